Context: an optimization exercise on an open-source flow, tuned for small area. The choices shown serve that exercise and are no tape-out recipe.
RTL that was checked went through simulation tests only; none was proved equivalent to the original.
Order is by start time. A run may have started before the one above it ended, and the first run may already hold edits.
Not every run is shown, and edits may drop behaviour that the tests do not exercise.
The RTL of run 12 was laid out without a check of its function.
Power and IR drop assume default switching activity.

### flow/config.mk
export PLATFORM = sky130hd
export DESIGN_NAME = top
export DESIGN_NICKNAME = top
export VERILOG_FILES = /design/flow/design.v
export SDC_FILE = /design/flow/constraint.sdc
export NUM_CORES = 4
export LEC_CHECK = 0
export CAP_MARGIN = 20
export CORE_MARGIN = 2
export CORE_UTILIZATION = 40
export SLEW_MARGIN = 20
### flow/constraint.sdc
create_clock -name core_clock -period 10.0 [get_ports {CLK}]
set_input_delay 2.0000 -clock core_clock [delete_from_list [all_inputs] [get_ports {CLK}]]
set_output_delay 2.0000 -clock core_clock [all_outputs]
set_load 0.01 [all_outputs]
### flow/design.v
module top (
    input CLK,     
    input RST,     
    input PIN_19,  
    output PIN_12,  
    output PIN_13,  
    output PIN_14,  
    output PIN_15,  
    output PIN_16,  
    output PIN_20,  
    output PIN_24,  
    output LED,    
    output USBPU   
);
    assign USBPU = 0;   
    assign LED = 0;  
    wire [2:0] rgb;  
    wire hsync;  
    wire vsync;  
    wire red;  
    wire green;  
    wire blue;  
    wire [9:0] x;  
    wire [9:0] y;
    wire [7:0] eightbit_mod_1;  
    wire servopulse_1;  
    wire cue_music;
    wire wave_form;
    reg serial;
    always @(posedge CLK) begin
      if (RST)
        serial <= 1'b1;
      else
        serial <= PIN_19;
      end
    uart_rx uart_rx_1 (
      .CLK (CLK),
      .RST (RST),
      .i_Rx_Serial (serial),
      .o_Rx_Byte (eightbit_mod_1)
      );
    vga_tx vga_tx_1 (
      .CLK (CLK),  
      .RST (RST),
      .rgb (rgb),  
      .hsync (hsync),  
      .vsync (vsync),
      .red (red),
      .green (green),
      .blue (blue),
      .x (x),
      .y (y));
    game game_1 (
      .CLK (CLK),
      .RST (RST),
      .eightbit_mod_1 (eightbit_mod_1),
      .x (x),
      .y (y),
      .rgb (rgb),
      .hit (cue_music)
      );
    servo servo_1 (
      .CLK (CLK),
      .RST (RST),
      .eightbit_mod_1 (eightbit_mod_1),
      .o_servopulse (servopulse_1)
      );
    music music_1 (
      .CLK (CLK),
      .RST (RST),
      .start (cue_music),
      .wave_form (wave_form)
      );
    assign PIN_12 = hsync;  
    assign PIN_13 = vsync;
    assign PIN_14 = red;  
    assign PIN_15 = green;  
    assign PIN_16 = blue;  
    assign PIN_24 = servopulse_1;  
    assign PIN_20 = wave_form;
endmodule  
module game (
  input CLK,
  input RST,
  input [7:0] eightbit_mod_1,
  input [9:0] x,
  input [9:0] y,
  output [2:0] rgb,
  output hit );
reg [27:0] tone;
    always @(posedge CLK) begin
    if (RST)
      tone <= 0;
    else
      tone <= tone +1;
    end
wire [7:0] ramp = (tone[25] ? tone[24:17] : ~tone[24:17]);
assign wall = (x == ramp);
assign player = (x > eightbit_mod_1 - 2 ? (x < eightbit_mod_1 + 2 ? 1 : 0) : 0)
  && (y > 25 ? (y < 30 ? 1 : 0) : 0);
assign impact = player && wall;
assign hit = impact;
assign box1 = (x > 0 ? (x < 116 ? 1 : 0) : 0);  
assign box2 = (x > 58 ? (x < 232 ? 1 : 0) : 0);  
assign box3 = (x > 174 ? (x < 348 ? 1 : 0) : 0);  
assign box4 = (x > 290 ? (x < 348 ? 1 : 0) : 0);  
assign rgb [2] = wall;  
assign rgb [1] = player;  
assign rgb [0] = impact;  
endmodule  
module servo (
    input CLK,
    input RST,
    input [7:0] eightbit_mod_1,  
    output o_servopulse    
    );
parameter ClkDiv = 63;  
reg [5:0] ClkCount;  
reg ClkTick;
reg [11:0] PulseCount;  
reg [7:0] RCServo_position;  
reg RCServo_pulse;  
  always @(posedge CLK) begin
    if (RST)
      ClkTick <= 1'b0;
    else
      ClkTick <= (ClkCount==ClkDiv);  
    end
  always @(posedge CLK) begin
    if (RST)
    ClkCount <= 0;
    else if (ClkTick)  
    ClkCount <= 0;  
    else
    ClkCount <= ClkCount +1;
    end
  always @(posedge CLK) begin
    if (RST)
    PulseCount <= 0;
    else if (ClkTick)  
    PulseCount <= PulseCount +1;  
    end
  always @(posedge CLK) begin
    if (RST)
    RCServo_position <= 0;
    else
    RCServo_position <= eightbit_mod_1;  
    end
  always @(posedge CLK) begin
   if (RST)
   RCServo_pulse <= 1'b0;
   else
   RCServo_pulse <= (PulseCount < {4'b0001, RCServo_position});
   end
assign o_servopulse = RCServo_pulse;
endmodule  
module uart_rx
  #(parameter CLKS_PER_BIT = 1667)
  (input CLK,
   input RST,
   input i_Rx_Serial,
   output [7:0] o_Rx_Byte
   );
  parameter s_IDLE         = 3'b000;
  parameter s_RX_START_BIT = 3'b001;
  parameter s_RX_DATA_BITS = 3'b010;
  parameter s_RX_STOP_BIT  = 3'b011;
  parameter s_CLEANUP      = 3'b100;
  reg          r_Rx_Data_R;
  reg          r_Rx_Data;
  reg [10:0] r_Clock_Count;
  reg [2:0]  r_Bit_Index;  
  reg [7:0]  r_Rx_Byte;
  reg        r_Rx_DV;
  reg [2:0]  r_SM_Main;
  always @(posedge CLK) begin
    if (RST)
     begin
      r_Rx_Data_R <= 1'b1;
      r_Rx_Data   <= 1'b1;
     end
    else
     begin
      r_Rx_Data_R <= i_Rx_Serial;
      r_Rx_Data   <= r_Rx_Data_R;
     end
     end
  always @(posedge CLK)
    if (RST)
    begin
      r_Clock_Count <= 0;
      r_Bit_Index   <= 0;
      r_Rx_Byte     <= 0;
      r_Rx_DV       <= 0;
      r_SM_Main     <= 0;
    end
    else
    begin
      case (r_SM_Main)
        s_IDLE :
          begin
            r_Rx_DV       <= 1'b0;
            r_Clock_Count <= 0;
            r_Bit_Index   <= 0;
            if (r_Rx_Data == 1'b0)           
              r_SM_Main <= s_RX_START_BIT;
            else
              r_SM_Main <= s_IDLE;
          end
        s_RX_START_BIT :
          begin
            if (r_Clock_Count == (CLKS_PER_BIT-1)/2)
              begin
                if (r_Rx_Data == 1'b0)
                  begin
                    r_Clock_Count <= 0;   
                    r_SM_Main     <= s_RX_DATA_BITS;
                  end
                else
                  r_SM_Main <= s_IDLE;
              end
            else
              begin
                r_Clock_Count <= r_Clock_Count + 1;
                r_SM_Main     <= s_RX_START_BIT;
              end
          end  
        s_RX_DATA_BITS :
          begin
            if (r_Clock_Count < CLKS_PER_BIT-1)
              begin
                r_Clock_Count <= r_Clock_Count + 1;
                r_SM_Main     <= s_RX_DATA_BITS;
              end
            else
              begin
                r_Clock_Count          <= 0;
                r_Rx_Byte[r_Bit_Index] <= r_Rx_Data;
                if (r_Bit_Index < 7)
                  begin
                    r_Bit_Index <= r_Bit_Index + 1;
                    r_SM_Main   <= s_RX_DATA_BITS;
                  end
                else
                  begin
                    r_Bit_Index <= 0;
                    r_SM_Main   <= s_RX_STOP_BIT;
                  end
              end
          end  
        s_RX_STOP_BIT :
          begin
            if (r_Clock_Count < CLKS_PER_BIT-1)
              begin
                r_Clock_Count <= r_Clock_Count + 1;
                r_SM_Main     <= s_RX_STOP_BIT;
              end
            else
              begin
                r_Rx_DV       <= 1'b1;
                r_Clock_Count <= 0;
                r_SM_Main     <= s_CLEANUP;
              end
          end  
        s_CLEANUP :
          begin
            r_SM_Main <= s_IDLE;
            r_Rx_DV   <= 1'b0;
          end
        default :
          r_SM_Main <= s_IDLE;
      endcase
    end
assign o_Rx_Byte = r_Rx_Byte;
endmodule  
module vga_tx (
  input CLK,
  input RST,
  input [2:0] rgb,
  output hsync,
  output vsync,
  output reg red,
  output reg green,
  output reg blue,
  output reg [9:0] x,
  output reg [9:0] y );
  parameter active_h_video = 407;  
  parameter active_v_video = 480;
  parameter h_FP = 10;  
  parameter h_pulse = 61;  
  parameter h_BP = 31;  
  parameter v_FP = 10;  
  parameter v_pulse = 2;  
  parameter v_BP = 33;  
  parameter blank_h = h_FP + h_pulse + h_BP;  
  parameter blank_v = v_FP + v_pulse + v_BP;
  parameter h_total = blank_h + active_h_video;  
  parameter v_total = blank_v + active_v_video;
  reg [8:0] h_counter;
  reg [9:0] v_counter;
  wire active_video;
  always @(posedge CLK) begin
    if (RST)
     begin
      h_counter <= 0;
      v_counter <= 0;
     end
    else if (h_counter < h_total -1)  
     h_counter <= h_counter +1;  
    else
     begin
      h_counter <= 0;  
      if (v_counter < v_total -1)  
       v_counter <= v_counter +1;  
      else
       v_counter <= 0;   
     end
    end
  assign hsync = (h_counter >= h_FP && h_counter < h_FP + h_pulse) ? 0:1;
  assign vsync = (v_counter >= v_FP && v_counter < v_FP + v_pulse) ? 0:1;
  assign active_video = (h_counter >= h_FP + h_pulse + h_BP
    && v_counter >= v_FP + v_pulse + v_BP) ? 1:0;
  always @(posedge CLK) begin
   if (RST)
    begin
     red <= 0;
     green <= 0;
     blue <= 0;
     x <= 0;
     y <= 0;
    end
   else if (active_video == 1)  
    begin
     red <= rgb [2];
     green <= rgb [1];
     blue <= rgb [0];
     x <= h_counter - h_FP - h_pulse - h_BP;  
     y <= v_counter - v_FP - v_pulse - v_BP;  
    end
   else  
    begin
     red <= 0;  
     green <= 0;
     blue <= 0;
     x <= 0;
     y <= 0;
    end
  end
  endmodule  
  module music (
      input CLK,     
      input RST,
      input start,
      output reg wave_form  
      );
  reg [30:0] tone;
   always @(posedge CLK) begin
   if (RST)
    tone <= 0;
   else if (start == 1)
    tone <= tone + 1;
   else
    tone <= 0;
    end
  wire [7:0] fullnote;
  music_ROM get_fullnote (
    .CLK (CLK),
    .RST (RST),
    .address (tone[27:26]),
    .note (fullnote)
    );
  wire [2:0] octave;
  wire [3:0] note;
  divide_by12 get_octave_and_note (
    .numer (fullnote[5:0]),
    .quotient (octave),
    .remain (note)
    );
reg [8:0] clkdivider;
  always @(note) begin
    case (note)
     0: clkdivider = 512-1;  
     1: clkdivider = 483-1;
     2: clkdivider = 456-1;
     3: clkdivider = 431-1;
     4: clkdivider = 406-1;
     5: clkdivider = 384-1;
     6: clkdivider = 362-1;
     7: clkdivider = 342-1;
     8: clkdivider = 323-1;
     9: clkdivider = 304-1;
    10: clkdivider = 287-1;
    11: clkdivider = 271-1;
    12: clkdivider = 0;
    13: clkdivider = 0;
    14: clkdivider = 0;
    15: clkdivider = 0;
    endcase
    end
reg [8:0] counter_note;
 always @(posedge CLK) begin
  if (RST)
    counter_note <= 0;
  else if (counter_note==0)
    counter_note <= clkdivider;
  else
    counter_note <= counter_note - 1;
    end
reg [7:0] counter_octave;
  always @(posedge CLK) begin
    if (RST)
      counter_octave <= 0;
    else if (counter_note==0)
    begin
      if(counter_octave==0)
       counter_octave <= (octave==0 ? 255 : octave==1 ? 127 : octave==2 ?
        63 : octave==3 ? 31 : octave==4 ? 15 : 7);
      else
      counter_octave <= counter_octave - 1;
      end
    end
  always @(posedge CLK) begin
    if (RST)
    wave_form <= 1'b0;
    else if (counter_note==0 && counter_octave==0 && tone[30]==0 && fullnote!=0)
    wave_form <= ~wave_form;
    end
endmodule  
module divide_by12 (
    input [5:0] numer,
    output reg [2:0] quotient,
    output [3:0] remain
    );
  reg [1:0] remain_bit3_bit2;
  always @(numer[5:2])  
    case(numer[5:2])
       0: begin quotient=0; remain_bit3_bit2=0; end
       1: begin quotient=0; remain_bit3_bit2=1; end
       2: begin quotient=0; remain_bit3_bit2=2; end
       3: begin quotient=1; remain_bit3_bit2=0; end
       4: begin quotient=1; remain_bit3_bit2=1; end
       5: begin quotient=1; remain_bit3_bit2=2; end
       6: begin quotient=2; remain_bit3_bit2=0; end
       7: begin quotient=2; remain_bit3_bit2=1; end
       8: begin quotient=2; remain_bit3_bit2=2; end
       9: begin quotient=3; remain_bit3_bit2=0; end
      10: begin quotient=3; remain_bit3_bit2=1; end
      11: begin quotient=3; remain_bit3_bit2=2; end
      12: begin quotient=4; remain_bit3_bit2=0; end
      13: begin quotient=4; remain_bit3_bit2=1; end
      14: begin quotient=4; remain_bit3_bit2=2; end
      15: begin quotient=5; remain_bit3_bit2=0; end
      endcase
      assign remain[1:0] = numer[1:0];   
      assign remain[3:2] = remain_bit3_bit2;   
    endmodule  
      module music_ROM (
      	input CLK,
      	input RST,
      	input [1:0] address,
      	output reg [7:0] note
        );
      always @(posedge CLK)
      if (RST)
      	  note <= 8'd0;
      else
      case(address)
      	  0: note <= 8'd25;
      	  1: note <= 8'd30;
      	  2: note <= 8'd35;
      	  3: note <= 8'd20;
      	default: note <= 8'd0;
      endcase
    endmodule  
### flow/run.sh
#!/bin/bash
# synth_recipe.tcl (not shown) runs the flow's synth.tcl, then flattens the netlist and writes it again
# the make line also repeats each setting of config.mk as NAME=value (left out here)
make -C /OpenROAD-flow-scripts/flow DESIGN_CONFIG=/design/flow/config.mk WORK_HOME=/design/flow/orfs CLKGATE_MAP_FILE= SYNTH_SCRIPT=/design/flow/synth_recipe.tcl finish
==> flow_summary.ini, run 1 <==
[sta]
relSlewSlack_pct = 41.1
tns_ns = 0
tightest_slew_ns = 0.876
fin_crit_ns = 4.26
maxSlewViolCount = 0
rsz0062_at_grt = no
clock.fmax_mhz = 235
skew_ns = 0.00884
min_period_over_period_pct = 42.6
setup_slack_ns = 5.74
whs_ns = 0.410
finalSetupViolations = 0
hold_viol = 0

[power]
power_density_mw_per_mm2 = 175
irDropWorstVdd_v = 0.000113
finalPower_mw = 1.72
cellLeakagePower_nw = 3.67

[synth]
ys_top_cells_by_count = dfxtp_1, nor2_1, nand2_1
yosysUniqueCellTypes = 62
ys_seq_area_share_pct = 40.7
synth_area_per_cell_um2 = 8.48
yosysMostFrequentCell = dfxtp_1
synth_edf_count = 0
synthCells = 1062
yosysTopAreaCell = dfxtp_1
yosys-top-cells-area = dfxtp_1, ha_1, nor2_1
synth-seq-cells = 183
ys.flop_type = dfxtp_1
netlist_area_mm2 = 0.00901
yosys_warnings = 15
synth_top_area_share_pct = 40.7
async_flop_share_pct = 0

[worst_setup_path]
critPathCaptureType = output pin
r2r_start = uart_rx_1.r_Rx_Byte[4]$_SDFFE_PP0P_
crit_top_cell = inv_1
crit_arrival_ns = 2.26
critPathMaxStageDelay_ns = 0.53
crit_slowest_cell = clkdlybuf4s50_1
crit_fanout = 7
path_class = reg2out
r2r_setup_slack_ns = 6.48
startpoint = vga_tx_1.h_counter[2]$_SDFF_PP0_
crit_required_ns = 8.00
cp_cell_sequence = inv_1 > ha_1 > inv_1 > o21ai_0 > a211oi_1 > o32ai_1 > nand2_1 > clkdlybuf4s50_1
start_kind = flip-flop

[clock_network]
cts_resized = 0
cts_setup_buffers = 0
cts_tree = done
clockBufferDepth = 2
root_buffer = clkbuf_16
cts_hold_buf = 0
htree_levels = 4
cts_sinks = 183
clock_latency_ns = 0.43
cts_buffers = 17
clkTransAtPathRegs_ns = 0.07

[floorplanning]
die_area_mm2 = 0.0237
rows = 54
die_h_um = 154
coreArea_mm2 = 0.0220
start_util_pct = 41.0
dieWidth_um = 154
boundaryPins = 12

[detailed_routing]
first_iter_violations = 258
via_count = 6712
dr.pass1.iters = 4
avgViaCountPerCell = 5.00
route.detailed.wl_per_inst_um = 12.0
wirelength_um = 16100
drcViolationCount = 0
ant_nets = 0

[placement]
port_buffers = 9
gp_congestion = 0.812
hpwl_um = 11500
place_ws_ns = 6.16

[global_routing]
globalRoute.totalOverflow = 0
track_usage_pct = 14.4
grt_pass1_vias = 6236
grt_antenna_before_repair = 0
grt_max_degree = 64
grt_pass1_wl_um = 28800

[min_path]
holdCritPathClass = reg2reg
hp-start = serial$_SDFF_PP1_

[finish]
fillers = 2146
syn2layout_area_growth_pct = 9.18
nNetsFinal = 1111
insertedDiodeCount = 0
drive_gt1_share_pct = 4.99

[run_status]
status = complete, no violations

[run]
drv_cap = 0
==> path summary, 6_finish.rpt <==
kind                                                         end  cells past startpoint
worst max-delay path                                      PIN_12                      8
worst min-delay path            uart_rx_1.r_Rx_Data_R$_SDFF_PP1_                      1
worst max register to register       music_1.tone[10]$_SDFF_PP0_                     10
worst min register to register  uart_rx_1.r_Rx_Data_R$_SDFF_PP1_                      1
==> per-stage QoR <==
| step | util (%) | instances | instance area (um2) |
|---|---|---|---|
| 3_5_place_dp | 42.2 | 1310 | 9260 |
| 6_report | 44.8 | 1342 | 9840 |
| 2_1_floorplan | - | 1065 | 9020 |
| 3_3_place_gp | 42.2 | 1310 | 9260 |
| 4_1_cts | 44.8 | 1342 | 9840 |
| 5_1_grt | 44.8 | 1342 | 9840 |
==> critical path, delay by kind of cell, from the launching register on <==
family                     cells  cell delay [ns]
buffers and inverters          3             0.68
AOI/OAI and AO/OA              3             0.43
DFF                            1             0.45
and+or+nand+nor                1             0.09
adders and majority gates      1             0.18
==> placed cells by master (no fill, tap or decap), types with 7 or more instances in the layout <==
master,count
nand3_1,54
mux2i_1,7
inv_1,54
clkdlybuf4s50_1,8
nor4_1,14
nor2b_1,14
nor2_1,182
xnor2_1,59
a21o_1,7
or2_2,13
or3_1,12
clkbuf_16,17
and4_1,11
ha_1,59
a211oi_1,11
o21ai_0,29
nand2_1,74
dfxtp_1,183
nor3_1,31
xor2_1,60
a31oi_1,10
and3_1,17
a21oi_1,34
nand4_1,20
==> cell type report <==
class | instances | area, um2 | area share (%)
clock buffer | 20 | 457 | 4.64
clock inverter | 12 | 116 | 1.18
inverter | 54 | 203 | 2.06
multi-input combinational | 783 | 4950 | 50.3
sequential | 183 | 3660 | 37.2
tap | 280 | 350 | 3.56
timing repair buffer | 10 | 95.1 | 0.967
==> state kept, by name (all words and copies together) (netlist names), 9 cells and up <==
name,count
music_1.tone,31
game_1.tone,26
servo_1.PulseCount,12
uart_rx_1.r_Clock_Count,11
vga_tx_1.v_counter,10
vga_tx_1.x,10
music_1.counter_note,9
vga_tx_1.h_counter,9
vga_tx_1.y,9
==> logic make-up after synthesis <==
logic type | share of synthesized area [%]
flops | 40.7
buf+inv | 4.50
mux | 1.03
compound gates | 9.35
fa+ha+maj | 8.19
xor+xnor | 11.6
other cells | 0.0416
simple gates | 24.7
==> per-layer routing <==
metal | vias to the layer above | global-route usage (%) | wire length [um]
li1 | 3561 | - | -
met2 | 75 | 22.4 | 6950
met5 | - | 0 | 0
met1 | 3057 | 19.5 | 8480
met4 | 0 | 5.92 | 241
met3 | 19 | 3.04 | 447
==> power breakdown <==
group / internal (mW) / total [mW] / switching, mW
Clock: 0.360 / 0.648 / 0.289
Sequential: 0.768 / 0.805 / 0.0372
Combinational: 0.114 / 0.270 / 0.156
Total: 1.24 / 1.72 / 0.482
==> run 2, diff against run 1 <==
==> flow/design.v (replaced) <==
module top (
    input CLK,     
    input RST,     
    input PIN_19,  
    output PIN_12,  
    output PIN_13,  
    output PIN_14,  
    output PIN_15,  
    output PIN_16,  
    output PIN_20,  
    output PIN_24,  
    output LED,    
    output USBPU   
);
    assign USBPU = 0;
    assign LED = 0;
    reg [3:0] sync;
    always @(posedge CLK) begin
      if (RST)
        sync <= 4'b1111;
      else
        sync <= {sync[2:0], PIN_19};
    end
    wire rx = sync[3];
    reg [10:0] cnt;
    reg [3:0]  st;
    reg [7:0]  pos;
    always @(posedge CLK) begin
      if (RST) begin
        cnt <= 0;
        st  <= 0;
        pos <= 0;
      end else begin
        if (st[3]) begin
          if (cnt < 1666)
            cnt <= cnt + 1;
          else begin
            cnt <= 0;
            pos[st[2:0]] <= rx;
            st <= (st == 4'd15) ? 4'd2 : st + 1;
          end
        end else case (st[1:0])
          2'd0: begin
            cnt <= 0;
            if (!rx) st <= 4'd1;
          end
          2'd1: begin
            if (cnt == 833) begin
              cnt <= 0;
              st  <= rx ? 4'd0 : 4'd8;
            end else
              cnt <= cnt + 1;
          end
          2'd2: begin
            if (cnt < 1666)
              cnt <= cnt + 1;
            else begin
              cnt <= 0;
              st  <= 4'd3;
            end
          end
          2'd3: st <= 4'd0;
        endcase
      end
    end
    reg [8:0] hc;
    reg [9:0] vc;
    wire hwrap = (hc == 9'd405);    
    always @(posedge CLK) begin
      if (RST) begin
        hc <= 9'd408;
        vc <= 0;
      end else begin
        hc <= hwrap ? 9'd409 : hc + 1;
        if (hwrap)
          vc <= (vc == 10'd524) ? 10'd0 : vc + 1;
      end
    end
    assign PIN_12 = ~(hc >= 9'd418 && hc < 9'd479);
    assign PIN_13 = ~(hwrap ? (vc == 10'd9 || vc == 10'd10)
                            : (vc == 10'd10 || vc == 10'd11));
    reg [25:0] tone;
    always @(posedge CLK) begin
      if (RST)
        tone <= {26{1'b1}};
      else
        tone <= tone + 1;
    end
    wire [7:0] ramp = tone[25] ? tone[24:17] : ~tone[24:17];
    wire active = (hc <= 9'd405 || hc == 9'd511) && (vc >= 10'd45);
    wire [8:0] x = (hc == 9'd511) ? 9'd0 : hc;
    wire wall = (x == {1'b0, ramp});
    wire [9:0] d = {1'b0, x} + 10'd1 - {2'b0, pos};    
    wire player = (pos >= 8'd2) && (d < 10'd3) && (vc >= 10'd71) && (vc <= 10'd74);
    assign PIN_14 = active & wall;
    assign PIN_15 = active & player;
    assign PIN_16 = active & wall & player;
    reg [5:0] ClkCount;
    reg ClkTick;
    reg [11:0] PulseCount;
    reg RCServo_pulse;
    always @(posedge CLK) begin
      if (RST) begin
        ClkTick <= 1'b0;
        ClkCount <= 0;
        PulseCount <= 0;
        RCServo_pulse <= 1'b0;
      end else begin
        ClkTick <= (ClkCount == 6'd63);
        ClkCount <= ClkTick ? 6'd0 : ClkCount + 1;
        if (ClkTick)
          PulseCount <= PulseCount + 1;
        RCServo_pulse <= (PulseCount < {4'b0001, pos});
      end
    end
    assign PIN_24 = RCServo_pulse;
    reg [8:0] cn;
    reg [8:0] co;
    reg wave_form;
    always @(posedge CLK) begin
      if (RST) begin
        cn <= 9'd29;
        co <= 9'd256;
        wave_form <= 1'b0;
      end else if (cn == 0) begin
        cn <= 9'd482;
        co <= (co == 0) ? 9'd63 : co - 1;
        if (co == 0)
          wave_form <= ~wave_form;
      end else
        cn <= cn - 1;
    end
    assign PIN_20 = wave_form;
endmodule
==> run 2 against run 1 <==
  * Register-to-register slack better by 0.96 ns
  * Worst hold slack gained 0.0039 ns
  * Highest routed layer unchanged
  * Critical endpoint is now PIN_16
  * Global-route usage rose by 1.5 points
  * Clock-buffer cell count decreased by 11
  * Non-clock buffer count rose by 1
  * Via count fell by 27%
==> flow_summary.ini, run 2 <==
[placement]
place_ws_ns = 3.24
port_buffers = 9
gp_congestion = 0.818
hpwl_um = 8830

[sta]
finalSetupViolations = 0
maxSlewViolCount = 0
tightest_slew_ns = 0.800
fin_crit_ns = 7.18
hold_viol = 0
rsz0062_at_grt = no
clock.fmax_mhz = 139
min_period_over_period_pct = 71.8
relSlewSlack_pct = 46.7
setup_slack_ns = 2.82
skew_ns = 0.00489
whs_ns = 0.414
tns_ns = 0

[finish]
register_area_mm2 = 0.00222
fin_util_pct = 44.6
nNetsFinal = 779
final_cell_mix = dfxtp_1, nor2_1, nand2_1
regMostFlops = tone
multi_input_area_mm2 = 0.00379
drive_gt1_share_pct = 5.31
largest_register_ffs = 26
fillers = 1523
insertedDiodeCount = 0
syn2layout_area_growth_pct = 8.57
top_regs = tone x26, PulseCount x12, cnt x11
final_common_cell = dfxtp_1

[synth]
synth_area_per_cell_um2 = 8.47
ys_top_cells_by_count = dfxtp_1, nor2_1, nand2_1
ys.flop_type = dfxtp_1
yosys-top-cells-area = dfxtp_1, ha_1, xor2_1
ys_seq_area_share_pct = 35.5
synth_top_area_share_pct = 35.5
yosysTopAreaCell = dfxtp_1
synth_edf_count = 0
yosys_warnings = 1
synthCells = 739
async_flop_share_pct = 0
yosysMostFrequentCell = dfxtp_1
netlist_area_mm2 = 0.00626
yosysUniqueCellTypes = 62
synth-seq-cells = 111

[clock_network]
root_buffer = clkbuf_16
cts_setup_buffers = 0
clock_latency_ns = 0.36
cts_sinks = 111
clockBufferDepth = 2
cts_buffers = 9
cts_resized = 0
clkTransAtPathRegs_ns = 0.08
cts_tree = done
htree_levels = 3
cts_hold_buf = 0

[worst_setup_path]
critPathMaxStageDelay_ns = 0.55
path_class = reg2out
crit_fanout = 14
crit_buf_inv = 4
critPathCaptureType = output pin
crit_top_cell = ha_1
cp_top_family = simple AND/OR/NAND/NOR gates
start_kind = flip-flop
crit_slowest_cell = clkdlybuf4s50_1
crit_required_ns = 8.00
cp_cell_sequence = ha_1 > nand2_1 > nor2_1 > nand4_1 > inv_1 > ha_1 > nand2b_1 > ha_1 > inv_1 > ha_1 > inv_1 > fa_1 > xor2_1 > nand4_1 > or4b_1 > nor4_1 > nand4_1 > nor2b_1 > clkdlybuf4s50_1
crit_arrival_ns = 5.18

[detailed_routing]
ant_nets = 0
avgViaCountPerCell = 5.21
wirelength_um = 12300
via_count = 4932
drcViolationCount = 0
dr.pass1.iters = 4
first_iter_violations = 275
route.detailed.wl_per_inst_um = 13.0

[global_routing]
grt_pass1_vias = 4734
grt_antenna_before_repair = 0
grt_max_degree = 86
track_usage_pct = 15.9
globalRoute.totalOverflow = 0
grt_pass1_wl_um = 21700

[floorplanning]
coreArea_mm2 = 0.0153
dieWidth_um = 129
start_util_pct = 41.0
rows = 45
die_h_um = 129
boundaryPins = 12
die_area_mm2 = 0.0167

[power]
power_density_mw_per_mm2 = 170
cellLeakagePower_nw = 2.58
finalPower_mw = 1.16
irDropWorstVdd_v = 0.0000947

[run]
drv_cap = 0

[min_path]
holdCritPathClass = reg2reg

[run_status]
status = complete, no violations
[run 2: per-stage QoR]
stage | area (um2) | std cells
after floorplan | 6270 | 740
after global placement | 6500 | 930
after detailed placement | 6500 | 930
after CTS | 6800 | 946
after global routing | 6800 | 946
final | 6800 | 946
[run 2: path summary, 6_finish.rpt]
path | from | to | slack [ns] | cells past startpoint
worst max-delay path | hc[0]$_SDFF_PP0_ | PIN_16 | 2.82 | 19
worst min-delay path | sync[2]$_SDFF_PP1_ | sync[3]$_SDFF_PP1_ | 0.41 | 1
worst max register to register | hc[0]$_SDFF_PP0_ | vc[6]$_SDFFE_PP0P_ | 7.44 | 6
worst min register to register | sync[2]$_SDFF_PP1_ | sync[3]$_SDFF_PP1_ | 0.41 | 1
[run 2: layout make-up]
cell class / count / share of cell area, %
multi-input cells: 565 / 55.8
flip-flops and latches: 111 / 32.7
well taps: 211 / 3.88
clock buffers: 9 / 3.31
inverters: 32 / 1.77
repair buffers: 11 / 1.47
clock inverters: 7 / 1.10
[run 2: power by group]
| part | leakage [nW] | switching, mW | internal, mW | total (mW) |
|---|---|---|---|---|
| logic | 1.53 | 0.137 | 0.115 | 0.251 |
| registers | 0.902 | 0.0614 | 0.482 | 0.544 |
| clock network | 0.148 | 0.184 | 0.178 | 0.361 |
| total | 2.58 | 0.382 | 0.775 | 1.16 |
[run 2: layer usage]
metal	GRT usage, %	routed length [um]
met3	4.00	407
met5	0	0
met1	19.7	5870
met4	3.77	91
met2	27.7	5920
[run 2: cells by family (layout without fill, tap and decap cells)]
family / count (synthesis) / in the layout / share of synthesized area, %
xor gates and xnor gates: 82 / 82 / 11.5
muxes: 4 / 4 / 0.639
DFF: 111 / 111 / 35.5
and+or+nand+nor: 319 / 319 / 26.9
other: 1 / 2 / 0.0599
AOI/OAI and AO/OA: 112 / 112 / 12.1
adders and majority gates: 46 / 46 / 9.31
buffers and inverters: 64 / 59 / 4.02
==> run 3, diff against run 2 <==
==> flow/design.v (replaced) <==
module top (
    input CLK,     
    input RST,     
    input PIN_19,  
    output PIN_12,  
    output PIN_13,  
    output PIN_14,  
    output PIN_15,  
    output PIN_16,  
    output PIN_20,  
    output PIN_24,  
    output LED,    
    output USBPU   
);
    function [11:0] inc12(input [11:0] a);
      integer i;
      reg c;
      begin
        c = 1'b1;
        for (i = 0; i < 12; i = i + 1) begin
          inc12[i] = a[i] ^ c;
          c = c & a[i];
        end
      end
    endfunction
    function lt12(input [11:0] a, input [11:0] b);
      integer i;
      reg l;
      begin
        l = 1'b0;
        for (i = 0; i < 12; i = i + 1)
          l = (~a[i] & b[i]) | (~(a[i] ^ b[i]) & l);
        lt12 = l;
      end
    endfunction
    function [11:0] sub12(input [11:0] a, input [11:0] b);
      integer i;
      reg c;
      begin
        c = 1'b1;
        for (i = 0; i < 12; i = i + 1) begin
          sub12[i] = a[i] ^ ~b[i] ^ c;
          c = (a[i] & ~b[i]) | (a[i] & c) | (~b[i] & c);
        end
      end
    endfunction
    assign USBPU = 0;
    assign LED = 0;
    reg [3:0] sync;
    always @(posedge CLK) begin
      if (RST)
        sync <= 4'b1111;
      else
        sync <= {sync[2:0], PIN_19};
    end
    wire rx = sync[3];
    localparam [10:0] UART_MID = 11'd323;
    localparam [10:0] UART_END = 11'd497;
    reg [10:0] cnt;
    reg [3:0]  st;
    reg [7:0]  pos;
    wire [11:0] st_inc = inc12({9'd0, st[2:0]});
    wire [10:0] cnt_inc = {cnt[9:0], ~(cnt[10] ^ cnt[8])};
    wire cnt_end = (cnt == UART_END);
    wire cnt_mid = (cnt == UART_MID);
    always @(posedge CLK) begin
      if (RST) begin
        cnt <= 0;
        st  <= 0;
        pos <= 0;
      end else begin
        if (st[3]) begin
          if (!cnt_end)
            cnt <= cnt_inc;
          else begin
            cnt <= 0;
            pos[st[2:0]] <= rx;
            st <= (st == 4'd15) ? 4'd2 : {1'b1, st_inc[2:0]};
          end
        end else case (st[1:0])
          2'd0: begin
            cnt <= 0;
            if (!rx) st <= 4'd1;
          end
          2'd1: begin
            if (cnt_mid) begin
              cnt <= 0;
              st  <= rx ? 4'd0 : 4'd8;
            end else
              cnt <= cnt_inc;
          end
          2'd2: begin
            if (!cnt_end)
              cnt <= cnt_inc;
            else begin
              cnt <= 0;
              st  <= 4'd3;
            end
          end
          2'd3: st <= 4'd0;
        endcase
      end
    end
    reg [8:0] hc;
    reg [9:0] vc;
    wire [11:0] hc_inc = inc12({3'd0, hc});
    wire [11:0] vc_inc = inc12({2'd0, vc});
    wire hwrap = (hc == 9'd405);    
    always @(posedge CLK) begin
      if (RST) begin
        hc <= 9'd408;
        vc <= 0;
      end else begin
        hc <= hwrap ? 9'd409 : hc_inc[8:0];
        if (hwrap)
          vc <= (vc == 10'd524) ? 10'd0 : vc_inc[9:0];
      end
    end
    assign PIN_12 = ~(!lt12({3'd0, hc}, 12'd418) && lt12({3'd0, hc}, 12'd479));
    assign PIN_13 = ~(hwrap ? (vc == 10'd9 || vc == 10'd10)
                            : (vc == 10'd10 || vc == 10'd11));
    reg [8:0] tone_hi;
    reg [16:0] pre;
    wire [11:0] th_inc = inc12({3'd0, tone_hi});
    wire pre_low0 = (pre[15:0] == 16'd0);
    wire pre_wrap = pre_low0 & ~pre[16];
    always @(posedge CLK) begin
      if (RST) begin
        pre <= 17'd0;
        tone_hi <= 9'h1ff;
      end else begin
        pre <= {pre[15:0], pre[16] ^ pre[13] ^ pre_low0};
        if (pre_wrap)
          tone_hi <= th_inc[8:0];
      end
    end
    wire [25:17] tone = tone_hi;
    wire [7:0] ramp = tone[25] ? tone[24:17] : ~tone[24:17];
    wire active = (lt12({3'd0, hc}, 12'd406) || hc == 9'd511) && !lt12({2'd0, vc}, 12'd45);
    wire [8:0] x = (hc == 9'd511) ? 9'd0 : hc;
    wire wall = (x == {1'b0, ramp});
    wire [11:0] d = sub12(inc12({3'd0, x}), {4'd0, pos});    
    wire player = (pos[7:1] != 7'd0) && (d[11:2] == 10'd0) && (d[1:0] != 2'd3) && (vc[9:2] == 8'd18 && vc[1:0] != 2'd3 || vc[9:2] == 8'd17 && vc[1:0] == 2'd3);
    assign PIN_14 = active & wall;
    assign PIN_15 = active & player;
    assign PIN_16 = active & wall & player;
    localparam [6:0] SRV_TERM = 7'd113;
    reg [6:0] pre_s;
    reg [11:0] PulseCount;
    reg RCServo_pulse;
    wire tick = (pre_s == SRV_TERM);
    always @(posedge CLK) begin
      if (RST) begin
        pre_s <= 0;
        PulseCount <= 0;
        RCServo_pulse <= 1'b0;
      end else begin
        pre_s <= tick ? 7'd0 : {pre_s[5:0], ~(pre_s[6] ^ pre_s[5])};
        if (tick)
          PulseCount <= inc12(PulseCount);
        RCServo_pulse <= lt12(PulseCount, {4'b0001, pos});
      end
    end
    assign PIN_24 = RCServo_pulse;
    localparam [14:0] MUS_TERM = 15'd25261;
    localparam [14:0] MUS_RST  = 15'd10100;
    reg [14:0] mper;
    reg [2:0] mcnt;
    reg wave_form;
    wire [11:0] mc_inc = inc12({9'd0, mcnt});
    wire mterm = (mper == MUS_TERM);
    always @(posedge CLK) begin
      if (RST) begin
        mper <= MUS_RST;
        mcnt <= 3'd0;
        wave_form <= 1'b0;
      end else begin
        mper <= mterm ? 15'd0 : {mper[13:0], ~(mper[14] ^ mper[13])};
        if (mterm) begin
          if (mcnt[2])
            wave_form <= ~wave_form;
          else
            mcnt <= mc_inc[2:0];
        end
      end
    end
    assign PIN_20 = wave_form;
endmodule
==> flow/flow/run.sh (new file) <==
#!/bin/bash
# Standard layout (the standard flow's own flow), output logged to standard.log.
bash standard.sh > standard.log 2>&1
==> flow/standard.sh (new file) <==
#!/bin/bash
# synth_recipe.tcl (not shown) runs the flow's synth.tcl, then flattens the netlist and writes it again
# the make line also repeats each setting of config.mk as NAME=value (left out here)
make -C /OpenROAD-flow-scripts/flow DESIGN_CONFIG=/design/flow/config.mk WORK_HOME=/design/flow/orfs CLKGATE_MAP_FILE= SYNTH_SCRIPT=/design/flow/synth_recipe.tcl "${@:-finish}"
removed: flow/run.sh
==> run 3 against run 2 <==
  * Synthesized cell count decreased by 19%
  * Worst hold slack about the same
  * Sequential share of layout area grew 3.7 points
  * Critical path depth grew 1
  * Non-clock buffer count unchanged
  * Still clean
  * Highest routed layer unchanged
  * Critical path type unchanged
==> flow_summary.ini, run 3 <==
[finish]
nNetsFinal = 664
multi_input_area_mm2 = 0.00316
register_area_mm2 = 0.00222
regMostFlops = pre
syn2layout_area_growth_pct = 8.56
drive_gt1_share_pct = 6.87
final_common_cell = dfxtp_1
largest_register_ffs = 17
insertedDiodeCount = 0
fillers = 1316
final_cell_mix = dfxtp_1, ha_1, nor2_1
top_regs = pre x17, mper x15, PulseCount x12

[synth]
async_flop_share_pct = 0
synth_area_per_cell_um2 = 9.42
ys.flop_type = dfxtp_1
yosys_warnings = 1
ys_seq_area_share_pct = 39.5
synthCells = 597
yosysTopAreaCell = dfxtp_1
ys_top_cells_by_count = dfxtp_1, ha_1, nor2_1
synth_top_area_share_pct = 39.5
synth-seq-cells = 111
yosysUniqueCellTypes = 63
netlist_area_mm2 = 0.00563
synth_edf_count = 0
yosysMostFrequentCell = dfxtp_1
yosys-top-cells-area = dfxtp_1, ha_1, nor2_1

[sta]
tightest_slew_ns = 0.818
clock.fmax_mhz = 123
min_period_over_period_pct = 81.2
maxSlewViolCount = 0
skew_ns = 0.00928
rsz0062_at_grt = no
whs_ns = 0.413
hold_viol = 0
tns_ns = 0
finalSetupViolations = 0
fin_crit_ns = 8.12
relSlewSlack_pct = 45.4

[clock_network]
clkTransAtPathRegs_ns = 0.07
clockBufferDepth = 2
cts_sinks = 111
clock_latency_ns = 0.36
htree_levels = 3
root_buffer = clkbuf_16
cts_buffers = 9
cts_setup_buffers = 0
cts_tree = done
cts_hold_buf = 0
cts_resized = 0

[global_routing]
globalRoute.totalOverflow = 0
grt_pass1_vias = 3803
grt_pass1_wl_um = 17900
grt_antenna_before_repair = 0
track_usage_pct = 15.0
grt_max_degree = 86

[power]
clockPowerShare_pct = 35.6
p_comb_share_pct = 12.5
irDropWorstVdd_v = 0.0000890
p_switching_mw = 0.266
seqPwrFrac_pct = 51.9
cellLeakagePower_nw = 2.50
p_int_mw = 0.686
p_sw_share_pct = 27.9
power_density_mw_per_mm2 = 156

[detailed_routing]
drcViolationCount = 0
avgViaCountPerCell = 5.25
via_count = 4077
ant_nets = 0
first_iter_violations = 333
wirelength_um = 10600
route.detailed.wl_per_inst_um = 13.6
dr.pass1.iters = 4

[floorplanning]
die_h_um = 123
dieWidth_um = 123
coreArea_mm2 = 0.0138
boundaryPins = 12
start_util_pct = 40.7
rows = 43
die_area_mm2 = 0.0150

[placement]
gp_congestion = 0.858
hpwl_um = 7410
port_buffers = 9

[run]
drv_cap = 0

[worst_setup_path]
critPathCaptureType = output pin
crit_required_ns = 8.00
crit_arrival_ns = 6.12
path_class = reg2out
crit_fanout = 10
start_kind = flip-flop

[run_status]
status = complete, no violations

[min_path]
holdCritPathClass = reg2reg
[run 3: cell type report]
class / count / share of cell area, %
Multi-Input combinational cell: 426 / 51.7
Sequential cell: 111 / 36.4
Clock buffer: 10 / 3.75
Tap cell: 180 / 3.69
Inverter: 34 / 2.09
Timing Repair Buffer: 11 / 1.64
Clock inverter: 5 / 0.717
[run 3: through the flow]
step	std cells	power [mW]	area (um2)	setup WS [ns]	util, %
CTS	777	0.963	6110	1.86	44.2
global placement	762	0.623	5830	2.47	42.2
finish	777	0.951	6110	1.88	44.2
floorplan	598	0.593	5630	3.02	-
detailed placement	762	0.623	5830	2.30	42.2
global route	777	0.998	6110	1.47	44.2
[run 3: final timing paths]
| path | start | cells past startpoint | slack [ns] | end |
|---|---|---|---|---|
| worst min register to register | sync[2]$_SDFF_PP1_ | 1 | 0.41 | sync[3]$_SDFF_PP1_ |
| worst min-delay path | sync[2]$_SDFF_PP1_ | 1 | 0.41 | sync[3]$_SDFF_PP1_ |
| worst max register to register | PulseCount[0]$_SDFFE_PP0P_ | 13 | 7.42 | PulseCount[11]$_SDFFE_PP0P_ |
| worst max-delay path | hc[0]$_SDFF_PP0_ | 20 | 1.88 | PIN_16 |
[run 3: cells by family (layout without fill, tap and decap cells)]
family / after synthesis / in the layout / share of synthesized area [%]
and+or+nand+nor: 222 / 222 / 22.2
buffers and inverters: 61 / 60 / 4.45
xor gates and xnor gates: 18 / 18 / 2.94
AOI/OAI and AO/OA: 101 / 101 / 12.1
DFF: 111 / 111 / 39.5
muxes: 15 / 15 / 2.67
adders and majority gates: 68 / 68 / 16.1
other: 1 / 2 / 0.0667
[run 3: power by group through the flow]
| stage | clock network [mW] | logic [mW] | registers [mW] |
|---|---|---|---|
| 6_report | 0.339 | 0.119 | 0.494 |
| 3_3_place_gp | 0 | 0.119 | 0.504 |
| 4_1_cts | 0.350 | 0.120 | 0.494 |
| 3_5_place_dp | 0 | 0.119 | 0.504 |
| 2_1_floorplan | 0 | 0.106 | 0.486 |
| 5_1_grt | 0.362 | 0.138 | 0.497 |
[run 3: worst max-delay path, stage by stage, from the launching register on]
cell and delay, ns:
dfxtp_1 0.43, ha_1 0.24, nand4_1 0.18, nor2_2 0.37
nor2_1 0.14, ha_1 0.31, inv_1 0.08, fa_1 0.18
inv_1 0.05, fa_1 0.40, fa_1 0.40, fa_1 0.39
fa_1 0.39, fa_1 0.37, inv_1 0.08, fa_1 0.16
nor4b_1 0.22, o2111ai_1 0.19, nor4_2 0.28, nor4b_1 0.28
clkdlybuf4s50_1 0.61
[run 3: metal layers]
layer | share of wire [%] | vias to the layer above | wire [um] | track usage (%)
met2 | 46 | 58 | 4830 | 23.5
met5 | 0 | - | 0 | 0
li1 | - | 2090 | - | -
met4 | 2.0 | 0 | 215 | 7.47
met3 | 2.7 | 14 | 286 | 2.46
met1 | 50 | 1915 | 5230 | 20.1
==> run 4, diff against run 3 <==
==> flow/flow/run.sh (replaced) <==
#!/bin/bash
# Standard layout, except that synthesis leaves adders as plain gates for
# ABC (no half/full adder cells), which gives a smaller netlist.
# The registers are those of the standard synthesis.
set -euo pipefail
echo 'export ADDER_MAP_FILE =' >> config.mk
bash standard.sh > standard.log 2>&1
--- a/flow/config.mk
+++ b/flow/config.mk
@@ -8,4 +8,6 @@
 export CAP_MARGIN = 20
 export CORE_MARGIN = 2
 export CORE_UTILIZATION = 40
+export CTS_BUF_LIST = sky130_fd_sc_hd__clkbuf_8
 export SLEW_MARGIN = 20
+export ADDER_MAP_FILE =
==> run 4 against run 3 <==
  * Still clean
  * Cell count is 1.5% lower
  * Wire length is 3.2% lower
  * Sequential power is 1% higher
  * Sequential cell count stayed put
  * Global-route usage is 0.23 points higher
  * Setup slack better by 2.6 ns
  * Clock-buffer cell count is 1 higher
  * Critical path type unchanged
  * Largest power group unchanged
  * Highest routed layer unchanged
==> flow_summary.ini, run 4 <==
[run_status]
status = complete, no violations

[detailed_routing]
avgViaCountPerCell = 5.23
ant_nets = 0
drcViolationCount = 0
first_iter_violations = 444
dr.pass1.iters = 5
route.detailed.wl_per_inst_um = 13.4
wirelength_um = 10200
via_count = 4003

[synth]
netlist_area_mm2 = 0.00524
yosys-top-cells-area = dfxtp_1, nor2_1, xor2_1
yosysMostFrequentCell = dfxtp_1
synth_compound_gate_area_share_pct = 12.7
synth_area_per_cell_um2 = 8.69
muxShareOfSynthArea_pct = 2.17
synth_fa_ha_area_share_pct = 1.46
synth_edf_count = 0
yosysTopAreaCell = dfxtp_1
yosys_warnings = 1
synth_top_family_by_area = simple AND/OR/NAND/NOR gates
synth-simple-area-share_pct = 26.7
yosysUniqueCellTypes = 77
synth-seq-cells = 111
synth_top_area_share_pct = 42.4
ys_top_cells_by_count = dfxtp_1, nor2_1, nand2_1
synth_xor_area_share_pct = 8.86
ys_seq_area_share_pct = 42.4
async_flop_share_pct = 0
ys.flop_type = dfxtp_1
synthCells = 603

[clock_network]
htree_levels = 3
cts_resized = 0
clock_latency_ns = 0.37
root_buffer = clkbuf_8
cts_hold_buf = 0
cts_buffers = 9
cts_setup_buffers = 0
cts_tree = done
clkTransAtPathRegs_ns = 0.10
cts_sinks = 111
clockBufferDepth = 2

[floorplanning]
start_util_pct = 41.2
boundaryPins = 12
dieWidth_um = 118
die_area_mm2 = 0.0140
die_h_um = 118
coreArea_mm2 = 0.0127
rows = 41

[sta]
finalSetupViolations = 0
clock.fmax_mhz = 180
hold_viol = 0
rsz0062_at_grt = no
tightest_slew_ns = 0.651
min_period_over_period_pct = 55.6
fin_crit_ns = 5.56
maxSlewViolCount = 0
tns_ns = 0
skew_ns = 0.00732
relSlewSlack_pct = 56.2

[finish]
regMostFlops = pre
insertedDiodeCount = 0
final_cell_mix = dfxtp_1, nor2_1, nand2_1
top_regs = pre x17, mper x15, PulseCount x12
largest_register_ffs = 17
nNetsFinal = 591
drive_gt1_share_pct = 9.95
final_common_cell = dfxtp_1
syn2layout_area_growth_pct = 5.87
fin_cells = 765

[power]
power_density_mw_per_mm2 = 163
cellLeakagePower_nw = 2.01
irDropWorstVdd_v = 0.0000663
p_switching_mw = 0.249
p_sw_share_pct = 27.6
clockPowerShare_pct = 31.3
p_comb_share_pct = 13.5
p_int_mw = 0.654
seqPwrFrac_pct = 55.2

[worst_setup_path]
critPathCaptureType = output pin
start_kind = flip-flop
crit_fanout = 15
r2r_setup_slack_ns = 7.68
crit_required_ns = 8.00
path_class = reg2out
r2r_start = pos[0]$_SDFFE_PP0P_
reg2reg_depth = 7
crit_arrival_ns = 3.56
r2r-end = RCServo_pulse$_SDFF_PP0_

[global_routing]
grt_pass1_wl_um = 17600
track_usage_pct = 15.3
grt_pass1_vias = 3651
globalRoute.totalOverflow = 0
grt_max_degree = 55
grt_antenna_before_repair = 0

[placement]
gp_congestion = 0.853
port_buffers = 9
hpwl_um = 7110
placed_cells = 749

[min_path]
min_to = sync[1]$_SDFF_PP1_
hp-start = sync[0]$_SDFF_PP1_
holdCritPathClass = reg2reg
whs_path_depth = 1

[run]
drv_cap = 0
run 4: worst max-delay path by stage:
| stage | startpoint | slack [ns] | end | depth (start not counted) |
|---|---|---|---|---|
| after floorplan | hc[0]$_SDFF_PP0_ | 5.72 | PIN_16 | 7 |
| after global placement | hc[0]$_SDFF_PP0_ | 4.94 | PIN_16 | 7 |
| after detailed placement | hc[0]$_SDFF_PP0_ | 4.86 | PIN_16 | 7 |
| after global routing | hc[0]$_SDFF_PP0_ | 4.16 | PIN_16 | 8 |
| final | hc[0]$_SDFF_PP0_ | 4.44 | PIN_16 | 7 |
| after CTS | hc[0]$_SDFF_PP0_ | 4.42 | PIN_16 | 7 |
run 4: per-layer routing:
| metal | up-vias | part of all wire, % | GRT usage, % |
|---|---|---|---|
| met4 | 0 | 2.1 | 6.99 |
| met3 | 14 | 4.0 | 2.65 |
| met1 | 1862 | 51 | 21.8 |
| li1 | 2040 | - | - |
| met5 | - | 0 | 0 |
| met2 | 87 | 43 | 22.3 |
run 4: cells by family (layout without fill, tap and decap cells):
group           after synthesis  after routing
flops                       111            111
xor+xnor                     53             53
compound gates               91             91
other cells                   1              2
mux                          11             11
buf+inv                      57             46
fa+ha+maj                     7              7
simple gates                272            272
run 4: power by group through the flow:
stage               combinational, mW  sequential (mW)  clock, mW
floorplan                       0.123            0.488          0
detailed placement              0.120            0.508          0
global route                    0.137            0.504      0.315
global placement                0.121            0.507          0
finish                          0.122            0.499      0.283
CTS                             0.121            0.498      0.296
run 4: per-stage QoR:
step	instance area, um2	power, mW	setup slack [ns]	hold slack, ns	util [%]
2_1_floorplan	5250	0.611	5.72	0.389	-
4_1_cts	5550	0.915	4.42	0.419	43.6
3_5_place_dp	5340	0.628	4.86	0.394	41.9
5_1_grt	5550	0.956	4.16	0.447	43.6
6_report	5550	0.903	4.44	0.414	43.6
3_3_place_gp	5340	0.628	4.94	0.391	41.9
run 4: cell type report:
| type | instances | area, um2 |
|---|---|---|
| Clock buffer | 11 | 151 |
| Clock inverter | 5 | 62.6 |
| Fill cell | 1309 | 7170 |
| Inverter | 19 | 71.3 |
| Multi-Input combinational cell | 436 | 2730 |
| Sequential cell | 111 | 2220 |
| Tap cell | 172 | 215 |
| Timing Repair Buffer | 11 | 100 |
run 4: worst max-delay path, stage by stage (launching register included):
cell and delay [ns]:
dfxtp_1 0.62, and4_4 0.42, nand4_1 0.25, and3_1 0.24
or4_1 0.54, nor4_2 0.29, nor4b_2 0.26, clkdlybuf4s50_1 0.57
==> run 5, diff against run 4 <==
==> flow/flow/run.sh (replaced) <==
#!/bin/bash
# The standard layout (standard.sh), run with the synthesis script
# flow/my_synth.tcl in place of synth_recipe.tcl.  Everything after synthesis
# is the standard flow.  Full tool output goes to flow.log.
set -euo pipefail
here=$(pwd)
sed "s#SYNTH_SCRIPT=[^ ]*#SYNTH_SCRIPT=$here/flow/my_synth.tcl#" standard.sh > my_standard.sh
grep -q "SYNTH_SCRIPT=$here/flow/my_synth.tcl" my_standard.sh
bash my_standard.sh > flow.log 2>&1
==> flow/flow/abc_area.script (new file) <==
strash
&get -n
&deepsyn -T 20
&put
&get -n
&dch -f
&nf -R 1000
&put
==> flow/flow/my_synth.tcl (new file) <==
# The standard synthesis (synth_recipe.tcl, same passes, same registers),
# with two changes to the gate mapping of the combinational logic:
#  - extract_fa is skipped, so adders stay plain gates for ABC;
#  - ABC runs an area-oriented script (abc_area.script beside this file)
#    with a loose delay target instead of ORFS's speed script.
proc extract_fa {args} { puts "my_synth: extract_fa skipped" }
proc abc {args} {
  set out {}
  set skip 0
  foreach a $args {
    if {$skip} { set skip 0; continue }
    if {$a eq "-script" || $a eq "-D"} { set skip 1; continue }
    lappend out $a
  }
  lappend out -script [file join $::my_synth_dir abc_area.script] -D 10000
  puts "my_synth: abc $out"
  yosys abc {*}$out
}
set ::my_synth_dir [file dirname [file normalize [info script]]]
source [file join $::my_synth_dir .. synth_recipe.tcl]
--- a/flow/config.mk
+++ b/flow/config.mk
@@ -10,4 +10,3 @@
 export CORE_UTILIZATION = 40
 export CTS_BUF_LIST = sky130_fd_sc_hd__clkbuf_8
 export SLEW_MARGIN = 20
-export ADDER_MAP_FILE =
==> run 5 against run 4 <==
  * Cell count is 16% lower
  * Register-to-register slack worse by 0.83 ns
  * Global-route usage is 0.71 points lower
  * Sequential power is 3% lower
  * Worst hold slack better by 0.014 ns
  * Wire length is 23% lower
  * Critical endpoint unchanged
  * Largest power group unchanged
==> flow_summary.ini, run 5 <==
[synth]
synth-seq-cells = 111
ys_top_cells_by_count = dfxtp_1, a21oi_1, nor2_1
ys_seq_area_share_pct = 50.4
synth_area_per_cell_um2 = 9.33
yosysTopAreaCell = dfxtp_1
yosysUniqueCellTypes = 45
async_flop_share_pct = 0
yosys-top-cells-area = dfxtp_1, a21oi_1, nor2b_1
ys.flop_type = dfxtp_1
synth_edf_count = 0
synthCells = 473
yosys_warnings = 1
synth_top_area_share_pct = 50.4
netlist_area_mm2 = 0.00441
yosysMostFrequentCell = dfxtp_1

[global_routing]
grt_max_degree = 88
grt_antenna_before_repair = 0
globalRoute.totalOverflow = 0
grt_pass1_wl_um = 13800
track_usage_pct = 14.6
grt_pass1_vias = 3005

[detailed_routing]
first_iter_violations = 202
ant_nets = 0
route.detailed.wl_per_inst_um = 12.3
wirelength_um = 7850
dr.pass1.iters = 4
via_count = 3287
avgViaCountPerCell = 5.14
drcViolationCount = 0

[finish]
stdcell_area_mm2 = 0.00487
multi_input_area_mm2 = 0.00214
insertedDiodeCount = 0
nNetsFinal = 497
final_cell_mix = dfxtp_1, a21oi_1, nor2_1
largest_register_ffs = 17
final_common_cell = dfxtp_1
regMostFlops = pre
fillers = 1036
drive_gt1_share_pct = 3.81
register_area_mm2 = 0.00222
top_regs = pre x17, mper x15, PulseCount x12
syn2layout_area_growth_pct = 10.4

[sta]
skew_ns = 0.0121
rsz0062_at_grt = no
tightest_slew_ns = 0.936
tns_ns = 0
min_period_over_period_pct = 54.0
clock.fmax_mhz = 185
finalSetupViolations = 0
maxSlewViolCount = 0
hold_viol = 0
relSlewSlack_pct = 37.1
fin_crit_ns = 5.40

[worst_setup_path]
critPathCaptureType = output pin
start_kind = flip-flop
crit_arrival_ns = 3.40
crit_fanout = 11
crit_top_cell = and3_1
cp_cell_sequence = and3_1 > and3_1 > and3_1 > xnor2_1 > a221oi_1 > a21oi_1 > nor4bb_1 > and2_0 > clkdlybuf4s50_1
crit_slowest_cell = dfxtp_1
r2r_setup_slack_ns = 6.85
critPathMaxStageDelay_ns = 0.54
path_class = reg2out
crit_buf_inv = 1
crit_required_ns = 8.00
cp_top_family = simple AND/OR/NAND/NOR gates

[min_path]
holdCritPathClass = reg2reg

[floorplanning]
rows = 38
start_util_pct = 40.9
dieWidth_um = 109
coreArea_mm2 = 0.0108
die_area_mm2 = 0.0119
die_h_um = 109
boundaryPins = 12

[clock_network]
clock_latency_ns = 0.37
clockBufferDepth = 2
cts_hold_buf = 0
clkTransAtPathRegs_ns = 0.11
cts_setup_buffers = 0
cts_buffers = 9
cts_resized = 0
htree_levels = 3
cts_sinks = 111
root_buffer = clkbuf_8
cts_tree = done

[power]
irDropWorstVdd_v = 0.0000837
power_density_mw_per_mm2 = 165
cellLeakagePower_nw = 1.78
finalPower_mw = 0.806

[placement]
port_buffers = 9
hpwl_um = 5280
dpl-instance-area_mm2 = 0.00468
gp_congestion = 0.785

[run_status]
status = complete, no violations

[run]
drv_cap = 0
==> run 5: cell types whose count changed after synthesis, sizes merged, moves of 19 or more <==
cell	delta
a21oi	+22
clkbuf	-23
inv	-19
nand2	-38
nor2	-39
==> run 5: layout make-up <==
class | instances | share of cell area, %
Timing Repair Buffer | 11 | 2.05
Inverter | 13 | 1.00
Clock inverter | 7 | 1.36
Clock buffer | 9 | 2.54
Sequential cell | 111 | 45.6
Tap cell | 140 | 3.60
Multi-Input combinational cell | 348 | 43.8
==> run 5: final timing paths <==
| check | from | endpoint | depth (start not counted) |
|---|---|---|---|
| min reg2reg | sync[2]$_SDFF_PP1_ | sync[3]$_SDFF_PP1_ | 1 |
| max reg2reg | pre_s[1]$_SDFF_PP0_ | PulseCount[11]$_SDFFE_PP0P_ | 10 |
| min | sync[2]$_SDFF_PP1_ | sync[3]$_SDFF_PP1_ | 1 |
| max | hc[1]$_SDFF_PP0_ | PIN_16 | 9 |
==> run 5: kinds of logic after synthesis <==
family	share of synthesized area (%)
simple gates	27.0
flops	50.4
compound gates	14.5
xor+xnor	4.96
buf+inv	1.45
fa+ha+maj	1.36
other cells	0.0850
mux	0.227
==> run 5: stage by stage <==
| stage | instances | setup WS, ns | util, % | hold slack [ns] |
|---|---|---|---|---|
| 2_1_floorplan | 474 | 5.58 | - | 0.391 |
| 3_3_place_gp | 623 | 5.14 | 43.3 | 0.394 |
| 3_5_place_dp | 623 | 5.00 | 43.3 | 0.398 |
| 4_1_cts | 639 | 4.57 | 45.1 | 0.440 |
| 5_1_grt | 639 | 4.36 | 45.1 | 0.469 |
| 6_report | 639 | 4.60 | 45.1 | 0.428 |
==> run 5: routing by layer <==
metal  vias up  GRT usage [%]  share of wire (%)  routed length (um)
met1      1502           18.5                 50                3930
li1       1738              -                  -                   -
met4         0           4.12                1.2                  92
met5         -              0                  0                   0
met3         9           4.54                3.3                 258
met2        38           23.8                 45                3560
==> run 5: power breakdown <==
part	internal, mW	switching [mW]	leakage [nW]
clock network	0.0964	0.157	0.100
registers	0.462	0.0210	0.904
logic	0.0329	0.0365	0.772
==> run 6, diff against run 5 <==
--- a/flow/design.v
+++ b/flow/design.v
@@ -136,14 +136,15 @@
     end
     wire [25:17] tone = tone_hi;
     wire [7:0] ramp = tone[25] ? tone[24:17] : ~tone[24:17];
-    wire active = (lt12({3'd0, hc}, 12'd406) || hc == 9'd511) && !lt12({2'd0, vc}, 12'd45);
-    wire [8:0] x = (hc == 9'd511) ? 9'd0 : hc;
-    wire wall = (x == {1'b0, ramp});
-    wire [11:0] d = sub12(inc12({3'd0, x}), {4'd0, pos});    
-    wire player = (pos[7:1] != 7'd0) && (d[11:2] == 10'd0) && (d[1:0] != 2'd3) && (vc[9:2] == 8'd18 && vc[1:0] != 2'd3 || vc[9:2] == 8'd17 && vc[1:0] == 2'd3);
-    assign PIN_14 = active & wall;
-    assign PIN_15 = active & player;
-    assign PIN_16 = active & wall & player;
+    wire ramp0 = (ramp == 8'd0);
+    wire wall = (~hc[8] & (hc[7:0] == ramp)) | ((hc == 9'h1ff) & ramp0);
+    wire [11:0] d = sub12(inc12({3'd0, hc}), {4'd0, pos});    
+    wire player = (pos[7:1] != 7'd0) && (d[11:2] == 10'd0) && (d[1:0] != 2'd3);
+    wire vact = !lt12({2'd0, vc}, 12'd45);
+    wire vrow = (vc[9:2] == 8'd18 && vc[1:0] != 2'd3 || vc[9:2] == 8'd17 && vc[1:0] == 2'd3);
+    assign PIN_14 = vact & wall;
+    assign PIN_15 = vrow & player;
+    assign PIN_16 = vrow & wall & player;
     localparam [6:0] SRV_TERM = 7'd113;
     reg [6:0] pre_s;
     reg [11:0] PulseCount;
==> flow/flow/run.sh (replaced) <==
#!/bin/bash
# The standard layout (standard.sh), with these changes:
#  - synthesis script flow/my_synth.tcl in place of synth_recipe.tcl (same
#    passes and registers; only the gate mapping of the logic differs);
#  - ports buffered with buf_1 (every port still gets its own buffer);
#  - clock tree of clkbuf_8 without dummy balancing loads.
# Full tool output goes to flow.log.
set -euo pipefail
here=$(pwd)
cat >> config.mk <<'EOC'
export BUFFER_PORTS_ARGS = -buffer_cell sky130_fd_sc_hd__buf_1
export CTS_ARGS = -sink_clustering_enable -repair_clock_nets -buf_list sky130_fd_sc_hd__clkbuf_8 -dont_use_dummy_load
EOC
sed "s#SYNTH_SCRIPT=[^ ]*#SYNTH_SCRIPT=$here/flow/my_synth.tcl#" standard.sh > my_standard.sh
grep -q "SYNTH_SCRIPT=$here/flow/my_synth.tcl" my_standard.sh
bash my_standard.sh > flow.log 2>&1
--- a/flow/config.mk
+++ b/flow/config.mk
@@ -10,3 +10,5 @@
 export CORE_UTILIZATION = 40
 export CTS_BUF_LIST = sky130_fd_sc_hd__clkbuf_8
 export SLEW_MARGIN = 20
+export BUFFER_PORTS_ARGS = -buffer_cell sky130_fd_sc_hd__buf_1
+export CTS_ARGS = -sink_clustering_enable -repair_clock_nets -buf_list sky130_fd_sc_hd__clkbuf_8 -dont_use_dummy_load
==> run 6 against run 5 <==
  * Design area shrank 2.5%
  * Sequential cell count is the same
  * Non-clock buffer count shrank 1
  * Synthesized cell count grew 3.4%
  * Sequential power grew 3%
  * Sequential share of layout area grew 1.2 points
  * Combinational power grew 57%
  * Setup slack gained 0.58 ns
  * Via count grew 2.7%
  * Clock skew grew 0.028 ns
  * Register-to-register slack lost 0.18 ns
  * Worst hold slack lost 0.026 ns
  * Critical endpoint unchanged
  * Highest routed layer unchanged
==> flow_summary.ini, run 6 <==
[detailed_routing]
route.met2.wl_um = 3480
dr.pass1.iters = 5
dr_wl_met3_um = 302
via_count = 3377
highest_layer = met4
first_iter_violations = 245
route.detailed.wl_per_inst_um = 12.3
ant_nets = 0
wirelength_um = 7940
wl_met1_um = 4050
avgViaCountPerCell = 5.22
drcViolationCount = 0

[worst_setup_path]
crit_arrival_ns = 2.81
startpoint = hc[0]$_SDFF_PP0_
r2r_setup_slack_ns = 6.67
path_class = reg2out
r2r-end = PulseCount[11]$_SDFFE_PP0P_
crit_required_ns = 8.00
r2r_start = pre_s[1]$_SDFF_PP0_
critPathCaptureType = output pin
crit_slowest_cell = dfxtp_1
crit_buf_inv = 1
cp_cell_sequence = and3_1 > and3_1 > nand3_1 > xnor2_1 > a21oi_1 > nor3_1 > o2111ai_1 > a21oi_1 > and2_0 > buf_1
start_kind = flip-flop
critPathMaxStageDelay_ns = 0.52
reg2reg_depth = 11
cp_top_family = simple AND/OR/NAND/NOR gates
crit_fanout = 8

[synth]
synth_top_area_share_pct = 50.3
ys_top_cells_by_count = dfxtp_1, nor2_1, nor3_1
ys.flop_type = dfxtp_1
synthCells = 489
synth_edf_count = 0
synth-seq-cells = 111
yosys-top-cells-area = dfxtp_1, nor2_1, nor3_1
ys_seq_area_share_pct = 50.3
yosysUniqueCellTypes = 41
async_flop_share_pct = 0
netlist_area_mm2 = 0.00442
synth_area_per_cell_um2 = 9.04
yosys_warnings = 1
yosysTopAreaCell = dfxtp_1
yosysMostFrequentCell = dfxtp_1

[clock_network]
root_buffer = clkbuf_8
clock_latency_ns = 0.38
cts_tree = done
cts_resized = 0
cts_hold_buf = 0
clockBufferDepth = 2
cts_setup_buffers = 0
cts_sinks = 111
cts_buffers = 9
htree_levels = 3
clkTransAtPathRegs_ns = 0.12

[finish]
nNetsFinal = 512
regMostFlops = pre
top_regs = pre x17, mper x15, PulseCount x12
syn2layout_area_growth_pct = 7.47
fillers = 1058
largest_register_ffs = 17
insertedDiodeCount = 0
final_common_cell = dfxtp_1
final_cell_mix = dfxtp_1, nor2_1, nor3_1
drive_gt1_share_pct = 2.17

[sta]
tns_ns = 0
fin_crit_ns = 4.81
finalSetupViolations = 0
setup_slack_ns = 5.19
maxSlewViolCount = 0
min_period_over_period_pct = 48.1
hold_viol = 0
whs_ns = 0.402
clock.fmax_mhz = 208
rsz0062_at_grt = no
skew_ns = 0.0398
relSlewSlack_pct = 39.2
tightest_slew_ns = 0.912

[power]
power_density_mw_per_mm2 = 172
cellLeakagePower_nw = 1.64
irDropWorstVdd_v = 0.0000730

[placement]
gp_congestion = 0.821
hpwl_um = 5420
place_ws_ns = 5.57
port_buffers = 9

[global_routing]
grt_max_degree = 97
grt_pass1_wl_um = 13900
grt_antenna_before_repair = 0
track_usage_pct = 14.4
globalRoute.totalOverflow = 0
grt_pass1_vias = 3154

[min_path]
holdCritPathClass = reg2reg
hp-start = pre[13]$_SDFF_PP0_
min_to = pre[14]$_SDFF_PP0_
whs_path_depth = 2

[run_status]
status = complete, no violations

[floorplanning]
die_h_um = 109
rows = 38
die_area_mm2 = 0.0119
coreArea_mm2 = 0.0108
start_util_pct = 41.0
dieWidth_um = 109
boundaryPins = 12

[run]
drv_cap = 0
run 6: cell count changes after synthesis, sizes merged, moves of 6 or more:
cell    before  now
a31oi        3   10
nor2b       26   20
a21oi       43   31
nor2        42   56
nand3b      10    1
a22oi        0   13
and2        15   21
nor3        23   33
a22o        11    0
run 6: cell families after synthesis:
kind of cell / after synthesis / synth area share (%)
adders and majority gates: 4 / 0.906
and+or+nand+nor: 231 / 27.5
DFF: 111 / 50.3
muxes: 1 / 0.255
xor gates and xnor gates: 26 / 5.15
buffers and inverters: 16 / 1.53
AOI/OAI and AO/OA: 99 / 14.3
other: 1 / 0.0848
run 6: through the flow:
step	total power, mW	std cells	util [%]	instance area, um2
after floorplan	0.587	490	-	4430
final	0.817	647	44.0	4750
after global routing	0.864	647	44.0	4750
after CTS	0.831	647	44.0	4750
after detailed placement	0.617	638	42.9	4630
after global placement	0.616	638	42.9	4630
run 6: metal layers:
metal,vias up,global-route usage [%]
met2,43,23.0
met5,-,0
met1,1544,19.0
li1,1779,-
met3,11,3.65
met4,0,4.76
run 6: worst max path at each step:
stage,endpoint,slack (ns),depth (start not counted)
after floorplan,PIN_16,5.83,9
after global placement,PIN_16,5.68,10
after detailed placement,PIN_16,5.57,10
after CTS,PIN_16,5.16,10
after global routing,PIN_16,4.83,10
final,PIN_16,5.19,10
run 6: final cells by class:
| class | instances | area [um2] | share of cell area (%) |
|---|---|---|---|
| sequential | 111 | 2220 | 46.8 |
| tap | 140 | 175 | 3.69 |
| clock buffer | 9 | 124 | 2.61 |
| multi-input combinational | 363 | 2140 | 44.9 |
| timing repair buffer | 10 | 42.5 | 0.895 |
| inverter | 14 | 52.6 | 1.11 |
run 6: tightest hold or removal path, stage by stage (launching register included):
cell      delay, ns
dfxtp_1        0.32
clkinv_1       0.05
nor2_1         0.03
run 6: where the power goes:
part           switching [mW]  internal (mW)  total [mW]
clock network           0.129         0.0812       0.210
logic                  0.0645         0.0441       0.109
registers              0.0327          0.466       0.498
total                   0.226          0.591       0.817
==> run 7, diff against run 6 <==
--- a/flow/design.v
+++ b/flow/design.v
@@ -119,19 +119,26 @@
     assign PIN_12 = ~(!lt12({3'd0, hc}, 12'd418) && lt12({3'd0, hc}, 12'd479));
     assign PIN_13 = ~(hwrap ? (vc == 10'd9 || vc == 10'd10)
                             : (vc == 10'd10 || vc == 10'd11));
+    localparam [5:0] DB_28 = 6'd28;    
     reg [8:0] tone_hi;
-    reg [16:0] pre;
+    reg [10:0] tone_mid;
+    reg [5:0] pre;
+    wire pre_low0 = (pre[4:0] == 5'd0);
+    wire pre_wrap = pre_low0 & ~pre[5];
+    wire [11:0] tm_inc = inc12({1'b0, tone_mid});
     wire [11:0] th_inc = inc12({3'd0, tone_hi});
-    wire pre_low0 = (pre[15:0] == 16'd0);
-    wire pre_wrap = pre_low0 & ~pre[16];
     always @(posedge CLK) begin
       if (RST) begin
-        pre <= 17'd0;
+        pre <= 6'd0;
+        tone_mid <= 11'h7ff;
         tone_hi <= 9'h1ff;
       end else begin
-        pre <= {pre[15:0], pre[16] ^ pre[13] ^ pre_low0};
-        if (pre_wrap)
-          tone_hi <= th_inc[8:0];
+        pre <= {pre[4:0], pre[5] ^ pre[4] ^ pre_low0};
+        if (pre_wrap) begin
+          tone_mid <= tm_inc[10:0];
+          if (tone_mid == 11'h7ff)
+            tone_hi <= th_inc[8:0];
+        end
       end
     end
     wire [25:17] tone = tone_hi;
@@ -163,26 +170,23 @@
       end
     end
     assign PIN_24 = RCServo_pulse;
-    localparam [14:0] MUS_TERM = 15'd25261;
-    localparam [14:0] MUS_RST  = 15'd10100;
-    reg [14:0] mper;
-    reg [2:0] mcnt;
+    localparam [8:0] NOTE_TERM = 9'd147;
+    localparam [8:0] NOTE_RST  = 9'd374;
+    reg [8:0] mnote;
+    reg marm;
     reg wave_form;
-    wire [11:0] mc_inc = inc12({9'd0, mcnt});
-    wire mterm = (mper == MUS_TERM);
+    wire nterm = (mnote == NOTE_TERM);
     always @(posedge CLK) begin
       if (RST) begin
-        mper <= MUS_RST;
-        mcnt <= 3'd0;
+        mnote <= NOTE_RST;
+        marm <= 1'b0;
         wave_form <= 1'b0;
       end else begin
-        mper <= mterm ? 15'd0 : {mper[13:0], ~(mper[14] ^ mper[13])};
-        if (mterm) begin
-          if (mcnt[2])
-            wave_form <= ~wave_form;
-          else
-            mcnt <= mc_inc[2:0];
-        end
+        mnote <= nterm ? 9'd0 : {mnote[7:0], ~(mnote[8] ^ mnote[4])};
+        if (tone_mid[10] & tone_mid[9] & ~tone_hi[0])
+          marm <= 1'b1;
+        if (marm & nterm & (pre == DB_28))
+          wave_form <= ~wave_form;
       end
     end
     assign PIN_20 = wave_form;
==> run 7 against run 6 <==
  * Cell count decreased by 0.62%
  * Critical endpoint unchanged
  * Still clean
  * Non-clock buffer count grew 1
  * Sequential power shrank 1%
==> flow_summary.ini, run 7 <==
[worst_setup_path]
crit_arrival_ns = 3.15
crit_required_ns = 8.00
critPathCaptureType = output pin
crit_fanout = 9
path_class = reg2out
start_kind = flip-flop

[detailed_routing]
route.detailed.wl_per_inst_um = 12.7
drcViolationCount = 0
dr.pass1.iters = 4
avgViaCountPerCell = 5.35
ant_nets = 0
wirelength_um = 8180
first_iter_violations = 186
via_count = 3437

[synth]
async_flop_share_pct = 0
yosys_warnings = 1
ys.flop_type = dfxtp_1
yosysTopAreaCell = dfxtp_1
yosys-top-cells-area = dfxtp_1, nor2_1, a21oi_1
synth_area_per_cell_um2 = 8.87
yosysMostFrequentCell = dfxtp_1
synthCells = 488
ys_top_cells_by_count = dfxtp_1, nor2_1, a21oi_1
netlist_area_mm2 = 0.00433
muxShareOfSynthArea_pct = 0
synth_fa_ha_area_share_pct = 0.462
synth_edf_count = 0
synth-simple-area-share_pct = 26.0
synth_compound_gate_area_share_pct = 17.5
synth-seq-cells = 103
synth_top_family_by_area = simple AND/OR/NAND/NOR gates
ys_seq_area_share_pct = 47.6
yosysUniqueCellTypes = 47
synth_xor_area_share_pct = 6.47
synth_top_area_share_pct = 47.6

[power]
power_density_mw_per_mm2 = 175
seqPwrFrac_pct = 60.1
p_switching_mw = 0.231
finalPower_mw = 0.817
clockPowerShare_pct = 25.0
irDropWorstVdd_v = 0.0000800
p_int_mw = 0.585
cellLeakagePower_nw = 1.67
p_sw_share_pct = 28.3
p_comb_share_pct = 14.9

[finish]
register_area_mm2 = 0.00206
top_regs = PulseCount x12, cnt x11, tone_mid x11
final_cell_mix = dfxtp_1, nor2_1, a21oi_1
syn2layout_area_growth_pct = 7.80
fin_cells = 643
largest_register_ffs = 12
insertedDiodeCount = 0
drive_gt1_share_pct = 2.56
multi_input_area_mm2 = 0.00220
nNetsFinal = 512
final_common_cell = dfxtp_1
regMostFlops = PulseCount
fillers = 1004

[sta]
clock.fmax_mhz = 194
skew_ns = 0.0224
fin_crit_ns = 5.15
maxSlewViolCount = 0
tns_ns = 0
rsz0062_at_grt = no
hold_viol = 0
finalSetupViolations = 0
min_period_over_period_pct = 51.5
setup_slack_ns = 4.85
tightest_slew_ns = 0.791
relSlewSlack_pct = 47.3

[floorplanning]
rows = 37
dieWidth_um = 108
boundaryPins = 12
die_h_um = 108
die_area_mm2 = 0.0117
coreArea_mm2 = 0.0104
start_util_pct = 41.6

[placement]
port_buffers = 9
place_ws_ns = 5.25
gp_congestion = 0.797
placed_cells = 634
hpwl_um = 5630

[global_routing]
track_usage_pct = 15.1
grtUsageMet1_pct = 19.1
gr-usage-met2_pct = 25.3
grtUsageMet3_pct = 3.62
grt_antenna_before_repair = 0
grt.busiest_layer = met2
globalRoute.totalOverflow = 0
grt_pass1_wl_um = 14400
grt_pass1_vias = 3242
grt_max_degree = 85

[clock_network]
cts_resized = 0
cts_hold_buf = 0
cts_setup_buffers = 0
htree_levels = 3
clkTransAtPathRegs_ns = 0.09
clockBufferDepth = 2
clock_latency_ns = 0.37
root_buffer = clkbuf_8
cts_sinks = 103
cts_buffers = 9
cts_tree = done

[run_status]
status = complete, no violations

[run]
drv_cap = 0

[min_path]
holdCritPathClass = reg2reg
## run 7: cell types whose count changed after synthesis, sizes merged, moves of 8 or more
| cell | change |
|---|---|
| nor4 | -9 |
| nand3 | +10 |
| and2 | -11 |
| a22o | +11 |
| o21bai | +8 |
| a22oi | -13 |
| dfxtp | -8 |
## run 7: logic make-up after synthesis
logic type | count (synthesis)
AO/OA/AOI/OAI | 114
XOR/XNOR | 32
adder cells (fa/ha/maj) | 2
flip-flops | 103
buffers and inverters | 19
AND/OR/NAND/NOR | 217
other | 1
## run 7: critical path: stages, from the launching register on
cell and delay, ns:
dfxtp_1 0.50, and3_1 0.27, and3_1 0.29, nand3_1 0.17
nand2_1 0.16, a21o_1 0.12, a21oi_1 0.06, or4_1 0.55
a311oi_1 0.33, nor2b_1 0.17, buf_1 0.15
## run 7: path summary, 6_finish.rpt
check | startpoint | to | slack [ns] | depth (start not counted)
max | hc[1]$_SDFF_PP0_ | PIN_16 | 4.85 | 10
min | sync[0]$_SDFF_PP1_ | sync[1]$_SDFF_PP1_ | 0.42 | 1
max reg2reg | pre[1]$_SDFF_PP0_ | tone_hi[8]$_SDFFE_PP1P_ | 6.56 | 12
min reg2reg | sync[0]$_SDFF_PP1_ | sync[1]$_SDFF_PP1_ | 0.42 | 1
## run 7: power groups by stage
stage	clock network [mW]	logic, mW	registers [mW]
after floorplan	0	0.101	0.490
after global placement	0	0.118	0.498
after detailed placement	0	0.122	0.500
after CTS	0.217	0.123	0.490
after global routing	0.230	0.140	0.499
final	0.204	0.121	0.491
## run 7: final cells by class
class                      instances  area share (%)
timing repair buffer              11            1.07
inverter                          17            1.37
multi-input combinational        367            47.1
clock buffer                       9            2.65
sequential                       103            44.2
tap                              136            3.65
## run 7: through the flow
step	util, %	area [um2]	hold WS [ns]
after floorplan	-	4330	0.391
after global placement	43.6	4540	0.395
after detailed placement	43.6	4540	0.399
after CTS	44.8	4660	0.420
after global routing	44.8	4670	0.454
final	44.8	4670	0.416
## run 7: metal layers
| layer | routed length [um] | vias up |
|---|---|---|
| met2 | 3750 | 36 |
| met1 | 4050 | 1597 |
| li1 | - | 1792 |
| met3 | 252 | 12 |
| met4 | 128 | 0 |
| met5 | 0 | - |
==> run 8, diff against run 7 <==
--- a/flow/design.v
+++ b/flow/design.v
@@ -97,7 +97,10 @@
               st  <= 4'd3;
             end
           end
-          2'd3: st <= 4'd0;
+          2'd3: begin
+            cnt <= 0;
+            st  <= 4'd0;
+          end
         endcase
       end
     end
==> flow/flow/my_synth.tcl (replaced) <==
# The standard synthesis (synth_recipe.tcl: same passes, same registers),
# with two changes to the gate mapping of the combinational logic:
#  - extract_fa is skipped, so adders stay plain gates for ABC;
#  - the final ABC mapping runs an area-oriented script (deep AIG
#    resynthesis, then area-recovering mapping) with a loose delay target,
#    once per seed in abc_seeds; the smallest result is kept.
set ::my_synth_dir [file dirname [file normalize [info script]]]
set ::abc_seeds {1 2 3 4 5 6 7 8}

proc extract_fa {args} { puts "my_synth: extract_fa skipped" }

proc my_area {lib} {
  set f [file join $::env(OBJECTS_DIR) my_synth_stat.txt]
  yosys tee -q -o $f stat -liberty $lib
  set fh [open $f r]
  set txt [read $fh]
  close $fh
  if {![regexp {Chip area for module[^:]*:\s*([0-9.]+)} $txt -> a]} { error "my_synth: no area" }
  return $a
}

proc abc {args} {
  set out {}
  set skip 0
  set lib ""
  set prev ""
  foreach a $args {
    if {$prev eq "-liberty" && $lib eq ""} { set lib $a }
    set prev $a
    if {$skip} { set skip 0; continue }
    if {$a eq "-script" || $a eq "-D"} { set skip 1; continue }
    lappend out $a
  }
  lappend out -D 10000
  yosys design -save my_pre_abc
  set best ""
  foreach seed $::abc_seeds {
    yosys design -load my_pre_abc
    set sf [file join $::env(OBJECTS_DIR) my_abc_$seed.script]
    set fh [open $sf w]
    puts $fh "strash\n&get -n\n&deepsyn -T 10 -S $seed\n&put\n&get -n\n&dch -f\n&nf -R 1000\n&put"
    close $fh
    yosys abc {*}$out -script $sf
    set a [my_area $lib]
    puts "my_synth: abc seed $seed area $a"
    if {$best eq "" || $a < $best} {
      set best $a
      yosys design -save my_best_abc
    }
  }
  yosys design -load my_best_abc
  puts "my_synth: kept area $best"
}

source [file join $::my_synth_dir .. synth_recipe.tcl]
removed: flow/flow/abc_area.script
==> run 8 against run 7 <==
  * Total power grew 2.1%
  * Register-to-register slack hardly changed
  * Design area decreased by 2.1%
  * Critical path type unchanged
  * Combinational power up 15%
  * Still clean on timing, DRC and antenna
  * Global-route usage hardly changed
  * Setup slack improved by 0.18 ns
  * Area after synthesis shrank 2.0%
  * Critical path depth is 1 higher
  * Largest cell class unchanged
  * Via count down 1.8%
  * Non-clock buffer count fell by 1
  * Sequential share of layout area up 0.97 points
==> flow_summary.ini, run 8 <==
[worst_setup_path]
path_class = reg2out
critPathCaptureType = output pin
crit_fanout = 8
crit_required_ns = 8.00
cp_cell_sequence = and3_1 > or2_0 > nor2_1 > nand2b_1 > a21oi_1 > o31ai_1 > a2111oi_0 > o311ai_0 > a211oi_1 > nor2b_1 > buf_1
critPathMaxStageDelay_ns = 0.49
crit_arrival_ns = 2.97
start_kind = flip-flop
crit_slowest_cell = dfxtp_1

[power]
p_switching_mw = 0.237
cellLeakagePower_nw = 1.67
power_density_mw_per_mm2 = 182
finalPower_mw = 0.833
p_int_mw = 0.596
p_sw_share_pct = 28.5
seqPwrFrac_pct = 59.3
irDropWorstVdd_v = 0.0000743
p_comb_share_pct = 16.7
clockPowerShare_pct = 24.0

[synth]
synthCells = 468
yosysMostFrequentCell = dfxtp_1
yosys-top-cells-area = dfxtp_1, a21oi_1, nor2_1
synth_top_area_share_pct = 48.6
ys.flop_type = dfxtp_1
synth_area_per_cell_um2 = 9.07
synth_edf_count = 0
ys_top_cells_by_count = dfxtp_1, a21oi_1, nor2_1
netlist_area_mm2 = 0.00424
synth-seq-cells = 103
ys_seq_area_share_pct = 48.6
yosys_warnings = 1
yosysTopAreaCell = dfxtp_1
yosysUniqueCellTypes = 46
async_flop_share_pct = 0

[floorplanning]
rows = 37
coreArea_mm2 = 0.0103
dieWidth_um = 107
boundaryPins = 12
die_h_um = 107
die_area_mm2 = 0.0114
start_util_pct = 41.1

[finish]
insertedDiodeCount = 0
top_regs = PulseCount x12, cnt x11, tone_mid x11
final_common_cell = dfxtp_1
fillers = 1015
drive_gt1_share_pct = 2.26
nNetsFinal = 491
regMostFlops = PulseCount
final_cell_mix = dfxtp_1, a21oi_1, nor2_1
largest_register_ffs = 12
syn2layout_area_growth_pct = 7.67

[detailed_routing]
ant_nets = 0
dr.pass1.iters = 4
drcViolationCount = 0
avgViaCountPerCell = 5.43
route.detailed.wl_per_inst_um = 12.7
via_count = 3376
wirelength_um = 7880
first_iter_violations = 199

[global_routing]
grt_pass1_wl_um = 14100
track_usage_pct = 15.1
grt_antenna_before_repair = 0
globalRoute.totalOverflow = 0
grt_max_degree = 79
grt_pass1_vias = 3184

[clock_network]
cts_setup_buffers = 0
cts_resized = 0
cts_sinks = 103
htree_levels = 3
clkTransAtPathRegs_ns = 0.08
clock_latency_ns = 0.35
cts_tree = done
cts_buffers = 9
clockBufferDepth = 2
root_buffer = clkbuf_8
cts_hold_buf = 0

[sta]
relSlewSlack_pct = 42.6
fin_crit_ns = 4.97
tns_ns = 0
rsz0062_at_grt = no
hold_viol = 0
maxSlewViolCount = 0
finalSetupViolations = 0
clock.fmax_mhz = 201
skew_ns = 0.0265
tightest_slew_ns = 0.852
min_period_over_period_pct = 49.7

[run_status]
status = complete, no violations

[placement]
port_buffers = 9
hpwl_um = 5380
gp_congestion = 0.825

[min_path]
holdCritPathClass = reg2reg

[run]
drv_cap = 0
-- run 8: cell count changes in the layout (fill, tap and decap cells not counted), sizes merged, moves of 4 or more --
cell,delta
nor3,-13
and3,+13
a211oi,+4
nor2,-12
nand3,-5
a21oi,+5
a22o,-11
-- run 8: cell families (layout without fill, tap and decap cells) --
kind of cell | count (synthesis) | in the layout | share of synthesized area (%)
buffers and inverters | 19 | 36 | 1.86
AND/OR/NAND/NOR | 198 | 198 | 25.0
AO/OA/AOI/OAI | 116 | 116 | 18.0
other | 1 | 2 | 0.0884
XOR/XNOR | 30 | 30 | 6.19
multiplexers | 1 | 1 | 0.236
flip-flops | 103 | 103 | 48.6
-- run 8: final cells by class --
type,count,area [um2],share of cell area (%)
clock buffers,9,124,2.71
inverters,17,63.8,1.40
multi-input cells,347,2110,46.1
flip-flops and latches,103,2060,45.1
well taps,136,170,3.73
repair buffers,10,42.5,0.931
-- run 8: critical path, delay by kind of cell, from the launching register on --
family | cells | cell delay [ns]
AOI/OAI and AO/OA | 5 | 1.14
buffers and inverters | 1 | 0.16
DFF | 1 | 0.49
and+or+nand+nor | 5 | 0.86
-- run 8: routing by layer --
layer	vias up	share of wire, %	track usage, %
met5	-	0	0
li1	1736	-	-
met1	1570	51	20.4
met4	0	2.5	7.51
met2	53	44	23.4
met3	17	2.3	2.49
-- run 8: final timing paths --
path                                    startpoint                       to  slack [ns]  depth (start not counted)
worst max register to register   pre[1]$_SDFF_PP0_  tone_hi[8]$_SDFFE_PP1P_        6.56                         13
worst max-delay path              hc[0]$_SDFF_PP0_                   PIN_16        5.03                         11
worst min register to register  sync[2]$_SDFF_PP1_       sync[3]$_SDFF_PP1_        0.41                          1
worst min-delay path            sync[2]$_SDFF_PP1_       sync[3]$_SDFF_PP1_        0.41                          1
-- run 8: per-stage QoR --
stage | hold WS, ns | utilization [%] | setup slack, ns | area [um2] | cells
6_report | 0.408 | 44.2 | 5.03 | 4570 | 622
5_1_grt | 0.438 | 44.2 | 4.64 | 4570 | 622
4_1_cts | 0.414 | 44.2 | 5.03 | 4570 | 622
3_5_place_dp | 0.401 | 43.0 | 5.45 | 4440 | 613
3_3_place_gp | 0.393 | 43.0 | 5.51 | 4440 | 613
2_1_floorplan | 0.391 | - | 5.62 | 4250 | 469
-- run 8: power groups by stage --
| stage | Combinational (mW) | Clock, mW | Sequential, mW |
|---|---|---|---|
| 2_1_floorplan | 0.117 | 0 | 0.493 |
| 3_3_place_gp | 0.137 | 0 | 0.502 |
| 3_5_place_dp | 0.140 | 0 | 0.502 |
| 4_1_cts | 0.141 | 0.211 | 0.493 |
| 5_1_grt | 0.160 | 0.226 | 0.501 |
| 6_report | 0.139 | 0.200 | 0.494 |
==> run 9, diff against run 8 <==
--- a/flow/flow/my_synth.tcl
+++ b/flow/flow/my_synth.tcl
@@ -3,9 +3,10 @@
 #  - extract_fa is skipped, so adders stay plain gates for ABC;
 #  - the final ABC mapping runs an area-oriented script (deep AIG
 #    resynthesis, then area-recovering mapping) with a loose delay target,
-#    once per seed in abc_seeds; the smallest result is kept.
+#    once per seed in abc_seeds; the smallest result is kept.  Each
+#    deepsyn run stops after 100 steps without improvement.
 set ::my_synth_dir [file dirname [file normalize [info script]]]
-set ::abc_seeds {1 2 3 4 5 6 7 8}
+set ::abc_seeds {1 2 3 4 5 6 7 8 9 10 11 12 13 14 15 16}
 
 proc extract_fa {args} { puts "my_synth: extract_fa skipped" }
 
@@ -38,7 +39,7 @@
     yosys design -load my_pre_abc
     set sf [file join $::env(OBJECTS_DIR) my_abc_$seed.script]
     set fh [open $sf w]
-    puts $fh "strash\n&get -n\n&deepsyn -T 10 -S $seed\n&put\n&get -n\n&dch -f\n&nf -R 1000\n&put"
+    puts $fh "strash\n&get -n\n&deepsyn -J 100 -T 120 -S $seed\n&put\n&get -n\n&dch -f\n&nf -R 1000\n&put"
     close $fh
     yosys abc {*}$out -script $sf
     set a [my_area $lib]
==> run 9 against run 8 <==
  * Utilization stayed put
  * Worst hold slack stayed put
  * Total power stayed put
  * Highest routed layer unchanged
  * Area after synthesis stayed put
  * Critical path type unchanged
  * Design area stayed put
==> flow_summary.ini, run 9 <==
[power]
power_density_mw_per_mm2 = 182
cellLeakagePower_nw = 1.67
finalPower_mw = 0.833
irDropWorstVdd_v = 0.0000743

[worst_setup_path]
crit_arrival_ns = 2.97
crit_slowest_cell = dfxtp_1
critPathMaxStageDelay_ns = 0.49
critPathCaptureType = output pin
cp_cell_sequence = and3_1 > or2_0 > nor2_1 > nand2b_1 > a21oi_1 > o31ai_1 > a2111oi_0 > o311ai_0 > a211oi_1 > nor2b_1 > buf_1
path_class = reg2out
cp_top_family = compound AO/OA/AOI/OAI gates
crit_required_ns = 8.00
crit_fanout = 8
start_kind = flip-flop
crit_buf_inv = 1

[finish]
nNetsFinal = 491
regMostFlops = PulseCount
syn2layout_area_growth_pct = 7.67
drive_gt1_share_pct = 2.26
stdcell_area_mm2 = 0.00457
top_regs = PulseCount x12, cnt x11, tone_mid x11
final_cell_mix = dfxtp_1, a21oi_1, nor2_1
fillers = 1015
fin_util_pct = 44.2
fin_cells = 622
insertedDiodeCount = 0
largest_register_ffs = 12
final_common_cell = dfxtp_1

[clock_network]
cts_buffers = 9
cts_hold_buf = 0
cts_setup_buffers = 0
cts_sinks = 103
clockBufferDepth = 2
cts_tree = done
clkTransAtPathRegs_ns = 0.08
clock_latency_ns = 0.35
cts_resized = 0
root_buffer = clkbuf_8
htree_levels = 3

[placement]
place_ws_ns = 5.45
port_buffers = 9
dpl-instance-area_mm2 = 0.00444
gp_congestion = 0.825
placed_cells = 613
hpwl_um = 5380

[sta]
rsz0062_at_grt = no
maxSlewViolCount = 0
whs_ns = 0.408
finalSetupViolations = 0
skew_ns = 0.0265
tns_ns = 0
setup_slack_ns = 5.03
hold_viol = 0
fin_crit_ns = 4.97
clock.fmax_mhz = 201
relSlewSlack_pct = 42.6
min_period_over_period_pct = 49.7
tightest_slew_ns = 0.852

[global_routing]
grt_pass1_vias = 3184
globalRoute.totalOverflow = 0
track_usage_pct = 15.1
grt_pass1_wl_um = 14100
grt_max_degree = 79
grt_antenna_before_repair = 0

[synth]
ys_seq_area_share_pct = 48.6
yosysUniqueCellTypes = 46
synthCells = 468
ys_top_cells_by_count = dfxtp_1, a21oi_1, nor2_1
synth-seq-cells = 103
synth_area_per_cell_um2 = 9.07
yosys_warnings = 1
yosysTopAreaCell = dfxtp_1
synth_top_area_share_pct = 48.6
yosys-top-cells-area = dfxtp_1, a21oi_1, nor2_1
ys.flop_type = dfxtp_1
synth_edf_count = 0
yosysMostFrequentCell = dfxtp_1
async_flop_share_pct = 0
netlist_area_mm2 = 0.00424

[detailed_routing]
avgViaCountPerCell = 5.43
dr.pass1.iters = 4
wirelength_um = 7880
first_iter_violations = 199
ant_nets = 0
drcViolationCount = 0
via_count = 3376
route.detailed.wl_per_inst_um = 12.7

[floorplanning]
die_area_mm2 = 0.0114
boundaryPins = 12
dieWidth_um = 107
coreArea_mm2 = 0.0103
rows = 37
start_util_pct = 41.1
die_h_um = 107

[run]
drv_cap = 0

[min_path]
holdCritPathClass = reg2reg

[run_status]
status = complete, no violations
-- run 9: worst paths after layout --
check	to	from	slack, ns	depth (start not counted)
max	PIN_16	hc[0]$_SDFF_PP0_	5.03	11
min	sync[3]$_SDFF_PP1_	sync[2]$_SDFF_PP1_	0.41	1
max reg2reg	tone_hi[8]$_SDFFE_PP1P_	pre[1]$_SDFF_PP0_	6.56	13
min reg2reg	sync[3]$_SDFF_PP1_	sync[2]$_SDFF_PP1_	0.41	1
-- run 9: power by group --
part | total (mW) | switching [mW] | internal [mW]
Clock | 0.200 | 0.119 | 0.0811
Combinational | 0.139 | 0.0728 | 0.0663
Sequential | 0.494 | 0.0455 | 0.449
Total | 0.833 | 0.237 | 0.596
-- run 9: cell type report --
type / instances / area, um2 / share of cell area [%]
inverter: 17 / 63.8 / 1.40
clock buffer: 9 / 124 / 2.71
tap: 136 / 170 / 3.73
sequential: 103 / 2060 / 45.1
timing repair buffer: 10 / 42.5 / 0.931
multi-input combinational: 347 / 2110 / 46.1
-- run 9: cell families after synthesis --
group / synth area share, %
simple gates: 25.0
compound gates: 18.0
flops: 48.6
xor+xnor: 6.19
buf+inv: 1.86
mux: 0.236
other cells: 0.0884
-- run 9: worst register-to-register path: cells and delay by family, from the launching register on --
family	cells	cell delay, ns
flip-flops	1	0.34
AND/OR/NAND/NOR	12	2.87
XOR/XNOR	1	0.14
-- run 9: layer usage --
metal	vias up	global-route usage [%]	wire length [um]	part of all wire, %
met5	-	0	0	0
met4	0	7.51	197	2.5
met3	17	2.49	183	2.3
met2	53	23.4	3470	44
met1	1570	20.4	4030	51
li1	1736	-	-	-
==> run 10, diff against run 9 <==
--- a/flow/design.v
+++ b/flow/design.v
@@ -61,8 +61,8 @@
     reg [7:0]  pos;
     wire [11:0] st_inc = inc12({9'd0, st[2:0]});
     wire [10:0] cnt_inc = {cnt[9:0], ~(cnt[10] ^ cnt[8])};
-    wire cnt_end = (cnt == UART_END);
-    wire cnt_mid = (cnt == UART_MID);
+    wire cnt_end = ((cnt & 11'h5ff) == (UART_END & 11'h5ff));
+    wire cnt_mid = ((cnt & 11'h2df) == (UART_MID & 11'h2df));
     always @(posedge CLK) begin
       if (RST) begin
         cnt <= 0;
@@ -108,7 +108,7 @@
     reg [9:0] vc;
     wire [11:0] hc_inc = inc12({3'd0, hc});
     wire [11:0] vc_inc = inc12({2'd0, vc});
-    wire hwrap = (hc == 9'd405);    
+    wire hwrap = (hc[8:2] == 7'b1100101) & hc[0];    
     always @(posedge CLK) begin
       if (RST) begin
         hc <= 9'd408;
@@ -116,7 +116,7 @@
       end else begin
         hc <= hwrap ? 9'd409 : hc_inc[8:0];
         if (hwrap)
-          vc <= (vc == 10'd524) ? 10'd0 : vc_inc[9:0];
+          vc <= (vc[9] & vc[3] & vc[2]) ? 10'd0 : vc_inc[9:0];    
       end
     end
     assign PIN_12 = ~(!lt12({3'd0, hc}, 12'd418) && lt12({3'd0, hc}, 12'd479));
@@ -159,7 +159,7 @@
     reg [6:0] pre_s;
     reg [11:0] PulseCount;
     reg RCServo_pulse;
-    wire tick = (pre_s == SRV_TERM);
+    wire tick = ((pre_s & 7'h5f) == (SRV_TERM & 7'h5f));
     always @(posedge CLK) begin
       if (RST) begin
         pre_s <= 0;
--- a/flow/flow/my_synth.tcl
+++ b/flow/flow/my_synth.tcl
@@ -6,7 +6,8 @@
 #    once per seed in abc_seeds; the smallest result is kept.  Each
 #    deepsyn run stops after 100 steps without improvement.
 set ::my_synth_dir [file dirname [file normalize [info script]]]
-set ::abc_seeds {1 2 3 4 5 6 7 8 9 10 11 12 13 14 15 16}
+set ::abc_seeds {}
+for {set i 1} {$i <= 32} {incr i} { lappend ::abc_seeds $i }
 
 proc extract_fa {args} { puts "my_synth: extract_fa skipped" }
 
==> run 10 against run 9 <==
  * Still clean
  * Clock skew up 0.0077 ns
  * Die area down 1.8%
  * Design area is 1.7% lower
  * Largest cell class is now registers
==> flow_summary.ini, run 10 <==
[run_status]
status = complete, no violations

[synth]
synth_xor_area_share_pct = 5.68
yosysTopAreaCell = dfxtp_1
ys_top_cells_by_count = dfxtp_1, nor2_1, a21oi_1, nand2_1, nor3_1
synth_compound_gate_area_share_pct = 14.3
synth-simple-area-share_pct = 28.3
yosysMostFrequentCell = dfxtp_1
ys_seq_area_share_pct = 49.5
synthCells = 481
muxShareOfSynthArea_pct = 0
synth_top_area_share_pct = 49.5
ys.flop_type = dfxtp_1
synth_edf_count = 0
yosys-top-cells-area = dfxtp_1, a21oi_1, nor2_1
netlist_area_mm2 = 0.00417
synth_fa_ha_area_share_pct = 0.240
async_flop_share_pct = 0
synth-seq-cells = 103
yosys_warnings = 1
synth_top_family_by_area = simple AND/OR/NAND/NOR gates
yosysUniqueCellTypes = 44
synth_area_per_cell_um2 = 8.66

[finish]
regMostFlops = PulseCount
final_common_cell = dfxtp_1
syn2layout_area_growth_pct = 7.81
multi_input_area_mm2 = 0.00203
final_cell_mix = dfxtp_1, nor2_1, a21oi_1, nand2_1, nor3_1
nNetsFinal = 504
register_area_mm2 = 0.00206
insertedDiodeCount = 0
fillers = 1010
largest_register_ffs = 12
top_regs = PulseCount x12, cnt x11, tone_mid x11
drive_gt1_share_pct = 2.20

[sta]
relSlewSlack_pct = 31.4
tightest_slew_ns = 1.02
fin_crit_ns = 5.00
rsz0062_at_grt = no
maxSlewViolCount = 0
tns_ns = 0
min_period_over_period_pct = 50.0
hold_viol = 0
finalSetupViolations = 0
clock.fmax_mhz = 200
skew_ns = 0.0342

[clock_network]
htree_levels = 3
clock_latency_ns = 0.38
cts_sinks = 103
cts_tree = done
clockBufferDepth = 2
cts_resized = 0
clkTransAtPathRegs_ns = 0.10
cts_buffers = 9
cts_setup_buffers = 0
cts_hold_buf = 0
root_buffer = clkbuf_8

[floorplanning]
coreArea_mm2 = 0.0102
rows = 37
dieWidth_um = 106
die_area_mm2 = 0.0112
start_util_pct = 40.7
boundaryPins = 12
die_h_um = 106

[worst_setup_path]
crit_slowest_cell = dfxtp_1
cp_cell_sequence = nand4_1 > nor2_1 > and2_0 > a21oi_1 > or2_0 > a21oi_1 > a21oi_1 > nor4_1 > nand2_1 > a31oi_1 > nor2b_1 > buf_1
crit_fanout = 10
critPathCaptureType = output pin
critPathMaxStageDelay_ns = 0.54
start_kind = flip-flop
crit_arrival_ns = 3.00
crit_top_cell = a21oi_1
crit_required_ns = 8.00
path_class = reg2out

[global_routing]
grt_pass1_vias = 3090
track_usage_pct = 15.4
grt_antenna_before_repair = 0
globalRoute.totalOverflow = 0
grt_pass1_wl_um = 14000
grt_max_degree = 48

[detailed_routing]
drcViolationCount = 0
ant_nets = 0
route.detailed.wl_per_inst_um = 12.5
avgViaCountPerCell = 5.21
dr.pass1.iters = 4
first_iter_violations = 160
via_count = 3308
wirelength_um = 7960

[power]
irDropWorstVdd_v = 0.0000976
cellLeakagePower_nw = 1.59
finalPower_mw = 0.808
power_density_mw_per_mm2 = 180

[placement]
hpwl_um = 5520
gp_congestion = 0.841
port_buffers = 9

[run]
drv_cap = 0

[min_path]
holdCritPathClass = reg2reg
run 10: worst paths after layout:
check,startpoint,endpoint,slack [ns],depth (start not counted)
worst max-delay path,hc[0]$_SDFF_PP0_,PIN_16,5.00,12
worst min-delay path,sync[2]$_SDFF_PP1_,sync[3]$_SDFF_PP1_,0.40,1
worst max register to register,pre[1]$_SDFF_PP0_,tone_hi[8]$_SDFFE_PP1P_,6.10,13
worst min register to register,sync[2]$_SDFF_PP1_,sync[3]$_SDFF_PP1_,0.40,1
run 10: metal layers:
metal	global-route usage, %	up-vias	share of wire (%)
li1	-	1730	-
met2	24.7	56	44
met5	0	-	0
met4	5.73	0	1.5
met1	20.0	1510	50
met3	4.05	12	4.2
run 10: logic make-up after synthesis:
logic type | Yosys count
buf+inv | 19
simple gates | 230
fa+ha+maj | 1
compound gates | 100
other cells | 1
xor+xnor | 27
flops | 103
run 10: stage by stage:
| step | hold WS (ns) | area, um2 | cells | setup WS, ns | util (%) |
|---|---|---|---|---|---|
| final | 0.399 | 4490 | 635 | 5.00 | 43.9 |
| after global routing | 0.421 | 4490 | 635 | 4.60 | 43.9 |
| after CTS | 0.401 | 4490 | 635 | 4.99 | 43.9 |
| after detailed placement | 0.402 | 4370 | 626 | 5.38 | 42.7 |
| after global placement | 0.394 | 4370 | 626 | 5.50 | 42.7 |
| after floorplan | 0.391 | 4170 | 482 | 5.59 | - |
run 10: final cells by class:
cell class,count,area share [%]
Tap cell,136,3.79
Clock buffer,9,2.76
Inverter,17,1.42
Timing Repair Buffer,10,0.947
Sequential cell,103,45.9
Multi-Input combinational cell,360,45.2
run 10: report_power, final:
| part | switching (mW) | internal, mW |
|---|---|---|
| Combinational | 0.0585 | 0.0565 |
| Clock | 0.121 | 0.0810 |
| Sequential | 0.0427 | 0.448 |
run 10: worst max-delay path: cells and delay by family (launching register included):
kind,cells,cell delay (ns)
buf+inv,1,0.16
flops,1,0.54
simple gates,7,1.47
compound gates,4,0.47
==> run 11, diff against run 10 <==
==> flow/flow/my_synth.tcl (replaced) <==
# The standard synthesis (synth_recipe.tcl: same passes, same registers),
# with two changes to the gate mapping of the combinational logic:
#  - extract_fa is skipped, so adders stay plain gates for ABC;
#  - the final ABC mapping runs area-oriented scripts (deep AIG
#    resynthesis, then area-recovering mapping) with a loose delay target,
#    once per script variant and seed; the smallest result is kept.  Each
#    deepsyn run stops after 100 steps without improvement, so the result
#    does not depend on the machine's speed.
set ::my_synth_dir [file dirname [file normalize [info script]]]
set ::abc_seeds {}
for {set i 1} {$i <= 32} {incr i} { lappend ::abc_seeds $i }
set ::abc_pre [list "" "&syn2\n"]

proc extract_fa {args} { puts "my_synth: extract_fa skipped" }

proc my_area {lib} {
  set f [file join $::env(OBJECTS_DIR) my_synth_stat.txt]
  yosys tee -q -o $f stat -liberty $lib
  set fh [open $f r]
  set txt [read $fh]
  close $fh
  if {![regexp {Chip area for module[^:]*:\s*([0-9.]+)} $txt -> a]} { error "my_synth: no area" }
  return $a
}

proc abc {args} {
  set out {}
  set skip 0
  set lib ""
  set prev ""
  foreach a $args {
    if {$prev eq "-liberty" && $lib eq ""} { set lib $a }
    set prev $a
    if {$skip} { set skip 0; continue }
    if {$a eq "-script" || $a eq "-D"} { set skip 1; continue }
    lappend out $a
  }
  lappend out -D 10000
  yosys design -save my_pre_abc
  set best ""
  foreach pre $::abc_pre {
    foreach seed $::abc_seeds {
      yosys design -load my_pre_abc
      set sf [file join $::env(OBJECTS_DIR) my_abc.script]
      set fh [open $sf w]
      puts $fh "strash\n&get -n\n$pre&deepsyn -J 100 -T 120 -S $seed\n&put\n&get -n\n&dch -f\n&nf -R 1000\n&put"
      close $fh
      yosys abc {*}$out -script $sf
      set a [my_area $lib]
      puts "my_synth: abc pre '$pre' seed $seed area $a"
      if {$best eq "" || $a < $best} {
        set best $a
        yosys design -save my_best_abc
      }
    }
  }
  yosys design -load my_best_abc
  puts "my_synth: kept area $best"
}

source [file join $::my_synth_dir .. synth_recipe.tcl]
==> run 11 against run 10 <==
  * Via count is essentially flat
  * Fmax grew 8.4%
  * Largest power group unchanged
  * Sequential power shrank 1%
  * Cell count grew 0.94%
  * Highest routed layer unchanged
==> flow_summary.ini, run 11 <==
[sta]
hold_viol = 0
tightest_slew_ns = 1.00
relSlewSlack_pct = 32.5
tns_ns = 0
min_period_over_period_pct = 46.1
rsz0062_at_grt = no
finalSetupViolations = 0
fin_crit_ns = 4.61
skew_ns = 0.0330
maxSlewViolCount = 0
clock.fmax_mhz = 217

[synth]
yosysTopAreaCell = dfxtp_1
ys.flop_type = dfxtp_1
synthCells = 485
synth_edf_count = 0
ys_top_cells_by_count = dfxtp_1, nor2_1, nand2_1
netlist_area_mm2 = 0.00414
synth-seq-cells = 103
ys_seq_area_share_pct = 49.8
yosysMostFrequentCell = dfxtp_1
synth_top_area_share_pct = 49.8
yosys_warnings = 1
async_flop_share_pct = 0
yosys-top-cells-area = dfxtp_1, nor2_1, and3_1
synth_area_per_cell_um2 = 8.54
yosysUniqueCellTypes = 39

[power]
power_density_mw_per_mm2 = 183
cellLeakagePower_nw = 1.64
p_int_mw = 0.589
p_comb_share_pct = 16.0
seqPwrFrac_pct = 59.4
clockPowerShare_pct = 24.7
p_switching_mw = 0.230
irDropWorstVdd_v = 0.000124
p_sw_share_pct = 28.0

[worst_setup_path]
crit_buf_inv = 2
path_class = reg2out
critPathCaptureType = output pin
endpoint = PIN_16
crit_slowest_cell = a2111oi_0
reg2reg_depth = 16
r2r_setup_slack_ns = 6.48
startpoint = pos[4]$_SDFFE_PP0P_
start_kind = flip-flop
r2r-end = tone_hi[6]$_SDFFE_PP1P_
r2r_start = pre[1]$_SDFF_PP0_
cp.depth = 9
cp_cell_sequence = clkinv_1 > or3_1 > nor2_1 > a21oi_1 > a211oi_1 > nand3_1 > a2111oi_0 > nor2b_1 > buf_1
cp_top_family = simple AND/OR/NAND/NOR gates
critPathMaxStageDelay_ns = 0.42
crit_arrival_ns = 2.61
crit_fanout = 5
crit_required_ns = 8.00

[finish]
nNetsFinal = 510
syn2layout_area_growth_pct = 8.21
fin_cells = 641
largest_register_ffs = 12
final_common_cell = dfxtp_1
regMostFlops = PulseCount
drive_gt1_share_pct = 2.57
final_cell_mix = dfxtp_1, nor2_1, nand2_1
top_regs = PulseCount x12, cnt x11, tone_mid x11
fin_util_pct = 44.0
insertedDiodeCount = 0

[detailed_routing]
ant_nets = 0
via_count = 3311
dr.pass1.iters = 4
wirelength_um = 7880
drcViolationCount = 0
first_iter_violations = 110
avgViaCountPerCell = 5.17
route.detailed.wl_per_inst_um = 12.3

[clock_network]
cts_tree = done
cts_resized = 0
cts_sinks = 103
cts_setup_buffers = 0
cts_hold_buf = 0
clkTransAtPathRegs_ns = 0.10
cts_buffers = 9
root_buffer = clkbuf_8
clockBufferDepth = 2
clock_latency_ns = 0.37
htree_levels = 3

[min_path]
holdCritPathClass = reg2reg
hp-start = sync[2]$_SDFF_PP1_

[global_routing]
grt_antenna_before_repair = 0
globalRoute.totalOverflow = 0
grt_max_degree = 44
grt_pass1_vias = 3072
grt_pass1_wl_um = 13600
track_usage_pct = 14.9

[floorplanning]
start_util_pct = 40.7
rows = 37
boundaryPins = 12
die_area_mm2 = 0.0112
die_h_um = 106
coreArea_mm2 = 0.0102
dieWidth_um = 106

[placement]
gp_congestion = 0.789
hpwl_um = 5570
placed_cells = 632
port_buffers = 9

[run_status]
status = complete, no violations

[run]
drv_cap = 0
-- run 11: power groups by stage --
stage / clock [mW] / combinational (mW) / sequential, mW
final: 0.202 / 0.131 / 0.486
after global placement: 0 / 0.128 / 0.496
after CTS: 0.212 / 0.132 / 0.487
after floorplan: 0 / 0.108 / 0.486
after detailed placement: 0 / 0.131 / 0.496
after global routing: 0.224 / 0.153 / 0.494
-- run 11: routing by layer --
metal  vias to the layer above  track usage, %  routed length, um
met5                         -               0                  0
li1                       1755               -                  -
met2                        26            23.3               3480
met1                      1521            19.9               4100
met3                         9            3.96                221
met4                         0            4.98                 78
-- run 11: worst min path at each step --
stage | end | slack [ns] | cells past startpoint
floorplan | sync[1]$_SDFF_PP1_ | 0.39 | 1
global placement | sync[1]$_SDFF_PP1_ | 0.40 | 1
detailed placement | sync[3]$_SDFF_PP1_ | 0.40 | 1
CTS | sync[3]$_SDFF_PP1_ | 0.41 | 1
global route | sync[3]$_SDFF_PP1_ | 0.43 | 1
finish | sync[3]$_SDFF_PP1_ | 0.41 | 1
-- run 11: cells by family (layout without fill, tap and decap cells) --
logic type | count (synthesis) | in the layout | synth area share (%)
other cells | 1 | 2 | 0.0905
flops | 103 | 103 | 49.8
xor+xnor | 24 | 24 | 5.07
simple gates | 243 | 243 | 29.6
buf+inv | 14 | 33 | 1.45
compound gates | 99 | 99 | 13.7
fa+ha+maj | 1 | 1 | 0.242
-- run 11: cell type report --
class / instances / area (um2)
inverters: 12 / 45.0
fillers: 1012 / 5700
well taps: 136 / 170
repair buffers: 12 / 57.6
multi-input cells: 369 / 2030
clock buffers: 9 / 124
flip-flops and latches: 103 / 2060
-- run 11: stage by stage --
step / total power, mW / setup WS, ns / area, um2 / hold slack, ns
floorplan: 0.594 / 5.67 / 4150 / 0.391
global placement: 0.624 / 5.75 / 4360 / 0.396
detailed placement: 0.627 / 5.71 / 4360 / 0.404
CTS: 0.830 / 5.32 / 4480 / 0.408
global route: 0.870 / 5.09 / 4480 / 0.425
finish: 0.819 / 5.39 / 4480 / 0.405
==> run 12, diff against run 11 <==
--- a/flow/design.v
+++ b/flow/design.v
@@ -63,44 +63,27 @@
     wire [10:0] cnt_inc = {cnt[9:0], ~(cnt[10] ^ cnt[8])};
     wire cnt_end = ((cnt & 11'h5ff) == (UART_END & 11'h5ff));
     wire cnt_mid = ((cnt & 11'h2df) == (UART_MID & 11'h2df));
+    wire cnt_clr = st[3] ? cnt_end
+                 : (st[1:0] == 2'd1) ? cnt_mid
+                 : (st[1:0] == 2'd2) ? cnt_end
+                 : 1'b1;                        
+    always @(posedge CLK)
+      cnt <= cnt_clr ? 11'd0 : cnt_inc;
     always @(posedge CLK) begin
       if (RST) begin
-        cnt <= 0;
         st  <= 0;
         pos <= 0;
       end else begin
         if (st[3]) begin
-          if (!cnt_end)
-            cnt <= cnt_inc;
-          else begin
-            cnt <= 0;
+          if (cnt_end) begin
             pos[st[2:0]] <= rx;
             st <= (st == 4'd15) ? 4'd2 : {1'b1, st_inc[2:0]};
           end
         end else case (st[1:0])
-          2'd0: begin
-            cnt <= 0;
-            if (!rx) st <= 4'd1;
-          end
-          2'd1: begin
-            if (cnt_mid) begin
-              cnt <= 0;
-              st  <= rx ? 4'd0 : 4'd8;
-            end else
-              cnt <= cnt_inc;
-          end
-          2'd2: begin
-            if (!cnt_end)
-              cnt <= cnt_inc;
-            else begin
-              cnt <= 0;
-              st  <= 4'd3;
-            end
-          end
-          2'd3: begin
-            cnt <= 0;
-            st  <= 4'd0;
-          end
+          2'd0: if (!rx) st <= 4'd1;
+          2'd1: if (cnt_mid) st <= rx ? 4'd0 : 4'd8;
+          2'd2: if (cnt_end) st <= 4'd3;
+          2'd3: st <= 4'd0;
         endcase
       end
     end
==> run 12 against run 11 <==
  * Total power is 0.87% higher
  * Via count decreased by 3.9%
  * Clock-buffer cell count unchanged
  * Register-to-register slack got worse by 0.17 ns
  * Clock power is essentially flat
  * Global-route usage down 0.71 points
  * Worst hold slack better by 0.014 ns
  * Cell count down 3.4%
  * Synthesized cell count down 4.1%
  * Critical endpoint unchanged
  * Highest routed layer unchanged
  * Critical path type unchanged
==> flow_summary.ini, run 12 <==
[sta]
setup_slack_ns = 5.12
skew_ns = 0.0278
finalSetupViolations = 0
clock.fmax_mhz = 205
maxSlewViolCount = 0
tightest_slew_ns = 0.940
rsz0062_at_grt = no
hold_viol = 0
relSlewSlack_pct = 36.7
fin_crit_ns = 4.88
tns_ns = 0
min_period_over_period_pct = 48.8

[floorplanning]
coreArea_mm2 = 0.0102
die_area_mm2 = 0.0113
rows = 37
boundaryPins = 12
die_h_um = 106
dieWidth_um = 106
start_util_pct = 40.8

[clock_network]
cts_setup_buffers = 0
root_buffer = clkbuf_8
clkTransAtPathRegs_ns = 0.10
clockBufferDepth = 2
htree_levels = 3
cts_hold_buf = 0
cts_sinks = 103
cts_buffers = 9
cts_tree = done
cts_resized = 0
clock_latency_ns = 0.36

[synth]
synth_edf_count = 0
yosysMostFrequentCell = dfxtp_1
ys_top_cells_by_count = dfxtp_1, a21oi_1, nor2_1
synthCells = 465
ys_seq_area_share_pct = 49.4
synth-seq-cells = 103
synth_top_area_share_pct = 49.4
ys.flop_type = dfxtp_1
async_flop_share_pct = 0
yosys_warnings = 1
synth_area_per_cell_um2 = 8.97
netlist_area_mm2 = 0.00417
yosysTopAreaCell = dfxtp_1
yosys-top-cells-area = dfxtp_1, a21oi_1, nor2_1
yosysUniqueCellTypes = 42

[worst_setup_path]
crit_slowest_cell = a2111oi_0
cp_top_family = simple AND/OR/NAND/NOR gates
start_kind = flip-flop
crit_required_ns = 8.00
critPathCaptureType = output pin
cp_cell_sequence = and4_1 > nand3_1 > xor2_1 > nor2_1 > o22ai_1 > a21oi_1 > o21ai_0 > a2111oi_0 > nor2b_1 > buf_1
crit_arrival_ns = 2.88
critPathMaxStageDelay_ns = 0.52
path_class = reg2out
crit_fanout = 8
crit_buf_inv = 1

[finish]
syn2layout_area_growth_pct = 7.80
insertedDiodeCount = 0
drive_gt1_share_pct = 2.28
largest_register_ffs = 12
regMostFlops = PulseCount
fin_cells = 619
final_common_cell = dfxtp_1
nNetsFinal = 488
top_regs = PulseCount x12, cnt x11, tone_mid x11
final_cell_mix = dfxtp_1, a21oi_1, nor2_1

[power]
cellLeakagePower_nw = 1.64
irDropWorstVdd_v = 0.0000777
power_density_mw_per_mm2 = 184

[detailed_routing]
first_iter_violations = 151
via_count = 3181
ant_nets = 0
drcViolationCount = 0
route.detailed.wl_per_inst_um = 11.8
dr.pass1.iters = 4
avgViaCountPerCell = 5.14
wirelength_um = 7310

[placement]
gp_congestion = 0.791
placed_cells = 610
place_ws_ns = 5.52
hpwl_um = 5070
port_buffers = 9

[global_routing]
grt_pass1_wl_um = 13000
grt_max_degree = 67
grt_antenna_before_repair = 0
grt_pass1_vias = 3020
track_usage_pct = 14.2
globalRoute.totalOverflow = 0

[run]
drv_cap = 0

[run_status]
status = complete, no violations

[min_path]
holdCritPathClass = reg2reg
==> run 12: metrics by stage <==
stage	utilization, %	hold slack, ns	total power, mW	instance area [um2]
2_1_floorplan	-	0.391	0.604	4180
3_3_place_gp	42.7	0.393	0.632	4370
3_5_place_dp	42.7	0.398	0.634	4370
4_1_cts	44.0	0.423	0.841	4500
5_1_grt	44.0	0.455	0.878	4500
6_report	44.0	0.419	0.826	4500
==> run 12: cell families after synthesis <==
family                     Yosys count  share of synthesized area (%)
AOI/OAI and AO/OA                  114                           16.7
xor gates and xnor gates            28                           5.88
adders and majority gates            2                          0.480
buffers and inverters               17                           1.71
DFF                                103                           49.4
muxes                                2                          0.510
other                                1                         0.0899
and+or+nand+nor                    198                           25.2
==> run 12: report_power, final <==
part	switching [mW]	total (mW)	internal, mW
clock	0.120	0.201	0.0810
sequential	0.0424	0.493	0.451
combinational	0.0674	0.132	0.0648
total	0.230	0.826	0.596
==> run 12: worst register-to-register path, delay by kind of cell (launching register included) <==
| kind | cells | cell delay (ns) |
|---|---|---|
| compound gates | 1 | 0.29 |
| flops | 1 | 0.33 |
| simple gates | 11 | 2.96 |
==> run 12: final timing paths <==
path,from,end,slack [ns],cells after the start
max,hc[0]$_SDFF_PP0_,PIN_16,5.12,10
min,sync[0]$_SDFF_PP1_,sync[1]$_SDFF_PP1_,0.42,1
max reg2reg,pre[1]$_SDFF_PP0_,tone_hi[8]$_SDFFE_PP1P_,6.31,12
min reg2reg,sync[0]$_SDFF_PP1_,sync[1]$_SDFF_PP1_,0.42,1
==> run 12: cell type report <==
class	count	area [um2]
Tap cell	136	170
Inverter	15	56.3
Sequential cell	103	2060
Timing Repair Buffer	10	42.5
Multi-Input combinational cell	346	2040
Fill cell	992	5730
Clock buffer	9	124
==> run 12: per-layer routing <==
| layer | share of wire, % | vias up | GRT usage (%) |
|---|---|---|---|
| li1 | - | 1678 | - |
| met1 | 50 | 1442 | 17.7 |
| met2 | 45 | 51 | 23.5 |
| met3 | 3.5 | 10 | 3.49 |
| met4 | 1.5 | 0 | 5.64 |
| met5 | 0 | - | 0 |
==> run 13, diff against run 12 <==
--- a/flow/design.v
+++ b/flow/design.v
@@ -63,27 +63,44 @@
     wire [10:0] cnt_inc = {cnt[9:0], ~(cnt[10] ^ cnt[8])};
     wire cnt_end = ((cnt & 11'h5ff) == (UART_END & 11'h5ff));
     wire cnt_mid = ((cnt & 11'h2df) == (UART_MID & 11'h2df));
-    wire cnt_clr = st[3] ? cnt_end
-                 : (st[1:0] == 2'd1) ? cnt_mid
-                 : (st[1:0] == 2'd2) ? cnt_end
-                 : 1'b1;                        
-    always @(posedge CLK)
-      cnt <= cnt_clr ? 11'd0 : cnt_inc;
     always @(posedge CLK) begin
       if (RST) begin
+        cnt <= 0;
         st  <= 0;
         pos <= 0;
       end else begin
         if (st[3]) begin
-          if (cnt_end) begin
+          if (!cnt_end)
+            cnt <= cnt_inc;
+          else begin
+            cnt <= 0;
             pos[st[2:0]] <= rx;
             st <= (st == 4'd15) ? 4'd2 : {1'b1, st_inc[2:0]};
           end
         end else case (st[1:0])
-          2'd0: if (!rx) st <= 4'd1;
-          2'd1: if (cnt_mid) st <= rx ? 4'd0 : 4'd8;
-          2'd2: if (cnt_end) st <= 4'd3;
-          2'd3: st <= 4'd0;
+          2'd0: begin
+            cnt <= 0;
+            if (!rx) st <= 4'd1;
+          end
+          2'd1: begin
+            if (cnt_mid) begin
+              cnt <= 0;
+              st  <= rx ? 4'd0 : 4'd8;
+            end else
+              cnt <= cnt_inc;
+          end
+          2'd2: begin
+            if (!cnt_end)
+              cnt <= cnt_inc;
+            else begin
+              cnt <= 0;
+              st  <= 4'd3;
+            end
+          end
+          2'd3: begin
+            cnt <= 0;
+            st  <= 4'd0;
+          end
         endcase
       end
     end
--- a/flow/flow/my_synth.tcl
+++ b/flow/flow/my_synth.tcl
@@ -9,7 +9,7 @@
 set ::my_synth_dir [file dirname [file normalize [info script]]]
 set ::abc_seeds {}
 for {set i 1} {$i <= 32} {incr i} { lappend ::abc_seeds $i }
-set ::abc_pre [list "" "&syn2\n"]
+set ::abc_pre [list "" "&syn2\n" "&synch2\n"]
 
 proc extract_fa {args} { puts "my_synth: extract_fa skipped" }
 
@@ -47,7 +47,7 @@
       close $fh
       yosys abc {*}$out -script $sf
       set a [my_area $lib]
-      puts "my_synth: abc pre '$pre' seed $seed area $a"
+      puts "my_synth: abc pre [string trim $pre] seed $seed area $a"
       if {$best eq "" || $a < $best} {
         set best $a
         yosys design -save my_best_abc
==> run 13 against run 12 <==
  * Register-to-register slack worse by 0.11 ns
  * Fmax increased by 0.58%
  * Via count fell by 0.31%
  * Area after synthesis shrank 1.6%
  * Largest cell class unchanged
  * First-iteration DRC count decreased by 34%
  * Design area decreased by 1.6%
  * Sequential share of layout area up 0.74 points
  * Critical path depth is 2 lower
  * Global-route usage increased by 0.76 points
  * Sequential cell count did not move
  * Synthesized cell count fell by 0.22%
  * Cell count decreased by 0.65%
==> flow_summary.ini, run 13 <==
[run_status]
status = complete, no violations

[floorplanning]
coreArea_mm2 = 0.00986
rows = 36
die_h_um = 105
boundaryPins = 12
start_util_pct = 41.6
dieWidth_um = 105
die_area_mm2 = 0.0111

[worst_setup_path]
crit_required_ns = 8.00
cp_top_family = compound AO/OA/AOI/OAI gates
start_kind = flip-flop
crit_fanout = 8
path_class = reg2out
crit_buf_inv = 1
crit_slowest_cell = dfxtp_1
critPathMaxStageDelay_ns = 0.52
cp_cell_sequence = xnor2_1 > o311ai_0 > o21ai_0 > a2111oi_0 > o211ai_1 > a221oi_1 > nor2b_1 > buf_1
crit_arrival_ns = 2.85
critPathCaptureType = output pin
r2r_setup_slack_ns = 6.20

[finish]
stdcell_area_mm2 = 0.00443
top_regs = PulseCount x12, cnt x11, tone_mid x11
insertedDiodeCount = 0
fillers = 984
regMostFlops = PulseCount
multi_input_area_mm2 = 0.00196
syn2layout_area_growth_pct = 7.84
fin_cells = 615
register_area_mm2 = 0.00206
final_cell_mix = dfxtp_1, nand2_1, nor2_1
fin_util_pct = 44.9
largest_register_ffs = 12
drive_gt1_share_pct = 2.28
nNetsFinal = 487
final_common_cell = dfxtp_1

[detailed_routing]
first_iter_violations = 99
drcViolationCount = 0
dr.pass1.iters = 4
route.detailed.wl_per_inst_um = 12.4
via_count = 3171
avgViaCountPerCell = 5.16
ant_nets = 0
wirelength_um = 7630

[synth]
synth_area_per_cell_um2 = 8.84
yosysUniqueCellTypes = 41
yosysMostFrequentCell = dfxtp_1
netlist_area_mm2 = 0.00410
ys.flop_type = dfxtp_1
synth_edf_count = 0
synth-seq-cells = 103
yosys-top-cells-area = dfxtp_1, xnor2_1, a21oi_1
yosysTopAreaCell = dfxtp_1
ys_seq_area_share_pct = 50.2
async_flop_share_pct = 0
synth_top_area_share_pct = 50.2
synthCells = 464
ys_top_cells_by_count = dfxtp_1, nand2_1, nor2_1
yosys_warnings = 1

[sta]
rsz0062_at_grt = no
tns_ns = 0
whs_ns = 0.413
min_period_over_period_pct = 48.5
clock.fmax_mhz = 206
skew_ns = 0.0287
relSlewSlack_pct = 47.5
maxSlewViolCount = 0
finalSetupViolations = 0
fin_crit_ns = 4.85
setup_slack_ns = 5.15
tightest_slew_ns = 0.782
hold_viol = 0

[clock_network]
clkTransAtPathRegs_ns = 0.09
root_buffer = clkbuf_8
htree_levels = 3
clock_latency_ns = 0.37
cts_hold_buf = 0
cts_tree = done
cts_resized = 0
cts_sinks = 103
clockBufferDepth = 2
cts_buffers = 9
cts_setup_buffers = 0

[power]
cellLeakagePower_nw = 1.59
power_density_mw_per_mm2 = 184
irDropWorstVdd_v = 0.0000669
finalPower_mw = 0.813

[run]
drv_cap = 0

[min_path]
holdCritPathClass = reg2reg

[placement]
hpwl_um = 5360
port_buffers = 9
place_ws_ns = 5.00
dpl-instance-area_mm2 = 0.00430
placed_cells = 606
gp_congestion = 0.847

[global_routing]
grt_pass1_vias = 3068
globalRoute.totalOverflow = 0
track_usage_pct = 14.9
grt_pass1_wl_um = 13700
grt_max_degree = 48
grt_antenna_before_repair = 0
## run 13: cell types whose count changed after synthesis, sizes merged, moves of 10 or more
cell    previous run  this run
a21oi             49        34
nand2             26        40
nand2b            12         2
o21ai             14        32
o21bai            13         0
## run 13: power breakdown
group / switching [mW] / internal [mW] / leakage [nW]
Clock: 0.120 / 0.0810 / 0.0647
Sequential: 0.0399 / 0.451 / 0.840
Combinational: 0.0628 / 0.0577 / 0.688
Total: 0.223 / 0.590 / 1.59
## run 13: cell families after synthesis
family / after synthesis / share of synthesized area, %
xor gates and xnor gates: 29 / 6.19
and+or+nand+nor: 199 / 24.8
DFF: 103 / 50.2
buffers and inverters: 22 / 2.19
other: 1 / 0.0914
adders and majority gates: 4 / 0.976
muxes: 2 / 0.488
AOI/OAI and AO/OA: 104 / 15.0
## run 13: metal layers
layer	GRT usage, %	share of wire, %	vias up
met2	24.7	45	28
met1	18.6	51	1468
li1	-	-	1668
met5	0	0	-
met4	4.95	1.1	0
met3	4.39	2.9	7
## run 13: layout make-up
type,count,share of cell area (%)
timing repair buffer,10,0.961
multi-input combinational,340,44.2
tap,133,3.76
inverter,20,1.70
clock buffer,9,2.80
sequential,103,46.6
## run 13: worst paths after layout
check                     start                 endpoint  cells after the start
max            hc[2]$_SDFF_PP0_                   PIN_16                      8
min          sync[2]$_SDFF_PP1_       sync[3]$_SDFF_PP1_                      1
max reg2reg   pre[1]$_SDFF_PP0_  tone_hi[8]$_SDFFE_PP1P_                     14
min reg2reg  sync[2]$_SDFF_PP1_       sync[3]$_SDFF_PP1_                      1

[what the ideal ports hide]
The flow's constraints put no driver on any port. The routed layouts listed below were extracted and timed again, unchanged, in two steps. Step 1: set_driving_cell puts a clkbuf_16 on CLK and a buf_2 on each other input, an assumption about the parent block. Step 2 moves the port delays by t, midway between the first and last clock arrival at a register: inputs arrive t later, outputs are due t later. That takes back most of the time a late clock gives input paths. Slacks: ideal ports / drivers / drivers and shift; pairs: ideal ports / drivers.
run | t, ns | setup slack, ns | slew at the worst register clock pin (ns) | pins driven straight from the clock port
run 1 | 0.469 | 5.737 / 5.694 / 6.163 | 0.07 / 0.07 | 1
run 2 | 0.395 | 2.822 / 2.782 / 3.177 | 0.08 / 0.08 | 1
run 3 | 0.394 | 1.880 / 1.839 / 2.233 | 0.07 / 0.07 | 1
run 4 | 0.406 | 4.441 / 4.405 / 4.811 | 0.10 / 0.10 | 1
run 5 | 0.401 | 4.604 / 4.570 / 4.971 | 0.11 / 0.11 | 1
run 6 | 0.392 | 5.185 / 5.156 / 5.548 | 0.12 / 0.12 | 1
run 7 | 0.390 | 4.852 / 4.822 / 5.212 | 0.10 / 0.10 | 1
run 8 | 0.367 | 5.031 / 5.000 / 5.368 | 0.10 / 0.10 | 1
run 9 | 0.367 | 5.031 / 5.000 / 5.368 | 0.10 / 0.10 | 1
run 10 | 0.386 | 5.002 / 4.971 / 5.358 | 0.11 / 0.11 | 1
run 11 | 0.380 | 5.388 / 5.357 / 5.737 | 0.10 / 0.10 | 1
run 12 | 0.377 | 5.125 / 5.091 / 5.468 | 0.10 / 0.10 | 1
run 13 | 0.385 | 5.153 / 5.121 / 5.041 | 0.10 / 0.10 | 1
After both steps every run listed still meets setup and hold. The setup slack of run 13, which loses most, moves by -0.032 ns with the drivers and by -0.112 ns with both steps.
